This design comes from an exercise in tuning for small area, a short achievable clock period and few clock cycles on the open sky130 flow, not from production work.
In this exercise RTL edits were held to simulation tests only and were not proved equivalent to the original.
Order is by start time. A run may have started before the one above it ended, and the first run may already hold edits.
The series may have gaps, and a smaller design here may also do less where the tests do not look.
Power is estimated from default activity; no workload was simulated.

===== run.sh =====
#!/bin/bash
# synth_recipe.tcl (not shown) runs the flow's synth.tcl, then flattens the netlist and writes it again
# the make line also repeats each setting of config.mk as NAME=value (left out here)
make -C /OpenROAD-flow-scripts/flow DESIGN_CONFIG=/design/flow/config.mk WORK_HOME=/design/flow/orfs CLKGATE_MAP_FILE= SYNTH_SCRIPT=/design/flow/synth_recipe.tcl finish

===== config.mk =====
export PLATFORM = sky130hd
export DESIGN_NAME = core
export DESIGN_NICKNAME = core
export VERILOG_FILES = /design/flow/design.v
export SDC_FILE = /design/flow/constraint.sdc
export NUM_CORES = 4
export LEC_CHECK = 0
export CAP_MARGIN = 20
export CORE_MARGIN = 2
export CORE_UTILIZATION = 40
export SLEW_MARGIN = 20

===== constraint.sdc =====
create_clock -name core_clock -period 12.0 [get_ports {clk}]
set_input_delay 2.4000 -clock core_clock [delete_from_list [all_inputs] [get_ports {clk}]]
set_output_delay 2.4000 -clock core_clock [all_outputs]
set_load 0.01 [all_outputs]

===== design.v =====
module alu(  
    input [31:0] srcA,  
    input [31:0] srcB,  
    output reg [31:0] result,  
    input [9:0] funct,  
    output reg zero  
);
always @(funct, srcA, srcB) begin
    case(funct)
        10'b0000000000:
            result = srcA + srcB;
        10'b1000000000:
            result = (srcA + srcB) & -32'd2;
        10'b0100000000:
            result = srcA - srcB;
        10'b0000000001:
            result = srcA << srcB[4:0];
        10'b0000000010:
            result = ((srcA[31] == 1 && srcB[31] == 0) || ((srcA[31] == srcB[31]) && (srcA[30:0] < srcB[30:0]))) ? 32'b1 : 32'b0;
        10'b0000000011:
            result = (srcA < srcB) ? 32'b1 : 32'b0;
        10'b0000000100:
            result = srcA ^ srcB;
        10'b0000000101:
            result = srcA >> srcB[4:0];
        10'b0100000101:
            result = ((srcA ^ {32{srcA[31]}}) >> srcB[4:0]) ^ {32{srcA[31]}};
        10'b0000000110:
            result = srcA | srcB;
        10'b0000000111:
            result = srcA & srcB;
        default: result = 32'b0;
    endcase
    zero = result == 32'b0;
end
endmodule
module load_extend(
  input [1:0] address,
  input [31:0] data_in,
  output reg [31:0] data_out,
  input [2:0] funct
);
reg [31:0] data_shift;
always @(address, data_in) begin
    case(address)
        2'b00:  
            data_shift = data_in;
        2'b01:  
            data_shift = data_in >> 8;
        2'b10:  
            data_shift = data_in >> 16;
        2'b11:  
            data_shift = data_in >> 24;
        default:
            data_shift = data_in;
    endcase
end
always @(funct, data_shift) begin
    case(funct)
        3'b000:  
            data_out = {{24{data_shift[7]}}, data_shift[7:0]};
        3'b001:  
            data_out = {{16{data_shift[15]}}, data_shift[15:0]};
        3'b010:  
            data_out = data_shift;
        3'b100:  
            data_out = {24'd0, data_shift[7:0]};
        3'b101:  
            data_out = {16'd0, data_shift[15:0]};
        default:
            data_out = data_shift;
    endcase
end
endmodule
module store_mask(
  input [1:0] address,
  input [31:0] data_in,
  input [31:0] data_current,
  output [31:0] data_out,
  input [1:0] funct
);
reg [31:0] data_masked;
reg [31:0] data_shifted;
reg [31:0] data_current_masked;
always @(funct, data_in) begin
    case(funct)
        2'b00:  
            data_masked = data_in & 32'hFF;
        2'b01:  
            data_masked = data_in & 32'hFFFF;
        2'b10:  
            data_masked = data_in;
        default:
            data_masked = data_in;
    endcase
end
always @(address, data_masked) begin
    case(address)
        2'b00:  
            data_shifted = data_masked;
        2'b01 :  
            data_shifted = data_masked << 8;
        2'b10:  
            data_shifted = data_masked << 16;
        2'b11:  
            data_shifted = data_masked << 24;
        default:
            data_shifted = data_masked;
    endcase
end
always @(funct, address, data_current) begin
    case(funct)
        2'b00:  
            case(address)
                2'b00:  
                    data_current_masked = data_current & 32'hFFFFFF00;
                2'b01:  
                    data_current_masked = data_current & 32'hFFFF00FF;
                2'b10:  
                    data_current_masked = data_current & 32'hFF00FFFF;
                2'b11:  
                    data_current_masked = data_current & 32'h00FFFFFF;
                default:
                    data_current_masked = 32'h0;
            endcase
        2'b01:  
            case(address)
                2'b00:  
                    data_current_masked = data_current & 32'hFFFF0000;
                2'b10:  
                    data_current_masked = data_current & 32'h0000FFFF;
                default:
                    data_current_masked = 32'h0;
            endcase
        2'b10:  
            data_current_masked = 32'h0;
        2'b11:
            data_current_masked = 32'h0;
        default:
            data_current_masked = 32'h0;
    endcase
end
assign data_out = data_current_masked | data_shifted;
endmodule
module regfile(  
    input clk,  
    input we,  
    input [4:0] rs1,  
    input [4:0] rs2,  
    input [4:0] rd,  
    input [31:0] wd,  
    output reg [31:0] rd1,  
    output reg [31:0] rd2  
);
reg [31:0] registers [31:1];  
always @(posedge clk) begin
    if(we == 1 && rd != 0) begin
        registers[rd] <= wd;
    end
    rd1 <= (rs1 == 0) ? 32'b0 : registers[rs1];
    rd2 <= (rs2 == 0) ? 32'b0 : registers[rs2];
end
endmodule
module control_unit(  
    input clk,  
    input resetn,  
    input zero,  
    input less,  
    input [6:0] opcode,  
    input [2:0] funct3,  
    input [6:0] funct7,  
    output reg [9:0] alu_control,  
    output reg pc_en,  
    output reg mem_en,
    output reg reg_en,
    output reg instr_en,
    output reg mask_en,
    output reg adr_sel,  
    output reg [2:0] imm_sel,
    output reg [1:0] srcA_sel,
    output reg [1:0] srcB_sel,
    output reg [1:0] result_sel,
    output reg mask_sel
);
reg [3:0] state, next_state;
parameter [3:0]
    FETCH = 4'd0,
    DECODE = 4'd1,
    R_EXECUTE = 4'd2,
    WRITE_BACK = 4'd3,
    I_EXECUTE = 4'd4,
    MEM_EXECUTE = 4'd5,
    MEM_READ = 4'd6,
    LOAD_WRITE_BACK = 4'd7,
    MEM_WRITE = 4'd8,
    COMPARE = 4'd9,
    DECIDE = 4'd10,
    LINK = 4'd11,
    JUMP = 4'd12,
    U_EXECUTE = 4'd13,
    MASK_EXECUTE = 4'd14,
    HALT = 4'd15;
parameter [6:0]
    rtype = 7'b0110011,
    itype = 7'b0010011,
    load = 7'b0000011,
    store = 7'b0100011,
    btype = 7'b1100011,
    jal = 7'b1101111,
    lui = 7'b0110111,
    auipc = 7'b0010111,
    jalr = 7'b1100111,
    ebreak = 7'b1110011;
always @(state, opcode, funct3, funct7, zero, less) begin
    pc_en = 1'b0;
    mem_en = 1'b0;
    reg_en = 1'b0;
    instr_en = 1'b0;
    mask_en = 1'b0;
    adr_sel = 1'b0;
    imm_sel = 3'b000;
    srcA_sel = 2'b01;
    srcB_sel = 2'b10;
    result_sel = 2'b10;
    mask_sel = 1'b0;
    alu_control = 10'b0000000000;
    next_state = FETCH;
    case(state)
        FETCH: begin
            instr_en = 1'b1;
            srcA_sel = 2'b00;
            srcB_sel = 2'b10;
            alu_control = 10'b0000000000;
            result_sel = 2'b00;
            pc_en = 1'b1;
            next_state = DECODE;
        end
        DECODE:
            case(opcode)
                rtype:
                    next_state = R_EXECUTE;
                itype:
                    next_state = I_EXECUTE;
                store, load:
                    next_state = MEM_EXECUTE;
                btype:
                    next_state = COMPARE;
                jal, jalr:
                    next_state = LINK;
                lui, auipc:
                    next_state = U_EXECUTE;
                ebreak:
                    next_state = HALT;
                default:
                    next_state = FETCH;
            endcase
        R_EXECUTE: begin
            srcA_sel = 2'b10;
            srcB_sel = 2'b00;
            alu_control = {funct7, funct3};
            next_state = WRITE_BACK;
        end
        WRITE_BACK: begin
            reg_en = 1'b1;
            result_sel = 2'b10;
            next_state = FETCH;
        end
        I_EXECUTE: begin
            srcA_sel = 2'b10;
            srcB_sel = 2'b01;
            alu_control = (funct3 == 3'b101) ? {funct7, funct3} : {7'd0, funct3};
            imm_sel = 3'b000;
            next_state = WRITE_BACK;
        end
        MEM_EXECUTE: begin
            srcA_sel = 2'b10;
            srcB_sel = 2'b01;
            alu_control = 10'b0000000000;
            if(opcode == load) begin
                imm_sel = 3'b000;
                next_state = MEM_READ;
            end else if(funct3 == 3'b010) begin
                imm_sel = 3'b001;
                next_state = MEM_WRITE;
            end else begin
                imm_sel = 3'b001;
                next_state = MASK_EXECUTE;
            end
        end
        MEM_READ: begin
            result_sel = 2'b10;
            adr_sel = 1'b1;
            next_state = LOAD_WRITE_BACK;
        end
        LOAD_WRITE_BACK: begin
            result_sel = 2'b01;
            reg_en = 1'b1;
            next_state = FETCH;
        end
        MEM_WRITE: begin
            result_sel = 2'b10;
            adr_sel = 1'b1;
            mem_en = 1'b1;
            if(funct3 != 3'b010)
                mask_sel = 1'b1;
            next_state = FETCH;
        end
        COMPARE: begin
            srcA_sel = 2'b10;
            srcB_sel = 2'b00;
                case(funct3)
                    3'b000, 3'b001:
                        alu_control = 10'b0100000000;
                    3'b100, 3'b101:
                        alu_control = 10'b0000000010;
                    3'b110, 3'b111:
                        alu_control = 10'b0000000011;
                    default:
                        alu_control = 10'b0000000000;
                endcase
            next_state = DECIDE;
        end
        DECIDE: begin
            srcA_sel = 2'b01;
            srcB_sel = 2'b01;
            imm_sel = 3'b010;
            alu_control = 10'b0000000000;
            result_sel = 2'b00;
            case(funct3)
                3'b000:
                    pc_en = zero;
                3'b001:
                    pc_en = ~zero;
                3'b100, 3'b110:
                    pc_en = less;
                3'b101, 3'b111:
                    pc_en = ~less;
                default:
                    pc_en = 1'b0;
            endcase
            next_state = FETCH;
        end
        LINK: begin
            srcA_sel = 2'b01;
            srcB_sel = 2'b10;
            alu_control = 10'b0000000000;
            result_sel = 2'b00;
            reg_en = 1'b1;
            next_state = JUMP;
        end
        JUMP: begin
            srcA_sel = (opcode == jal) ? 2'b01 : 2'b10;
            srcB_sel = 2'b01;
            imm_sel = (opcode == jal) ? 3'b011: 3'b000;
            alu_control = (opcode == jal) ? 10'b0000000000 : 10'b1000000000;
            result_sel = 2'b00;
            pc_en = 1'b1;
            next_state = FETCH;
        end
        U_EXECUTE: begin
            srcA_sel = (opcode == lui) ? 2'b11 : 2'b01;
            srcB_sel = 2'b01;
            imm_sel = 3'b101;
            alu_control = 10'b0000000000;
            next_state = WRITE_BACK;
        end
        MASK_EXECUTE: begin
            srcA_sel = 2'b10;
            srcB_sel = 2'b01;
            alu_control = 10'b0000000000;
            imm_sel = 3'b001;
            result_sel = 2'b10;
            adr_sel = 1'b1;
            mask_en = 1'b1;
            next_state = MEM_WRITE;
        end
        HALT:
            next_state = HALT;
        default:
            next_state = FETCH;
    endcase
end
always @(posedge clk) begin
    if (resetn == 1'b0) state <= FETCH;
    else state <= next_state;
end
endmodule
module core(  
  input clk,  
  input resetn,  
  output reg [31:0] address,  
  output [31:0] data_out,  
  input [31:0] data_in,  
  output we  
);
wire reg_en;
wire pc_en;
reg [31:0] instr;
wire [31:0] rd1;
wire [31:0] rd2;
reg [31:0] srcA;
reg [31:0] srcB;
wire [31:0] alu_result;
wire zero;
wire [9:0]  alu_control;
reg [31:0] alu_out;
reg zero_out;
reg [31:0] result;
reg [31:0] imm_ext;
wire instr_en;
wire adr_sel;
wire [1:0] srcA_sel;
wire [1:0] srcB_sel;
wire [2:0] imm_sel;
wire [1:0] result_sel;
wire mask_en;
wire mask_sel;
reg [31:0] pc_out;
reg [31:0] old_pc;
reg [31:0] data_in_stored;
wire [31:0] data_in_ext;
reg [31:0] data_current;
wire [31:0] data_masked;
store_mask smsk_inst(
  .data_in(rd2),
  .address(result[1:0]),
  .data_current(data_current),
  .data_out(data_masked),
  .funct(instr[13:12])
);
load_extend ext_inst(
  .data_in(data_in),
  .address(address[1:0]),
  .data_out(data_in_ext),
  .funct(instr[14:12])
);
alu alu_inst(
  .srcA(srcA),
  .srcB(srcB),
  .result(alu_result),
  .funct(alu_control),
  .zero(zero)
);
regfile reg_inst(
  .clk(clk),  
  .we(reg_en),  
  .rs1(instr[19:15]),  
  .rs2(instr[24:20]),  
  .rd(instr[11:7]),  
  .wd(result),  
  .rd1(rd1),  
  .rd2(rd2)  
);
control_unit ctrl_inst(
  .clk(clk),
  .resetn(resetn),
  .zero(zero_out),
  .less(alu_out[0]),
  .opcode(instr[6:0]),
  .funct3(instr[14:12]),
  .funct7(instr[31:25]),
  .alu_control(alu_control),
  .pc_en(pc_en),
  .mem_en(we),
  .reg_en(reg_en),
  .instr_en(instr_en),
  .mask_en(mask_en),
  .adr_sel(adr_sel),
  .imm_sel(imm_sel),
  .srcA_sel(srcA_sel),
  .srcB_sel(srcB_sel),
  .result_sel(result_sel),
  .mask_sel(mask_sel)
);
always @(adr_sel, pc_out, result) begin
  if(adr_sel == 1'b0) begin
    address = pc_out;
  end else begin
    address = result;
  end
end
always @(srcA_sel, pc_out, old_pc, rd1) begin
  case(srcA_sel)
    2'b00:
      srcA = pc_out;
    2'b01:
      srcA = old_pc;
    2'b10:
      srcA = rd1;
    2'b11:
      srcA = 32'd0;
    default:
      srcA = rd1;
  endcase
end
always @(srcB_sel, imm_ext, rd2) begin
  case(srcB_sel)
    2'b00:
      srcB = rd2;
    2'b01:
      srcB = imm_ext;
    2'b10:
      srcB = 32'd4;
    default:
      srcB = 32'd0;
  endcase
end
always @(result_sel, alu_result, alu_out, data_in_stored) begin
  case(result_sel)
    2'b00:
      result = alu_result;
    2'b01:
      result = data_in_stored;
    2'b10:
      result = alu_out;
    default:
      result = alu_out;
  endcase
end
always @(imm_sel, instr[31:7]) begin
  case(imm_sel)
    3'b000:
      imm_ext = {{21{instr[31]}}, instr[30:20]};
    3'b001:
      imm_ext = {{21{instr[31]}}, instr[30:25], instr[11:7]};
    3'b010:
      imm_ext = {{20{instr[31]}}, instr[7], instr[30:25], instr[11:8], 1'b0};
    3'b011:
      imm_ext = {{12{instr[31]}}, instr[19:12], instr[20], instr[30:21], 1'b0};
    3'b100:
      imm_ext = {{13{instr[31]}}, instr[30:12]};
    3'b101:
      imm_ext = {instr[31:12], 12'd0};
    default
      imm_ext = 32'd0;
  endcase
end
assign data_out = mask_sel ? data_masked : rd2;
always @(posedge clk) begin
  if(mask_en == 1'b1) begin
    data_current <= data_in;
  end
end
always @(posedge clk) begin
  data_in_stored <= data_in_ext;
end
always @(posedge clk) begin
  alu_out <= alu_result;
  zero_out <= zero;
end
always @(posedge clk) begin
  if(instr_en == 1'b1) begin
    old_pc <= pc_out;
    instr <= data_in;
  end
end
always @(posedge clk) begin
  if (resetn == 1'b0) begin
    pc_out <= 32'h00000000;
  end else if(pc_en == 1'b1) begin
    pc_out <= result;
  end
end
endmodule

==> impl_metrics.env, run 1 <==
export IMPL_status="complete, no violations"
export IMPL_required_ns=9.60
export IMPL_dieArea_mm2=0.170
export IMPL_wl_per_cell_um=36.4
export IMPL_place_area_mm2=0.0707
export IMPL_cts_clk_slew_worst_paths_ns=0.06
export IMPL_synth_mux_area_frac=0.237
export IMPL_grt_overflow_total=0
export IMPL_yosysWarnings=6
export IMPL_ir_drop_v=0.000159
export IMPL_drt_wl_total_um=257000
export IMPL_synth_top_family_by_area="multiplexers"
export IMPL_synth_fa_ha_area_frac=0.0193
export IMPL_path_class="register to primary output"
export IMPL_die_width_um=412
export IMPL_coreArea_mm2=0.165
export IMPL_netlist_top_cells_count="edfxtp_1, mux4_2, nor2_1"
export IMPL_critPathCaptureType="primary output"
export IMPL_combinationalPowerShare=0.229
export IMPL_portBuffers=98
export IMPL_drtIter0Drc=6957
export IMPL_dp_hpwl_um=171000
export IMPL_nNetsFinal=4889
export IMPL_synth_simple_gate_area_frac=0.0679
export IMPL_ys_types=108
export IMPL_cts_tree="yes"
export IMPL_n_fill_cell=14619
export IMPL_cts_buffers=134
export IMPL_finalClockSkew_ns=0.0476
export IMPL_dp_slack_ns=0.736
export IMPL_max_slew_margin=0.177
export IMPL_seqPwrFrac=0.436
export IMPL_tns_ns=0
export IMPL_avgSynthCellArea_um2=14.2
export IMPL_fin_ws_ns=0.399
export IMPL_ioPinCount=99
export IMPL_synth_seq_cells=1253
export IMPL_crit_path_start_kind="register"
export IMPL_grt_usage=0.299
export IMPL_power_internal_uw=8530
export IMPL_synth_xor_area_frac=0.00287
export IMPL_synth_most_common_cell="edfxtp_1"
export IMPL_viasPerCell=6.62
export IMPL_dr_pass1_iters=6
export IMPL_hold_viol=0
export IMPL_post_route_period_util=0.967
export IMPL_p_per_area_mw_per_mm2=164
export IMPL_leakagePower_uw=0.0258
export IMPL_stdcell_count=7047
export IMPL_cp_slowest_cell="clkdlybuf4s50_1"
export IMPL_critPathMaxStageDelay_ns=0.54
export IMPL_clockRootBuffer="clkbuf_16"
export IMPL_synth_edf_count=1088
export IMPL_mappedNetlistArea_mm2=0.0666
export IMPL_drv_cap=0
export IMPL_critPathArrivalTime_ns=9.20
export IMPL_grt_pass1_vias=45140
export IMPL_synthArstFlopShare=0
export IMPL_synthToLayoutAreaGrowth_pct=12.8
export IMPL_slew_viol_final=0
export IMPL_fmax_mhz=86.2
export IMPL_ant_nets=0
export IMPL_final_min_clock_period_ns=11.60
export IMPL_insertion_delay_ns=0.78
export IMPL_switching_share=0.309
export IMPL_grt_pass1_wl_um=357000
export IMPL_seq_area_frac_synth=0.540
export IMPL_drc=0
export IMPL_synth_compound_area_frac=0.102
export IMPL_setup_viol=0
export IMPL_gp_congestion=1.05
export IMPL_hp_class="register to register"
export IMPL_vias=46679
export IMPL_cts_buffer_depth=3
export IMPL_die_h_um=412
export IMPL_yosys_area_top_type="edfxtp_1"
export IMPL_path_common_cell="buf_4"
export IMPL_antenna_found_initial=18
export IMPL_grt_start_max_net_pins=124
export IMPL_stdcell_area_mm2=0.0752
export IMPL_synth_top_area_share=0.490
export IMPL_synth_top_flop_cell="edfxtp_1"
export IMPL_drive_gt1_frac=0.228
export IMPL_postSynthCellCount=4693
export IMPL_dp_cells=6798
export IMPL_cp_max_fo=23
export IMPL_rows=149
export IMPL_initial_utilization=0.403
export IMPL_ys_top_cells_by_area="edfxtp_1, mux4_2, dfxtp_1"
export IMPL_holdWs_ns=0.493
export IMPL_h_tree_depth=4
export IMPL_worst_pin_slew_ns=1.23
export IMPL_power_switching_uw=3810
export IMPL_clkSinkCount=1253
export IMPL_pwr_share_clk=0.336
-- path summary, 6_finish.rpt --
kind              start      endpoint  slack [ns]  cells past startpoint
max            instr[4]  data_out[14]        0.40                     34
min          pc_out[22]    old_pc[22]        0.49                      0
max reg2reg    instr[4]      zero_out        3.22                     33
min reg2reg  pc_out[22]    old_pc[22]        0.49                      0
-- power groups by stage --
stage | clock network, uW | logic (uW) | registers (uW)
after floorplan | 0 | 1660 | 5290
after global placement | 0 | 2730 | 5440
after detailed placement | 0 | 2740 | 5440
after CTS | 4190 | 2740 | 5350
after global routing | 4360 | 2960 | 5370
final | 4150 | 2820 | 5370
-- stage by stage --
| step | total power, uW | utilization |
|---|---|---|
| finish | 12300 | 0.455 |
| global route | 12700 | 0.455 |
| CTS | 12300 | 0.454 |
| detailed placement | 8180 | 0.428 |
| global placement | 8180 | 0.428 |
| floorplan | 6960 | - |
-- registers in the layout, indices dropped and copies added (netlist names) --
name,cells
ctrl_inst.state,4
old_pc,32
zero_out,1
alu_out,32
pc_out,32
reg_inst.registers,992
reg_inst.rd1,32
data_current,32
reg_inst.rd2,32
instr,32
data_in_stored,32
-- what timing repair did --
item,CTS,global route
endpoints found under the setup margin,15,32
buffers inserted,0,10
resized for setup,2,13
pin swaps,0,5
hold buffers,0,0
-- layout by cell type (no fill, tap or decap), types with 47 or more instances in the layout --
cell type        Yosys  routed
ha_1                97      96
clkbuf_16            0     136
nor3_1              57      56
inv_1              128     128
buf_4               11     180
o21ai_0            133     124
mux4_2             593     593
nand3_1             66      65
nand2_1            295     294
dfxtp_1            165     161
edfxtp_1          1088    1088
nor2_1             377     336
mux2i_1            221     221
a21oi_1            300     296
and2_1              48      47
clkdlybuf4s50_1      0      97
-- routing by layer --
layer	track usage	vias to the layer above	share of wire
met5	0	-	0.00043
met4	0.131	16	0.049
met3	0.0676	571	0.10
met2	0.458	2818	0.45
met1	0.410	24220	0.40
li1	-	19054	-
-- cell type report --
| class | count | area [um2] | share of cell area |
|---|---|---|---|
| clock inverters | 57 | 709 | 0.00944 |
| diodes | 1 | 2.50 | 0.0000333 |
| inverters | 144 | 547 | 0.00727 |
| repair buffers | 287 | 2490 | 0.0332 |
| flip-flops and latches | 1253 | 36000 | 0.479 |
| clock buffers | 181 | 3650 | 0.0486 |
| multi-input cells | 2935 | 29000 | 0.386 |
| well taps | 2189 | 2740 | 0.0364 |
-- kinds of logic (layout without fill, tap and decap cells) --
family	count (synthesis)	count (layout)
AOI/OAI and AO/OA	989	989
xor gates and xnor gates	21	21
adders and majority gates	101	101
buffers and inverters	505	669
DFF	1253	1253
muxes	829	829
other	0	1
and+or+nand+nor	995	995
-- critical path: cells and delay by family, from the launching register on --
family          cells  cell delay, ns
flops               1            0.44
simple gates        7            1.68
compound gates     17            3.82
buf+inv             8            1.75
fa+ha+maj           2            0.75
Testbench counts, summed over its fixed seeds: cycles 693,069.
==> run 2: changes to the inputs <==
==> design.v (replaced) <==
module core(
  input clk,
  input resetn,
  output [31:0] address,
  output [31:0] data_out,
  input [31:0] data_in,
  output we
);
reg [31:0] ir;         
reg        v;          
reg [31:1] pc;         
reg        m;          
reg        halted;
reg [31:0] maddr;      
reg [4:0]  mrd;        
reg [2:0]  mf3;        
reg        mst;        
reg [4:0]  r2;         
reg [31:0] rf [1:31];
wire [6:0] op = ir[6:0];
wire [2:0] f3 = ir[14:12];
wire [4:0] rd = ir[11:7];
wire [4:0] rs1 = ir[19:15];
wire is_lui   = op == 7'b0110111;
wire is_auipc = op == 7'b0010111;
wire is_jal   = op == 7'b1101111;
wire is_jalr  = op == 7'b1100111;
wire is_br    = op == 7'b1100011;
wire is_load  = op == 7'b0000011;
wire is_store = op == 7'b0100011;
wire is_opi   = op == 7'b0010011;
wire is_op    = op == 7'b0110011;
wire is_sys   = op == 7'b1110011;
wire ex = v & ~m & ~halted;    
wire [31:0] imm_i = {{21{ir[31]}}, ir[30:20]};
wire [31:0] imm_s = {{21{ir[31]}}, ir[30:25], ir[11:7]};
wire [31:0] imm_b = {{20{ir[31]}}, ir[7], ir[30:25], ir[11:8], 1'b0};
wire [31:0] imm_u = {ir[31:12], 12'd0};
wire [31:0] imm_j = {{12{ir[31]}}, ir[19:12], ir[20], ir[30:21], 1'b0};
wire [31:0] a  = (rs1 == 5'd0) ? 32'd0 : rf[rs1];
wire [31:0] b  = (r2 == 5'd0) ? 32'd0 : rf[r2];
wire [31:0] pcv = {pc, 1'b0};
wire [31:0] pc4 = pcv + 32'd4;
reg [31:0] add_a, add_b;
always @(*) begin
  if (is_auipc | is_jal | is_br) add_a = pcv;
  else if (is_lui) add_a = 32'd0;
  else add_a = a;
  if (is_op) add_b = b;
  else if (is_store) add_b = imm_s;
  else if (is_br) add_b = imm_b;
  else if (is_jal) add_b = imm_j;
  else if (is_lui | is_auipc) add_b = imm_u;
  else add_b = imm_i;
end
wire [31:0] sum = add_a + add_b;
wire [31:0] cb = is_opi ? imm_i : b;
wire [32:0] diff = {1'b0, a} - {1'b0, cb};
wire ltu = diff[32];
wire lt  = (a[31] ^ cb[31]) ? a[31] : diff[31];
wire eq  = (a == b);
wire [4:0] shamt = is_op ? b[4:0] : ir[24:20];
wire shl = ~f3[2];
reg [31:0] sh_in, sh_rev;
integer k;
always @(*) begin
  for (k = 0; k < 32; k = k + 1) sh_in[k] = shl ? a[31-k] : a[k];
end
wire sh_fill = ir[30] & a[31] & ~shl;
wire [63:0] sh_ext = {{32{sh_fill}}, sh_in} >> shamt;
wire [31:0] sh_out = sh_ext[31:0];
always @(*) begin
  for (k = 0; k < 32; k = k + 1) sh_rev[k] = shl ? sh_out[31-k] : sh_out[k];
end
wire alt = is_op & ir[30];    
reg [31:0] alu;
always @(*) begin
  case (f3)
    3'b000: alu = alt ? diff[31:0] : sum;
    3'b001: alu = sh_rev;
    3'b010: alu = {31'd0, lt};
    3'b011: alu = {31'd0, ltu};
    3'b100: alu = a ^ cb;
    3'b101: alu = sh_rev;
    3'b110: alu = a | cb;
    default: alu = a & cb;
  endcase
end
reg taken;
always @(*) begin
  case (f3)
    3'b000: taken = eq;
    3'b001: taken = ~eq;
    3'b100: taken = lt;
    3'b101: taken = ~lt;
    3'b110: taken = ltu;
    3'b111: taken = ~ltu;
    default: taken = 1'b0;
  endcase
end
reg [31:0] ldata;
reg [31:0] lsh;
always @(*) begin
  lsh = data_in >> {maddr[1:0], 3'b000};
  case (mf3)
    3'b000: ldata = {{24{lsh[7]}}, lsh[7:0]};
    3'b001: ldata = {{16{lsh[15]}}, lsh[15:0]};
    3'b100: ldata = {24'd0, lsh[7:0]};
    3'b101: ldata = {16'd0, lsh[15:0]};
    default: ldata = lsh;
  endcase
end
reg [31:0] sdata;
always @(*) begin
  sdata = b;
  if (mf3[1:0] == 2'b00) begin
    sdata = data_in;
    case (maddr[1:0])
      2'b00: sdata[7:0]   = b[7:0];
      2'b01: sdata[15:8]  = b[7:0];
      2'b10: sdata[23:16] = b[7:0];
      default: sdata[31:24] = b[7:0];
    endcase
  end else if (mf3[1:0] == 2'b01) begin
    sdata = data_in;
    if (maddr[1]) sdata[31:16] = b[15:0];
    else sdata[15:0] = b[15:0];
  end
end
assign address  = m ? maddr : (v ? pc4 : pcv);
assign data_out = sdata;
assign we       = m & mst;
reg [31:0] wdata;
always @(*) begin
  if (m) wdata = ldata;
  else if (is_jal | is_jalr) wdata = pc4;
  else if (is_op | is_opi) wdata = alu;
  else wdata = sum;
end
wire wen_ex = ex & (is_op | is_opi | is_lui | is_auipc | is_jal | is_jalr);
wire wen = m ? ~mst : wen_ex;
wire [4:0] wa = m ? mrd : rd;
always @(posedge clk) begin
  if (wen && wa != 5'd0) rf[wa] <= wdata;
end
wire redirect = ex & (is_jal | is_jalr | (is_br & taken));
wire mem_op = ex & (is_load | is_store);
wire fetch = ~m & ~halted;
always @(posedge clk) begin
  if (!resetn) begin
    pc <= 31'd0;
    v <= 1'b0;
    m <= 1'b0;
    halted <= 1'b0;
  end else begin
    if (ex & is_sys) begin
      halted <= 1'b1;
      v <= 1'b0;
    end else if (redirect) begin
      pc <= sum[31:1];
      v <= 1'b0;
    end else if (fetch) begin
      pc <= address[31:1];
      v <= 1'b1;
    end
    m <= mem_op;
  end
end
always @(posedge clk) begin
  if (fetch) ir <= data_in;
  if (mem_op) begin
    maddr <= sum;
    mrd <= rd;
    mf3 <= f3;
    mst <= is_store;
  end
  if (fetch & ~(ex & is_store)) r2 <= data_in[24:20];
  else if (m) r2 <= ir[24:20];
end
endmodule
==> run 2 against run 1 <==
Effect of this change: still clean; count of clock-buffer cells in the layout is 38 lower; core utilization is 0.28 points lower; hold slack better by 0.053 ns; critical path depth shrank 6; combinational power shrank 1%; clock skew is 0.0044 ns lower; synthesized cell count grew 10%; largest cell class unchanged; highest routed layer unchanged.
==> impl_metrics.env, run 2 <==
export IMPL_status="complete, no violations"
export IMPL_grt_usage=0.327
export IMPL_antenna_found_initial=7
export IMPL_ys_top_cells_by_area="edfxtp_1, mux4_2, mux2i_1"
export IMPL_drt_wl_total_um=274000
export IMPL_fmax_mhz=115
export IMPL_reg2reg_depth=28
export IMPL_stdcell_count=7510
export IMPL_drv_cap=0
export IMPL_grt_overflow_total=0
export IMPL_grt_pass1_wl_um=378000
export IMPL_combinationalPowerShare=0.248
export IMPL_critPathMaxStageDelay_ns=0.94
export IMPL_yosysWarnings=1
export IMPL_setup_viol=0
export IMPL_dieArea_mm2=0.166
export IMPL_leakagePower_uw=0.0255
export IMPL_wl_per_cell_um=36.5
export IMPL_largest_register_ffs=992
export IMPL_hp_class="register to register"
export IMPL_h_tree_depth=3
export IMPL_max_slew_margin=0.123
export IMPL_cts_buffers=119
export IMPL_cts_buffer_depth=3
export IMPL_ioPinCount=99
export IMPL_slew_viol_final=0
export IMPL_crit_path_start_kind="register"
export IMPL_post_route_period_util=0.722
export IMPL_vias=49698
export IMPL_mostFrequentLayoutCells="edfxtp_1, mux2i_1, nor2_1, nand2_1, a21oi_1"
export IMPL_path_common_cell="o21ai_0"
export IMPL_synth_seq_cells=1114
export IMPL_synth_most_common_cell="edfxtp_1"
export IMPL_synth_top_area_share=0.494
export IMPL_required_ns=12.60
export IMPL_cts_tree="yes"
export IMPL_timing_rr_end="pc[20]"
export IMPL_p_per_area_mw_per_mm2=154
export IMPL_ys_types=105
export IMPL_cp_slowest_cell="dfxtp_4"
export IMPL_die_h_um=407
export IMPL_hold_depth=0
export IMPL_grt_pass1_vias=47649
export IMPL_ant_nets=0
export IMPL_reg_largest_list="rf x992, ir x32, maddr x32"
export IMPL_cts_clk_slew_worst_paths_ns=0.06
export IMPL_finalClockSkew_ns=0.0433
export IMPL_seqPwrFrac=0.427
export IMPL_place_area_mm2=0.0689
export IMPL_hold_viol=0
export IMPL_initial_utilization=0.404
export IMPL_synthArstFlopShare=0
export IMPL_fin_ws_ns=3.34
export IMPL_regMostFlops="rf"
export IMPL_yosys_area_top_type="edfxtp_1"
export IMPL_pwr_share_clk=0.325
export IMPL_synth_top_flop_cell="edfxtp_1"
export IMPL_mostFrequentLayoutCell="edfxtp_1"
export IMPL_power_switching_uw=3650
export IMPL_gp_congestion=1.04
export IMPL_switching_share=0.325
export IMPL_drc=0
export IMPL_drive_gt1_frac=0.174
export IMPL_grt_start_max_net_pins=114
export IMPL_seq_area_frac_synth=0.508
export IMPL_path_class="register to register"
export IMPL_critPathCaptureType="register"
export IMPL_rows=147
export IMPL_ir_drop_v=0.000134
export IMPL_nNetsFinal=5409
export IMPL_min_from="ir[11]"
export IMPL_tns_ns=0
export IMPL_synth_edf_count=1070
export IMPL_netlist_top_cells_count="edfxtp_1, mux2i_1, nor2_1"
export IMPL_power_internal_uw=7570
export IMPL_clkSinkCount=1114
export IMPL_clockRootBuffer="clkbuf_16"
export IMPL_post_cts_buffers=0
export IMPL_final_min_clock_period_ns=8.66
export IMPL_synthToLayoutAreaGrowth_pct=12.0
export IMPL_insertion_delay_ns=0.78
export IMPL_critPathArrivalTime_ns=9.26
export IMPL_avgSynthCellArea_um2=12.6
export IMPL_min_to="mrd[4]"
export IMPL_coreArea_mm2=0.161
export IMPL_hold_buffers=0
export IMPL_dp_slack_ns=3.28
export IMPL_mappedNetlistArea_mm2=0.0650
export IMPL_portBuffers=98
export IMPL_worst_pin_slew_ns=1.31
export IMPL_dp_hpwl_um=184000
export IMPL_stdcell_area_mm2=0.0728
export IMPL_cts_resized=0
export IMPL_viasPerCell=6.62
export IMPL_die_width_um=407
export IMPL_cp_max_fo=44
export IMPL_dp_cells=7282
export IMPL_ff2ff_setup_slack_ns=3.34
export IMPL_drtIter0Drc=7209
export IMPL_rsz0062_at_grt="no"
export IMPL_dr_pass1_iters=6
export IMPL_postSynthCellCount=5160
-- run 2: cell families (layout without fill, tap and decap cells) --
logic type,count (synthesis),after routing,share of synthesized area
fa+ha+maj,131,131,0.0256
flops,1114,1114,0.508
buf+inv,495,681,0.0410
other cells,0,4,0
compound gates,1239,1239,0.125
mux,902,902,0.201
simple gates,1144,1144,0.0815
xor+xnor,135,135,0.0182
-- run 2: metal layers --
layer	global-route usage	vias to the layer above	routed length (um)
li1	-	20468	-
met1	0.444	25378	108000
met2	0.495	3193	120000
met3	0.0701	657	29700
met4	0.162	2	15800
met5	0	-	13
-- run 2: worst max-delay path by stage --
stage / from / end / cells past startpoint
after floorplan: register / rf[10][0] / 30
after global placement: register / rf[11][30] / 22
after detailed placement: register / rf[9][30] / 19
after CTS: register / rf[22][30] / 19
after global routing: register / rf[5][30] / 19
final: register / pc[20] / 28
-- run 2: area by class of cell --
cell class,instances,area [um2]
timing repair buffer,334,2860
tap,2160,2700
multi-input combinational,3551,29900
clock buffer,143,3070
clock inverter,80,737
antenna,4,10.0
sequential,1114,33000
inverter,124,465
fill,14491,88100
-- run 2: critical path, delay by kind of cell (launching register included) --
family / cells / cell delay [ns]
mux: 2 / 0.83
fa+ha+maj: 2 / 0.50
buf+inv: 2 / 1.11
compound gates: 15 / 3.55
flops: 1 / 0.94
xor+xnor: 1 / 0.08
simple gates: 6 / 1.37
-- run 2: power groups by stage --
stage                     logic (uW)  clock network, uW  registers, uW
final                           2780               3650           4800
after detailed placement        2680                  0           4880
after floorplan                 1510                  0           4860
after global placement          2650                  0           4880
after global routing            2890               3830           4800
after CTS                       2680               3680           4800
-- run 2: per-stage QoR --
stage	power (uW)	hold WS, ns	utilization
global placement	7530	0.493	0.428
detailed placement	7550	0.511	0.428
finish	11200	0.546	0.452
floorplan	6370	0.424	-
CTS	11200	0.542	0.452
global route	11500	0.558	0.452
Testbench counts for the RTL of run 2, summed over its fixed seeds: cycles 215,680.
==> run 3: changes to the inputs <==
==> design.v (replaced) <==
module core(
  input clk,
  input resetn,
  output [31:0] address,
  output [31:0] data_out,
  input [31:0] data_in,
  output we
);
reg [31:0] areg;       
reg [31:1] fpc;        
reg [31:0] sd;         
reg [31:0] ir;         
reg        v;          
reg [31:1] alt;        
reg [31:0] ra;         
reg [31:0] bx;         
reg        cin;        
reg        bpa, bpb, bps;   
reg is_lui, is_auipc, is_jal, is_jalr, is_br, is_load, is_store, is_opi, is_op, is_sys;
reg        m;          
reg        mw;         
reg        halted;
reg [4:0]  mrd;        
reg [2:0]  mf3;        
reg        mst;        
reg [31:0] wb;         
reg [4:0]  wbr;        
reg        wbv;        
reg [31:0] rf [1:31];
wire [2:0] f3 = ir[14:12];
wire [4:0] rd = ir[11:7];
wire ex = v & ~m & ~halted;
wire [31:0] xa = bpa ? wb : ra;
wire [31:0] xb = bpb ? (cin ? ~wb : wb) : bx;
wire [32:0] sum = {1'b0, xa} + {1'b0, xb} + {32'd0, cin};
wire ltu = ~sum[32];
wire lt  = (xa[31] == xb[31]) ? xa[31] : sum[31];
wire eq  = &(xa ^ xb);    
wire [4:0] shamt = xb[4:0];
wire shl = ~f3[2];
reg [31:0] sh_in, sh_rev;
integer k;
always @(*) begin
  for (k = 0; k < 32; k = k + 1) sh_in[k] = shl ? xa[31-k] : xa[k];
end
wire sh_fill = ir[30] & xa[31] & ~shl;
wire [63:0] sh_ext = {{32{sh_fill}}, sh_in} >> shamt;
wire [31:0] sh_out = sh_ext[31:0];
always @(*) begin
  for (k = 0; k < 32; k = k + 1) sh_rev[k] = shl ? sh_out[31-k] : sh_out[k];
end
reg [31:0] alu;
always @(*) begin
  case (f3)
    3'b000: alu = sum[31:0];
    3'b001: alu = sh_rev;
    3'b010: alu = {31'd0, lt};
    3'b011: alu = {31'd0, ltu};
    3'b100: alu = xa ^ xb;
    3'b101: alu = sh_rev;
    3'b110: alu = xa | xb;
    default: alu = xa & xb;
  endcase
end
reg taken;
always @(*) begin
  case (f3)
    3'b000: taken = eq;
    3'b001: taken = ~eq;
    3'b100: taken = lt;
    3'b101: taken = ~lt;
    3'b110: taken = ltu;
    3'b111: taken = ~ltu;
    default: taken = 1'b0;
  endcase
end
wire pred = is_br & ir[31];
wire redirect = ex & (is_jalr | is_jal | (is_br & (taken ^ pred)));
wire mem_op = ex & (is_load | is_store);
reg [31:0] result;
always @(*) begin
  if (is_op | is_opi) result = alu;
  else if (is_auipc) result = sum[31:0];
  else if (is_lui) result = bx;
  else result = {alt, 1'b0};
end
wire e_wr = ex & (is_op | is_opi | is_lui | is_auipc | is_jal | is_jalr);
reg [31:0] lsh, ldata;
always @(*) begin
  lsh = data_in >> {areg[1:0], 3'b000};
  case (mf3)
    3'b000: ldata = {{24{lsh[7]}}, lsh[7:0]};
    3'b001: ldata = {{16{lsh[15]}}, lsh[15:0]};
    3'b100: ldata = {24'd0, lsh[7:0]};
    3'b101: ldata = {16'd0, lsh[15:0]};
    default: ldata = lsh;
  endcase
end
reg [31:0] merged;
always @(*) begin
  merged = data_in;
  if (mf3[0]) begin
    if (areg[1]) merged[31:16] = sd[15:0];
    else merged[15:0] = sd[15:0];
  end else begin
    case (areg[1:0])
      2'b00: merged[7:0]   = sd[7:0];
      2'b01: merged[15:8]  = sd[7:0];
      2'b10: merged[23:16] = sd[7:0];
      default: merged[31:24] = sd[7:0];
    endcase
  end
end
wire sub_word = ~mf3[1];             
wire m_last = m & (mw | ~mst | ~sub_word);
wire [31:0] faddr = areg;
assign address  = areg;
assign data_out = sd;
assign we       = m & mst & (mw | ~sub_word);
always @(posedge clk) begin
  if (wbv && wbr != 5'd0) rf[wbr] <= wb;
end
wire fetch = ~m & ~halted;
wire [31:0] fi = data_in;
wire f_jal   = fi[6:0] == 7'b1101111;
wire f_jalr  = fi[6:0] == 7'b1100111;
wire f_br    = fi[6:0] == 7'b1100011;
wire f_auipc = fi[6:0] == 7'b0010111;
wire f_lui   = fi[6:0] == 7'b0110111;
wire f_store = fi[6:0] == 7'b0100011;
wire f_op    = fi[6:0] == 7'b0110011;
wire kill = ex & is_store & f_store;    
wire f_pred  = f_br & fi[31];
wire [12:0] f_imm = {fi[31], fi[7], fi[30:25], fi[11:8], 1'b0};
wire [13:0] f_lo;
wire [18:0] f_hi = faddr[31:13];
wire [18:0] f_hi_p, f_hi_m, f_up;
core_add13 u_flo (.a(faddr[12:0]), .b(f_imm), .s(f_lo));
core_incdec19 u_fhi (.h(f_hi), .hp(f_hi_p), .hm(f_hi_m));
core_csel19 u_fup (.h(f_hi), .hp(f_hi_p), .hm(f_hi_m), .neg(fi[31]), .c(f_lo[13]), .up(f_up));
wire [31:0] f_tgt = {f_up, f_lo[12:0]};
wire [31:0] f_seq = faddr + 32'd4;
wire [4:0] rs1 = fi[19:15];
wire [4:0] rs2 = fi[24:20];
reg [31:0] rd1, rd2;
integer i;
always @(*) begin
  rd1 = 32'd0;
  rd2 = 32'd0;
  for (i = 1; i < 32; i = i + 1) begin
    rd1 = rd1 | ({32{rs1 == i}} & rf[i]);
    rd2 = rd2 | ({32{rs2 == i}} & rf[i]);
  end
end
wire fw = wbv & (wbr != 5'd0);
wire [31:0] opa = (fw && wbr == rs1) ? wb : rd1;
wire [31:0] opb = (fw && wbr == rs2) ? wb : rd2;
wire e_dst = (e_wr | (ex & is_load)) & (rd != 5'd0);
wire f_use1 = ~(f_lui | f_auipc | f_jal);
wire hit1 = e_dst & (rd == rs1);
wire hit2 = e_dst & (rd == rs2);
wire [2:0] s_f3 = fi[14:12];
wire s_cmp = (s_f3 == 3'b010) | (s_f3 == 3'b011);
reg [31:0] s_b;
reg s_inv;
always @(*) begin
  s_inv = 1'b0;
  case (fi[6:0])
    7'b0110011: begin    
      s_b = opb;
      s_inv = s_cmp | (s_f3 == 3'b000 & fi[30]);
    end
    7'b1100011: begin    
      s_b = opb;
      s_inv = 1'b1;
    end
    7'b0100011: s_b = {{21{fi[31]}}, fi[30:25], fi[11:7]};    
    7'b0110111, 7'b0010111: s_b = {fi[31:12], 12'd0};          
    7'b1101111: s_b = {{12{fi[31]}}, fi[19:12], fi[20], fi[30:21], 1'b0};   
    default: begin        
      s_b = {{21{fi[31]}}, fi[30:20]};
      s_inv = (fi[6:0] == 7'b0010011) & s_cmp;
    end
  endcase
end
always @(posedge clk) begin
  if (!resetn) begin
    areg <= 32'd0;
    v <= 1'b0;
    m <= 1'b0;
    mw <= 1'b0;
    halted <= 1'b0;
    wbv <= 1'b0;
  end else begin
    if (ex & is_sys) begin
      halted <= 1'b1;
      v <= 1'b0;
    end else if (fetch) begin
      v <= ~redirect & ~kill;
    end
    if (mem_op) areg <= sum[31:0];
    else if (m_last) areg <= {fpc, 1'b0};
    else if (m | halted) areg <= areg;
    else if (redirect) areg <= is_br ? {alt, 1'b0} : {sum[31:1], 1'b0};
    else areg <= f_pred ? f_tgt : f_seq;
    if (mem_op) m <= 1'b1;
    else if (m_last) m <= 1'b0;
    mw <= m & ~mw & mst & sub_word;
    wbv <= (m & ~mst) | e_wr;
  end
end
always @(posedge clk) begin
  if (m) begin
    wb <= ldata;
    wbr <= mrd;
  end else begin
    wb <= result;
    wbr <= rd;
  end
  if (m) begin
    if (~m_last) sd <= merged;
  end else if (ex & is_store) begin
    if (bps) sd <= wb;
  end else if (fetch & f_store) sd <= opb;
  if (fetch) begin
    ir <= fi;
    fpc <= kill ? faddr[31:1] : f_pred ? f_tgt[31:1] : f_seq[31:1];
    alt <= (f_pred | f_jalr | f_jal) ? f_seq[31:1] : f_tgt[31:1];
    is_lui   <= f_lui;
    is_auipc <= f_auipc;
    is_jal   <= f_jal;
    is_jalr  <= f_jalr;
    is_br    <= f_br;
    is_load  <= fi[6:0] == 7'b0000011;
    is_store <= f_store;
    is_opi   <= fi[6:0] == 7'b0010011;
    is_op    <= f_op;
    is_sys   <= fi[6:0] == 7'b1110011;
    ra <= (f_auipc | f_jal) ? faddr : opa;
    bx <= s_inv ? ~s_b : s_b;
    cin <= s_inv;
    bpa <= hit1 & f_use1;
    bpb <= hit2 & (f_op | f_br);
    bps <= hit2 & f_store;
  end
  if (mem_op) begin
    mrd <= rd;
    mf3 <= f3;
    mst <= is_store;
  end
end
endmodule
module core_add13(input [12:0] a, input [12:0] b, output [13:0] s);
assign s = {1'b0, a} + {1'b0, b};
endmodule
module core_incdec19(input [18:0] h, output [18:0] hp, output [18:0] hm);
assign hp = h + 19'd1;
assign hm = h - 19'd1;
endmodule
module core_csel19(input [18:0] h, input [18:0] hp, input [18:0] hm, input neg, input c, output [18:0] up);
assign up = (neg == c) ? h : (c ? hp : hm);
endmodule
==> flow/run.sh (new file) <==
#!/bin/bash
# The standard layout (standard.sh) in two parts:
#  - synthesis to clock tree: adders are not mapped to the library's full/half-adder cells
#    (slow carry chains), ports are buffered with buf_4 (instead of a delay cell), and timing
#    repair aims at a 7.5 ns setup slack margin;
#  - global and detailed route: timing repair aims at a 7.0 ns margin, so it only fixes what
#    routing parasitics made worse.
# Registers are mapped as in the standard synthesis. Each part's make output goes to its own log.
set -euo pipefail
COMMON=(ADDER_MAP_FILE= "BUFFER_PORTS_ARGS=-buffer_cell sky130_fd_sc_hd__buf_4")
bash standard.sh "${COMMON[@]}" SETUP_SLACK_MARGIN=7.5 cts > make_to_cts.log 2>&1
bash standard.sh "${COMMON[@]}" SETUP_SLACK_MARGIN=7.0 finish > make_finish.log 2>&1
==> standard.sh (new file) <==
#!/bin/bash
# synth_recipe.tcl (not shown) runs the flow's synth.tcl, then flattens the netlist and writes it again
# the make line also repeats each setting of config.mk as NAME=value (left out here)
make -C /OpenROAD-flow-scripts/flow DESIGN_CONFIG=/design/flow/config.mk WORK_HOME=/design/flow/orfs CLKGATE_MAP_FILE= SYNTH_SCRIPT=/design/flow/synth_recipe.tcl "${@:-finish}"
--- a/config.mk
+++ b/config.mk
@@ -9,3 +9,4 @@
 export CORE_MARGIN = 2
-export CORE_UTILIZATION = 40
+export CORE_UTILIZATION = 45
 export SLEW_MARGIN = 20
+export SYNTH_HIERARCHICAL = 1
removed: run.sh
==> run 3 against run 2 <==
Effect of this change: routed wire length increased by 30%; largest cell class unchanged; still clean on timing, DRC and antenna; die area shrank 9.9%; cell count increased by 3.5%; register-to-register slack better by 3.9 ns; global-route usage rose by 14 points; setup slack gained 3.7 ns; combinational power increased to 2.8 times the previous value; fmax is 75% higher; highest routed layer unchanged; total power up 67%; via count rose by 23%.
==> impl_metrics.env, run 3 <==
export IMPL_status="complete, no violations"
export IMPL_grt_overflow_total=0
export IMPL_fin_ws_ns=7.06
export IMPL_post_route_period_util=0.412
export IMPL_h_tree_depth=4
export IMPL_worst_pin_slew_ns=1.25
export IMPL_insertion_delay_ns=0.83
export IMPL_path_common_cell="buf_4"
export IMPL_n_fill_cell=12386
export IMPL_die_h_um=386
export IMPL_cts_tree="yes"
export IMPL_topRoutingLayerUsed="met5"
export IMPL_clkSinkCount=1257
export IMPL_avgSynthCellArea_um2=11.8
export IMPL_route_met3_wl_um=53800
export IMPL_cts_buffer_depth=3
export IMPL_hold_depth=1
export IMPL_mostFrequentLayoutCell="edfxtp_1"
export IMPL_mostFrequentLayoutCells="edfxtp_1, a22oi_1, buf_4, nand2_1, a221oi_1"
export IMPL_drtIter0Drc=13123
export IMPL_critPathMaxStageDelay_ns=0.44
export IMPL_p_per_area_mw_per_mm2=241
export IMPL_leakagePower_uw=0.0255
export IMPL_ioPinCount=99
export IMPL_ir_drop_v=0.000131
export IMPL_yosysWarnings=7
export IMPL_grt_pass1_vias=56307
export IMPL_fmax_mhz=202
export IMPL_ff2ff_setup_slack_ns=7.25
export IMPL_grt_usage=0.467
export IMPL_wl_met2_um=147000
export IMPL_largest_register_ffs=992
export IMPL_crit_family="compound AO/OA/AOI/OAI gates"
export IMPL_critPathCaptureType="register"
export IMPL_die_width_um=386
export IMPL_path_class="input port to register"
export IMPL_fin_util=0.534
export IMPL_synthToLayoutAreaGrowth_pct=18.1
export IMPL_dp_slack_ns=5.35
export IMPL_setup_viol=0
export IMPL_synth_most_common_cell="edfxtp_1"
export IMPL_grt_start_max_net_pins=73
export IMPL_timing_rr_start="bpa"
export IMPL_synthArstFlopShare=0
export IMPL_cts_clk_slew_worst_paths_ns=0.06
export IMPL_cp_slowest_cell="nor3_1"
export IMPL_netlist_top_cells_count="edfxtp_1, a22oi_1, nor2_1"
export IMPL_drt_wl_total_um=357000
export IMPL_tns_ns=0
export IMPL_ys_top_cells_by_area="edfxtp_1, a22oi_1, a221oi_1"
export IMPL_grt_pass1_wl_um=475000
export IMPL_postSynthCellCount=5597
export IMPL_rsz0062_at_grt="no"
export IMPL_wl_per_cell_um=45.9
export IMPL_dp_hpwl_um=210000
export IMPL_dieArea_mm2=0.149
export IMPL_wl_met1_um=118000
export IMPL_initial_utilization=0.453
export IMPL_antenna_found_initial=25
export IMPL_slew_viol_final=0
export IMPL_coreArea_mm2=0.145
export IMPL_cts_buffers=138
export IMPL_drive_gt1_frac=0.198
export IMPL_mappedNetlistArea_mm2=0.0658
export IMPL_yosys_area_top_type="edfxtp_1"
export IMPL_path_depth=12
export IMPL_cp_buffers_inverters=3
export IMPL_portBuffers=98
export IMPL_ant_nets=0
export IMPL_vias=60947
export IMPL_reg2reg_depth=17
export IMPL_required_ns=12.52
export IMPL_seq_area_frac_synth=0.562
export IMPL_synth_top_flop_cell="edfxtp_1"
export IMPL_cp_max_fo=29
export IMPL_hold_viol=0
export IMPL_synth_edf_count=1183
export IMPL_max_slew_margin=0.160
export IMPL_final_min_clock_period_ns=4.94
export IMPL_hold_buffers=0
export IMPL_hp_class="register to register"
export IMPL_viasPerCell=7.84
export IMPL_clockRootBuffer="clkbuf_16"
export IMPL_crit_path_start_kind="input port"
export IMPL_drc=0
export IMPL_finalClockSkew_ns=0.0309
export IMPL_nNetsFinal=5767
export IMPL_min_from="mw"
export IMPL_rows=140
export IMPL_ys_types=104
export IMPL_timing_rr_end="areg[18]"
export IMPL_p_total_uw=18700
export IMPL_critPathArrivalTime_ns=5.46
export IMPL_worstPathCellList="buf_4 > nand3b_1 > buf_4 > nor2_4 > buf_4 > a22o_1 > a221oi_1 > nand4_1 > nor3_1 > nand2_1 > o21ai_0 > o21ai_0"
export IMPL_synth_top_area_share=0.540
export IMPL_drv_cap=0
export IMPL_critPathLaunch="data_in[15]"
export IMPL_min_to="mw"
export IMPL_regMostFlops="rf"
export IMPL_gp_congestion=1.04
export IMPL_dr_pass1_iters=14
export IMPL_synth_seq_cells=1257
run 3: worst max-delay path by stage:
stage               slack, ns  endpoint
global placement         5.36    bx[21]
detailed placement       5.35   areg[2]
CTS                      7.37    ra[26]
global route             7.14    ra[11]
finish                   7.06    ra[28]
floorplan                7.28  areg[15]
run 3: final cells by class:
type                            count  area [um2]  share of cell area
Timing Repair Buffer              479        4570              0.0588
Antenna cell                       12        30.0            0.000387
Tap cell                         1917        2400              0.0309
Inverter                           30         136             0.00176
Clock inverter                     83        1060              0.0136
Clock buffer                      166        3610              0.0465
Sequential cell                  1257       37000               0.476
Multi-Input combinational cell   3827       28900               0.372
run 3: kinds of logic after synthesis:
| family | synth area share |
|---|---|
| compound gates | 0.220 |
| xor+xnor | 0.0351 |
| fa+ha+maj | 0.00487 |
| buf+inv | 0.0331 |
| flops | 0.562 |
| mux | 0.0550 |
| other cells | 0.0000570 |
| simple gates | 0.0890 |
run 3: metrics by stage:
step                cell area (um2)  instances  hold WS (ns)
floorplan                     66000       5599         0.407
global placement              69300       7324         0.418
detailed placement            69300       7325         0.423
CTS                           77600       7759         0.432
global route                  77700       7761         0.456
finish                        77700       7771         0.436
run 3: power breakdown:
group	total, uW	leakage, uW	internal (uW)	switching, uW
Clock	4510	0.00225	2600	1910
Combinational	7910	0.0116	2650	5260
Sequential	6280	0.0116	5720	556
Total	18700	0.0255	11000	7720
run 3: per-layer routing:
metal	up-vias	global-route usage
met4	20	0.379
met5	-	0.00617
met1	29576	0.552
met3	2042	0.188
li1	22923	-
met2	6386	0.666
run 3: what timing repair did:
| item | 4_1_cts | 5_1_grt |
|---|---|---|
| gates resized for setup | 365 | 1 |
| hold endpoints to repair | 0 | 0 |
| cloned | 16 | 0 |
| setup endpoints to repair | 206 | 3 |
| setup buffers | 169 | 0 |
| pin swaps | 110 | 0 |
run 3: per-module statistics from Yosys, one instance, submodules excluded:
module         area (um2)  copies in the design  flip-flops and latches
core                64000                     1                    1257
core_incdec19         631                     1                       0
core_add13            536                     1                       0
core_csel19           642                     1                       0
Testbench counts for the RTL of run 3, summed over its fixed seeds: cycles 196,504.
==> run 4: changes to the inputs <==
==> flow/run.sh (replaced) <==
#!/bin/bash
# The standard layout (standard.sh) in two parts:
#  - synthesis to clock tree: adders are not mapped to the library's full/half-adder cells
#    (slow carry chains), ports are buffered with buf_4 (instead of a delay cell), the clock
#    tree uses clkbuf_4/clkbuf_8, and timing repair aims at a 7.5 ns setup slack margin;
#  - global and detailed route: timing repair aims at a 7.0 ns margin, so it only fixes what
#    routing parasitics made worse.
# Registers are mapped as in the standard synthesis. Each part's make output goes to its own log.
set -euo pipefail
COMMON=(ADDER_MAP_FILE= "BUFFER_PORTS_ARGS=-buffer_cell sky130_fd_sc_hd__buf_4"
        "CTS_BUF_LIST=sky130_fd_sc_hd__clkbuf_4 sky130_fd_sc_hd__clkbuf_8")
bash standard.sh "${COMMON[@]}" SETUP_SLACK_MARGIN=7.5 cts > make_to_cts.log 2>&1
bash standard.sh "${COMMON[@]}" SETUP_SLACK_MARGIN=7.0 finish > make_finish.log 2>&1
==> run 4 against run 3 <==
Effect of this change: still clean; fmax up 0.37%; clock skew is 0.035 ns higher; setup slack better by 0.018 ns; hold slack got worse by 0.0026 ns; synthesized cell count unchanged; count of clock-buffer cells in the layout up 110; core utilization shrank 0.65 points; critical path type unchanged; largest cell class unchanged; highest routed layer unchanged.
==> impl_metrics.env, run 4 <==
export IMPL_holdWs_ns=0.433
export IMPL_worst_pin_slew_ns=1.27
export IMPL_antenna_found_initial=19
export IMPL_yosys_area_top_type="edfxtp_1"
export IMPL_crit_path_start_kind="input port"
export IMPL_mappedNetlistArea_mm2=0.0658
export IMPL_dp_slack_ns=5.35
export IMPL_leakagePower_uw=0.0254
export IMPL_rows=140
export IMPL_cts_buffer_depth=3
export IMPL_coreArea_mm2=0.145
export IMPL_p_per_area_mw_per_mm2=237
export IMPL_post_route_period_util=0.410
export IMPL_worstPathCellList="buf_4 > nand3b_1 > buf_4 > nor2_4 > buf_4 > a22o_1 > a221oi_1 > nand4_1 > nor3_1 > nand2_1 > o21ai_0 > o21ai_0"
export IMPL_ys_top_cells_by_area="edfxtp_1, a22oi_1, a221oi_1"
export IMPL_grt_usage=0.466
export IMPL_netlist_top_cells_count="edfxtp_1, a22oi_1, nor2_1"
export IMPL_ant_nets=0
export IMPL_insertion_delay_ns=1.01
export IMPL_rsz0062_at_grt="no"
export IMPL_mostFrequentLayoutCell="edfxtp_1"
export IMPL_cts_buffers=205
export IMPL_h_tree_depth=4
export IMPL_clockRootBuffer="clkbuf_8"
export IMPL_required_ns=12.65
export IMPL_cp_buffers_inverters=3
export IMPL_fin_util=0.528
export IMPL_avgSynthCellArea_um2=11.8
export IMPL_drtIter0Drc=13564
export IMPL_mostFrequentLayoutCells="edfxtp_1, a22oi_1, buf_4, nand2_1, a221oi_1"
export IMPL_dp_hpwl_um=210000
export IMPL_drive_gt1_frac=0.213
export IMPL_die_h_um=386
export IMPL_clkSinkCount=1257
export IMPL_ioPinCount=99
export IMPL_n_fill_cell=12624
export IMPL_nNetsFinal=5825
export IMPL_ir_drop_v=0.000129
export IMPL_critPathArrivalTime_ns=5.58
export IMPL_gp_congestion=1.04
export IMPL_cp_slowest_cell="nor3_1"
export IMPL_fmax_mhz=203
export IMPL_regMostFlops="rf"
export IMPL_postSynthCellCount=5597
export IMPL_path_common_cell="buf_4"
export IMPL_portBuffers=98
export IMPL_synth_seq_cells=1257
export IMPL_grt_pass1_wl_um=475000
export IMPL_hold_buffers=0
export IMPL_grt_overflow_total=0
export IMPL_final_min_clock_period_ns=4.92
export IMPL_synth_top_flop_cell="edfxtp_1"
export IMPL_dr_pass1_iters=10
export IMPL_synth_edf_count=1183
export IMPL_synthArstFlopShare=0
export IMPL_drt_wl_total_um=356000
export IMPL_cts_tree="yes"
export IMPL_p_total_uw=18200
export IMPL_tns_ns=0
export IMPL_seq_area_frac_synth=0.562
export IMPL_hp_class="register to register"
export IMPL_hold_viol=0
export IMPL_fin_ws_ns=7.08
export IMPL_slew_viol_final=0
export IMPL_grt_start_max_net_pins=73
export IMPL_max_slew_margin=0.151
export IMPL_status="complete, no violations"
export IMPL_ys_types=104
export IMPL_critPathMaxStageDelay_ns=0.92
export IMPL_die_width_um=386
export IMPL_largest_register_ffs=992
export IMPL_cts_clk_slew_worst_paths_ns=0.06
export IMPL_viasPerCell=7.75
export IMPL_vias=61180
export IMPL_crit_family="simple AND/OR/NAND/NOR gates"
export IMPL_grt_pass1_vias=56814
export IMPL_dieArea_mm2=0.149
export IMPL_synth_top_area_share=0.540
export IMPL_path_class="input port to register"
export IMPL_setup_viol=0
export IMPL_synth_most_common_cell="edfxtp_1"
export IMPL_initial_utilization=0.453
export IMPL_yosysWarnings=7
export IMPL_wl_per_cell_um=45.1
export IMPL_drv_cap=0
export IMPL_drc=0
export IMPL_synthToLayoutAreaGrowth_pct=16.6
export IMPL_finalClockSkew_ns=0.0659
export IMPL_cp_max_fo=18
export IMPL_critPathCaptureType="register"
==> run 4: cell counts after synthesis <==
Identical to the previous run, type by type.
==> run 4: worst reg2reg max path, delay by kind of cell (launching register included) <==
| family | cells | cell delay (ns) |
|---|---|---|
| AO/OA/AOI/OAI | 5 | 1.84 |
| multiplexers | 5 | 1.84 |
| buffers and inverters | 2 | 0.45 |
| flip-flops | 1 | 0.40 |
| AND/OR/NAND/NOR | 1 | 0.07 |
==> run 4: what timing repair did <==
item,in CTS,in global routing
setup endpoints to repair,183,0
setup buffers,166,0
gates resized for setup,285,0
==> run 4: stage by stage <==
step / cell area (um2) / std cells
final: 76700 / 7893
after floorplan: 66000 / 5599
after detailed placement: 69300 / 7325
after CTS: 76700 / 7882
after global placement: 69300 / 7324
after global routing: 76700 / 7884
==> run 4: layer usage <==
metal,vias up,wire [um],global-route usage
li1,23037,-,-
met1,29604,117000,0.548
met2,6514,146000,0.661
met3,2005,54800,0.191
met4,20,38200,0.389
met5,-,338,0.00845
==> run 4: cell families after synthesis <==
group           after synthesis  share of synthesized area
xor+xnor                    264                     0.0351
flops                      1257                      0.562
mux                         309                     0.0550
compound gates             1978                      0.220
other cells                   1                  0.0000570
fa+ha+maj                    31                    0.00487
buf+inv                     517                     0.0331
simple gates               1240                     0.0890
==> run 4: worst paths after layout <==
check         startpoint    end  slack (ns)  cells past startpoint
min reg2reg           mw     mw        0.43                      1
max reg2reg          bpa  wb[3]        7.26                     13
min                   mw     mw        0.43                      1
max          data_in[17]  ra[0]        7.08                     12
==> run 4: power by group <==
group	internal [uW]	total (uW)	switching, uW
clock network	2160	4060	1900
logic	2640	7870	5230
registers	5720	6280	553
==> run 4: area by class of cell <==
cell class	instances	area, um2	share of cell area
sequential	1257	37000	0.482
multi-input combinational	3826	28600	0.373
timing repair buffer	471	4220	0.0550
clock buffer	276	3390	0.0442
tap	1917	2400	0.0313
clock inverter	105	942	0.0123
inverter	30	136	0.00178
antenna	11	27.5	0.000359
==> run 4: modules after synthesis (local to each module, per instance) <==
| module | copies in the design | flip-flops and latches | cells |
|---|---|---|---|
| core | 1 | 1257 | 5363 |
| core_csel19 | 1 | 0 | 63 |
| core_incdec19 | 1 | 0 | 94 |
| core_add13 | 1 | 0 | 77 |
==> run 5: changes to the inputs <==
--- a/flow/run.sh
+++ b/flow/run.sh
@@ -5,4 +5,4 @@
 #    tree uses clkbuf_4/clkbuf_8, and timing repair aims at a 7.5 ns setup slack margin;
-#  - global and detailed route: timing repair aims at a 7.0 ns margin, so it only fixes what
-#    routing parasitics made worse.
+#  - global and detailed route: timing repair aims at the same 7.5 ns margin, and fixes what
+#    global-routing parasitics made worse.
 # Registers are mapped as in the standard synthesis. Each part's make output goes to its own log.
@@ -12,2 +12,2 @@
 bash standard.sh "${COMMON[@]}" SETUP_SLACK_MARGIN=7.5 cts > make_to_cts.log 2>&1
-bash standard.sh "${COMMON[@]}" SETUP_SLACK_MARGIN=7.0 finish > make_finish.log 2>&1
+bash standard.sh "${COMMON[@]}" SETUP_SLACK_MARGIN=7.5 finish > make_finish.log 2>&1
==> run 5 against run 4 <==
Effect of this change: register-to-register slack improved by 0.08 ns; largest cell class unchanged; setup slack better by 0.25 ns; core utilization grew 0.79 points; combinational power rose by 3.4%; cell count is 0.49% higher; synthesized area did not move; clock skew up 0.0073 ns.
==> impl_metrics.env, run 5 <==
export IMPL_h_tree_depth=4
export IMPL_cts_buffer_depth=3
export IMPL_reg2reg_depth=16
export IMPL_synth_seq_cells=1257
export IMPL_cp_buffers_inverters=2
export IMPL_initial_utilization=0.453
export IMPL_stdcell_count=7932
export IMPL_rows=140
export IMPL_grt_usage=0.466
export IMPL_synthArstFlopShare=0
export IMPL_dp_hpwl_um=210000
export IMPL_path_common_cell="a21oi_1"
export IMPL_drc=0
export IMPL_nNetsFinal=5866
export IMPL_fin_util=0.536
export IMPL_p_per_area_mw_per_mm2=237
export IMPL_mappedNetlistArea_mm2=0.0658
export IMPL_grt_overflow_total=0
export IMPL_drv_cap=0
export IMPL_power_switching_uw=7830
export IMPL_stdcell_area_mm2=0.0779
export IMPL_grt_pass1_vias=56814
export IMPL_largest_register_ffs=992
export IMPL_avgSynthCellArea_um2=11.8
export IMPL_ant_nets=0
export IMPL_synth_most_common_cell="edfxtp_1"
export IMPL_synth_top_area_share=0.540
export IMPL_die_h_um=386
export IMPL_ir_drop_v=0.000132
export IMPL_leakagePower_uw=0.0258
export IMPL_fmax_mhz=214
export IMPL_multi_input_area_mm2=0.0292
export IMPL_grt_start_max_net_pins=73
export IMPL_yosys_area_top_type="edfxtp_1"
export IMPL_coreArea_mm2=0.145
export IMPL_synth_top_flop_cell="edfxtp_1"
export IMPL_power_internal_uw=10700
export IMPL_path_depth=11
export IMPL_status="complete, no violations"
export IMPL_portBuffers=98
export IMPL_dp_slack_ns=5.35
export IMPL_antenna_found_initial=18
export IMPL_grt_pass1_wl_um=475000
export IMPL_wl_per_cell_um=45.1
export IMPL_required_ns=12.73
export IMPL_postSynthCellCount=5597
export IMPL_insertion_delay_ns=1.04
export IMPL_setup_viol=0
export IMPL_synthToLayoutAreaGrowth_pct=18.4
export IMPL_combinationalPowerShare=0.440
export IMPL_dieArea_mm2=0.149
export IMPL_cts_buffers=205
export IMPL_gp_congestion=1.04
export IMPL_vias=61422
export IMPL_dp_cells=7325
export IMPL_final_min_clock_period_ns=4.67
export IMPL_n_fill_cell=12504
export IMPL_worst_pin_slew_ns=1.24
export IMPL_clkSinkCount=1257
export IMPL_seqPwrFrac=0.340
export IMPL_cts_tree="yes"
export IMPL_crit_path_start_kind="input port"
export IMPL_crit_family="compound AO/OA/AOI/OAI gates"
export IMPL_clockRootBuffer="clkbuf_8"
export IMPL_die_width_um=386
export IMPL_cp_max_fo=27
export IMPL_slew_viol_final=0
export IMPL_synth_edf_count=1183
export IMPL_drtIter0Drc=13067
export IMPL_dr_pass1_iters=16
export IMPL_ys_types=104
export IMPL_hp_class="register to register"
export IMPL_ys_top_cells_by_area="edfxtp_1, a22oi_1, a221oi_1"
export IMPL_cp_slowest_cell="buf_6"
export IMPL_critPathArrivalTime_ns=5.41
export IMPL_drive_gt1_frac=0.229
export IMPL_pwr_share_clk=0.220
export IMPL_critPathMaxStageDelay_ns=0.59
export IMPL_hold_viol=0
export IMPL_place_area_mm2=0.0693
export IMPL_finalClockSkew_ns=0.0733
export IMPL_critPathCaptureType="register"
export IMPL_worstPathCellList="buf_8 > nand3_2 > nor2_4 > buf_6 > a22o_1 > a221oi_1 > nand4_1 > nor3_2 > a21oi_1 > mux2i_1 > a21oi_1"
export IMPL_hold_depth=1
export IMPL_yosysWarnings=7
export IMPL_cts_clk_slew_worst_paths_ns=0.07
export IMPL_fin_ws_ns=7.33
export IMPL_regMostFlops="rf"
export IMPL_post_route_period_util=0.390
export IMPL_drt_wl_total_um=358000
export IMPL_switching_share=0.423
export IMPL_tns_ns=0
export IMPL_path_class="input port to register"
export IMPL_mostFrequentLayoutCells="edfxtp_1, a22oi_1, buf_4, nand2_1, a221oi_1"
export IMPL_viasPerCell=7.74
export IMPL_netlist_top_cells_count="edfxtp_1, a22oi_1, nor2_1"
export IMPL_seq_area_mm2=0.0370
export IMPL_max_slew_margin=0.169
export IMPL_mostFrequentLayoutCell="edfxtp_1"
export IMPL_rsz0062_at_grt="yes"
export IMPL_seq_area_frac_synth=0.562
export IMPL_ioPinCount=99
-- run 5: changes by cell type in the layout (fill, tap and decap cells not counted), moves of 5 or more --
cell / change
nor3_1: -9
nor3_4: +17
buf_12: +9
a221oi_1: -6
a211oi_1: -6
o21ai_1: +5
a221oi_2: +6
a21oi_2: +11
nor3_2: -8
buf_6: +7
a21oi_1: -12
o21ai_0: -8
buf_8: +10
buf_4: +12
-- run 5: metrics by stage --
step | power, uW | hold slack (ns)
floorplan | 10200 | 0.407
global placement | 12900 | 0.418
detailed placement | 13000 | 0.423
CTS | 17800 | 0.431
global route | 18900 | 0.477
finish | 18500 | 0.454
-- run 5: per-layer routing --
layer / vias to the layer above / share of wire / global-route usage / routed length, um
met4: 22 / 0.11 / 0.389 / 40200
met3: 2129 / 0.15 / 0.191 / 55200
li1: 23125 / - / - / -
met5: - / 0.0010 / 0.00845 / 357
met1: 29626 / 0.33 / 0.548 / 117000
met2: 6520 / 0.41 / 0.661 / 145000
-- run 5: path summary, 6_finish.rpt --
path	startpoint	end	slack [ns]
worst max-delay path	data_in[22]	sd[27]	7.33
worst min-delay path	mw	mw	0.45
worst max register to register	cin	areg[17]	7.34
worst min register to register	mw	mw	0.45
-- run 5: per-module statistics from Yosys, one instance, submodules excluded --
module / copies in the design / flops+latches / cell area [um2]
core_add13: 1 / 0 / 536
core: 1 / 1257 / 64000
core_incdec19: 1 / 0 / 631
core_csel19: 1 / 0 / 642
-- run 5: power groups by stage --
stage	clock (uW)	sequential [uW]	combinational, uW
floorplan	0	6270	3960
global placement	0	6300	6640
detailed placement	0	6310	6680
CTS	4050	6240	7510
global route	4240	6280	8360
finish	4060	6280	8140
-- run 5: worst register-to-register path, cell delays in order (launching register included) --
cell and delay, ns:
edfxtp_1 0.43, buf_12 0.20, buf_16 0.23, xnor2_1 0.32
a211oi_2 0.15, maj3_1 0.42, clkinv_1 0.10, o21bai_1 0.10
a211o_1 0.34, or2_1 0.25, a211o_1 0.29, or4_4 0.58
a311o_2 0.45, buf_6 0.14, a21oi_2 0.15, a21oi_2 0.05
o41ai_2 0.33
-- run 5: final cells by class --
class | instances | area share
Clock inverter | 105 | 0.0121
Sequential cell | 1257 | 0.475
Timing Repair Buffer | 511 | 0.0611
Clock buffer | 276 | 0.0436
Multi-Input combinational cell | 3827 | 0.375
Antenna cell | 9 | 0.000289
Inverter | 30 | 0.00180
Tap cell | 1917 | 0.0308
-- run 5: kinds of logic after synthesis --
logic type	Yosys count	share of synthesized area
buffers and inverters	517	0.0331
xor gates and xnor gates	264	0.0351
muxes	309	0.0550
AOI/OAI and AO/OA	1978	0.220
DFF	1257	0.562
adders and majority gates	31	0.00487
other	1	0.0000570
and+or+nand+nor	1240	0.0890
-- run 5: timing repair --
| action | in CTS | in global routing |
|---|---|---|
| pin swaps | 88 | 79 |
| gates resized for setup | 285 | 169 |
| setup endpoints to repair | 183 | 133 |
| hold buffers | 0 | 0 |
| buffers inserted | 166 | 38 |
| gates cloned | 10 | 3 |
==> run 6: changes to the inputs <==
--- a/design.v
+++ b/design.v
@@ -10,2 +10,3 @@
 reg [31:1] fpc;        
+reg [31:2] xaddr;      
 reg [31:0] sd;         
@@ -132,2 +133,3 @@
 wire kill = ex & is_store & f_store;    
+wire smc = mst & v & (areg[31:16] == 16'd0) & (areg[15:2] == xaddr[15:2]);
 wire f_pred  = f_br & fi[31];
@@ -199,5 +201,7 @@
       v <= ~redirect & ~kill;
+    end else if (m_last & smc) begin
+      v <= 1'b0;
     end
     if (mem_op) areg <= sum[31:0];
-    else if (m_last) areg <= {fpc, 1'b0};
+    else if (m_last) areg <= smc ? {xaddr, 2'b00} : {fpc, 1'b0};
     else if (m | halted) areg <= areg;
@@ -245,2 +249,3 @@
   end
+  if (ex & is_store) xaddr <= faddr[31:2];
   if (mem_op) begin
==> run 6 against run 5 <==
Effect of this change: total power decreased by 1.5%; non-clock buffer count increased by 21; cell count increased by 1.3%; final area increased by 1.3%; combinational power decreased by 3.3%; global-route usage decreased by 2.9 points; core utilization decreased by 0.14 points; via count increased by 1.0%; hold slack got worse by 0.024 ns; routed wire length decreased by 3.3%; sequential power increased by 1%.
==> impl_metrics.env, run 6 <==
export IMPL_status="complete, no violations"
export IMPL_grt_pass1_vias=56700
export IMPL_max_slew_margin=0.183
export IMPL_power_internal_uw=10500
export IMPL_crit_path_start_kind="register"
export IMPL_critPathArrivalTime_ns=5.63
export IMPL_h_tree_depth=4
export IMPL_ys_top_cells_by_area="edfxtp_1, a22oi_1, a221oi_1"
export IMPL_ioPinCount=99
export IMPL_die_width_um=390
export IMPL_hold_viol=0
export IMPL_synthToLayoutAreaGrowth_pct=17.9
export IMPL_drv_cap=0
export IMPL_cp_slowest_cell="maj3_1"
export IMPL_rows=141
export IMPL_cp_buffers_inverters=3
export IMPL_ff2ff_setup_slack_ns=7.26
export IMPL_fmax_mhz=211
export IMPL_avgSynthCellArea_um2=11.8
export IMPL_p_per_area_mw_per_mm2=231
export IMPL_mostFrequentLayoutCells="edfxtp_1, buf_4, a22oi_1, nand2_1, a21oi_1"
export IMPL_insertion_delay_ns=1.02
export IMPL_min_to="mw"
export IMPL_coreArea_mm2=0.148
export IMPL_cts_buffers=210
export IMPL_dp_hpwl_um=204000
export IMPL_pwr_share_clk=0.218
export IMPL_ir_drop_v=0.000142
export IMPL_regMostFlops="rf"
export IMPL_synth_edf_count=1213
export IMPL_dieArea_mm2=0.152
export IMPL_grt_start_max_net_pins=71
export IMPL_slew_viol_final=0
export IMPL_clockRootBuffer="clkbuf_8"
export IMPL_crit_family="compound AO/OA/AOI/OAI gates"
export IMPL_post_route_period_util=0.395
export IMPL_ant_nets=0
export IMPL_cts_clk_slew_worst_paths_ns=0.06
export IMPL_leakagePower_uw=0.0265
export IMPL_finalClockSkew_ns=0.133
export IMPL_grt_overflow_total=0
export IMPL_synthArstFlopShare=0
export IMPL_gp_congestion=1.06
export IMPL_hold_buffers=0
export IMPL_drc=0
export IMPL_nNetsFinal=5966
export IMPL_path_depth=17
export IMPL_rsz0062_at_grt="yes"
export IMPL_drtIter0Drc=14831
export IMPL_stdcell_count=8039
export IMPL_hp_class="register to register"
export IMPL_final_min_clock_period_ns=4.74
export IMPL_postSynthCellCount=5672
export IMPL_synth_top_flop_cell="edfxtp_1"
export IMPL_antenna_found_initial=14
export IMPL_critPathCaptureType="register"
export IMPL_combinationalPowerShare=0.432
export IMPL_dp_cells=7434
export IMPL_synth_seq_cells=1287
export IMPL_worst_pin_slew_ns=1.22
export IMPL_timing_rr_start="bpa"
export IMPL_switching_share=0.421
export IMPL_seqPwrFrac=0.350
export IMPL_critPathMaxStageDelay_ns=0.46
export IMPL_vias=62039
export IMPL_clkSinkCount=1287
export IMPL_netlist_top_cells_count="edfxtp_1, a22oi_1, nor2_1"
export IMPL_tns_ns=0
export IMPL_largest_register_ffs=992
export IMPL_synth_top_area_share=0.544
export IMPL_worstPathCellList="buf_12 > bufbuf_16 > mux2i_2 > a211oi_2 > maj3_1 > a311oi_2 > nor3_2 > o21ai_1 > o311a_4 > o32ai_4 > mux2i_2 > mux2_4 > or2_4 > buf_8 > mux2_4 > a221o_1 > a221oi_2"
export IMPL_grt_usage=0.437
export IMPL_required_ns=12.89
export IMPL_dr_pass1_iters=17
export IMPL_seq_area_frac_synth=0.566
export IMPL_n_fill_cell=12616
export IMPL_die_h_um=390
export IMPL_cts_buffer_depth=3
export IMPL_mostFrequentLayoutCell="edfxtp_1"
export IMPL_power_switching_uw=7670
export IMPL_wl_per_cell_um=43.0
export IMPL_portBuffers=98
export IMPL_viasPerCell=7.72
export IMPL_drt_wl_total_um=346000
export IMPL_setup_viol=0
export IMPL_path_class="register to register"
export IMPL_drive_gt1_frac=0.228
export IMPL_cts_tree="yes"
export IMPL_initial_utilization=0.453
export IMPL_timing_rr_end="areg[4]"
export IMPL_yosys_area_top_type="edfxtp_1"
export IMPL_yosysWarnings=7
export IMPL_min_from="mw"
export IMPL_hold_depth=1
export IMPL_grt_pass1_wl_um=461000
export IMPL_reg2reg_depth=17
export IMPL_mappedNetlistArea_mm2=0.0669
export IMPL_synth_most_common_cell="edfxtp_1"
export IMPL_cp_max_fo=15
export IMPL_ys_types=98
==> run 6: cell types whose count changed after synthesis, sizes merged, moves of 9 or more <==
cell | before | now
a211oi | 82 | 73
a21oi | 285 | 329
a22oi | 434 | 416
edfxtp | 1183 | 1213
mux2 | 60 | 77
nor2 | 370 | 380
==> run 6: power by group through the flow <==
stage	logic [uW]	clock network (uW)	registers, uW
6_report	7870	3970	6370
3_3_place_gp	6380	0	6400
2_1_floorplan	3800	0	6350
4_1_cts	7060	3960	6320
5_1_grt	8060	4150	6360
3_5_place_dp	6420	0	6400
==> run 6: kinds of logic (layout without fill, tap and decap cells) <==
| family | after synthesis | count (layout) | share of synthesized area |
|---|---|---|---|
| buf+inv | 515 | 943 | 0.0321 |
| simple gates | 1239 | 1239 | 0.0867 |
| fa+ha+maj | 29 | 29 | 0.00447 |
| flops | 1287 | 1287 | 0.566 |
| mux | 331 | 331 | 0.0574 |
| compound gates | 1994 | 1996 | 0.217 |
| other cells | 1 | 8 | 0.0000560 |
| xor+xnor | 276 | 276 | 0.0361 |
==> run 6: area by class of cell <==
class	count	area, um2	share of cell area
sequential	1287	37900	0.481
multi-input combinational	3874	29400	0.372
timing repair buffer	532	4840	0.0613
clock buffer	276	3410	0.0432
tap	1930	2410	0.0306
clock inverter	108	827	0.0105
inverter	27	109	0.00138
antenna	5	12.5	0.000159
==> run 6: repair_timing <==
item                       in CTS  in global routing
resized for setup             231                199
pin swaps                      71                 84
gates cloned                    8                  6
setup endpoints to repair     184                169
setup buffers                 103                 99
==> run 6: per-stage QoR <==
stage                     instance area (um2)  power [uW]  setup WS, ns  hold WS [ns]   util
after global placement                  70600       12800          5.39         0.420  0.478
after CTS                               77100       17300          7.27         0.433  0.522
after detailed placement                70600       12800          5.47         0.426  0.478
after global routing                    78900       18600          7.25         0.466  0.534
after floorplan                         67200       10100          7.13         0.411      -
final                                   78900       18200          7.26         0.429  0.534
==> run 6: Yosys stat by module, one instance, submodules excluded <==
| module | cell area (um2) | copies in the design | cells inside | flops+latches |
|---|---|---|---|---|
| core_add13 | 536 | 1 | 77 | 0 |
| core | 65100 | 1 | 5438 | 1287 |
| core_csel19 | 642 | 1 | 63 | 0 |
| core_incdec19 | 631 | 1 | 94 | 0 |
==> run 6: worst max path at each step <==
| stage | slack (ns) | endpoint | start |
|---|---|---|---|
| 5_1_grt | 7.25 | areg[4] | bpa |
| 2_1_floorplan | 7.13 | areg[29] | data_in[26] |
| 3_3_place_gp | 5.39 | bx[22] | data_in[20] |
| 6_report | 7.26 | areg[4] | bpa |
| 4_1_cts | 7.27 | areg[4] | bpa |
| 3_5_place_dp | 5.47 | bx[22] | data_in[20] |
==> run 6: per-layer routing <==
metal	track usage	vias to the layer above	wire, um
li1	-	23477	-
met1	0.530	29504	113000
met2	0.617	6888	138000
met3	0.180	2150	57400
met4	0.333	20	37100
met5	0.00861	-	299
Testbench counts for the RTL of run 6, summed over its fixed seeds: cycles 196,504.
==> run 7: changes to the inputs <==
--- a/design.v
+++ b/design.v
@@ -146,12 +146,22 @@
 wire [4:0] rs2 = fi[24:20];
-reg [31:0] rd1, rd2;
+reg [31:1] sel1, sel2;
 integer i;
 always @(*) begin
-  rd1 = 32'd0;
-  rd2 = 32'd0;
   for (i = 1; i < 32; i = i + 1) begin
-    rd1 = rd1 | ({32{rs1 == i}} & rf[i]);
-    rd2 = rd2 | ({32{rs2 == i}} & rf[i]);
-  end
-end
+    sel1[i] = rs1 == i;
+    sel2[i] = rs2 == i;
+  end
+end
+wire [31:0] rd1, rd2;
+genvar gb, gr;
+generate
+  for (gb = 0; gb < 32; gb = gb + 1) begin : g_rd
+    wire [31:1] col;
+    for (gr = 1; gr < 32; gr = gr + 1) begin : g_col
+      assign col[gr] = rf[gr][gb];
+    end
+    core_rdbit u_rd1 (.d(col), .s(sel1), .y(rd1[gb]));
+    core_rdbit u_rd2 (.d(col), .s(sel2), .y(rd2[gb]));
+  end
+endgenerate
 wire fw = wbv & (wbr != 5'd0);
@@ -267 +277,16 @@
 endmodule
+module core_rdbit(input [31:1] d, input [31:1] s, output y);
+wire [10:0] n;
+genvar g;
+generate
+  for (g = 0; g < 10; g = g + 1) begin : g_aoi
+    core_aoi222 u (.a0(d[3*g+1]), .b0(s[3*g+1]), .a1(d[3*g+2]), .b1(s[3*g+2]),
+                   .a2(d[3*g+3]), .b2(s[3*g+3]), .y(n[g]));
+  end
+endgenerate
+assign n[10] = ~(d[31] & s[31]);
+assign y = ~(&n);
+endmodule
+module core_aoi222(input a0, input b0, input a1, input b1, input a2, input b2, output y);
+assign y = ~((a0 & b0) | (a1 & b1) | (a2 & b2));
+endmodule
==> run 7 against run 6 <==
Effect of this change: still clean; sequential cell count unchanged; combinational power increased by 22%; total power increased by 11%; clock power increased by 4%; highest routed layer unchanged.
==> impl_metrics.env, run 7 <==
export IMPL_dieArea_mm2=0.150
export IMPL_nNetsFinal=5630
export IMPL_cts_tree="yes"
export IMPL_rows=140
export IMPL_grtUsageMet3=0.170
export IMPL_fmax_mhz=213
export IMPL_regMostFlops="rf"
export IMPL_crit_path_start_kind="input port"
export IMPL_grt_pass1_vias=52813
export IMPL_grt_usage=0.398
export IMPL_slew_viol_final=0
export IMPL_cp_buffers_inverters=3
export IMPL_timing_rr_start="bpa"
export IMPL_dp_hpwl_um=198000
export IMPL_gp_congestion=1.04
export IMPL_grt_overflow_total=0
export IMPL_mappedNetlistArea_mm2=0.0662
export IMPL_cts_clk_slew_worst_paths_ns=0.06
export IMPL_hold_viol=0
export IMPL_netlist_top_cells_count="edfxtp_1, a222oi_1, nand2_1"
export IMPL_clkSinkCount=1287
export IMPL_drtIter0Drc=13476
export IMPL_antenna_found_initial=32
export IMPL_ir_drop_v=0.000205
export IMPL_coreArea_mm2=0.146
export IMPL_ff2ff_setup_slack_ns=7.53
export IMPL_drt_wl_total_um=318000
export IMPL_worstSetupEndpoint="ra[25]"
export IMPL_status="complete, no violations"
export IMPL_rsz0062_at_grt="yes"
export IMPL_busiest_layer="met2"
export IMPL_ys_top_cells_by_area="edfxtp_1, a222oi_1, mux2i_1"
export IMPL_die_h_um=388
export IMPL_hp_class="register to register"
export IMPL_ant_nets=0
export IMPL_crit_family="compound AO/OA/AOI/OAI gates"
export IMPL_stdcell_area_mm2=0.0785
export IMPL_n_fill_cell=12297
export IMPL_largest_register_ffs=992
export IMPL_post_route_period_util=0.391
export IMPL_seq_area_mm2=0.0379
export IMPL_portBuffers=98
export IMPL_vias=58201
export IMPL_insertion_delay_ns=0.98
export IMPL_synthToLayoutAreaGrowth_pct=18.5
export IMPL_die_width_um=388
export IMPL_critPathCaptureType="register"
export IMPL_multi_input_area_mm2=0.0284
export IMPL_initial_utilization=0.454
export IMPL_leakagePower_uw=0.0268
export IMPL_seq_area_frac_synth=0.572
export IMPL_ioPinCount=99
export IMPL_viasPerCell=7.56
export IMPL_yosysWarnings=7
export IMPL_drive_gt1_frac=0.222
export IMPL_tns_ns=0
export IMPL_mostFrequentLayoutCells="edfxtp_1, a222oi_1, buf_4, nand2_1, mux2i_1"
export IMPL_wl_per_cell_um=41.3
export IMPL_ys_types=110
export IMPL_mostFrequentLayoutCell="edfxtp_1"
export IMPL_path_depth=10
export IMPL_required_ns=12.66
export IMPL_cts_buffer_depth=3
export IMPL_timing_rr_end="wb[12]"
export IMPL_place_area_mm2=0.0705
export IMPL_reg2reg_depth=15
export IMPL_cp_slowest_cell="nand4_1"
export IMPL_synth_top_area_share=0.550
export IMPL_clockRootBuffer="clkbuf_8"
export IMPL_drc=0
export IMPL_yosys_area_top_type="edfxtp_1"
export IMPL_grt_start_max_net_pins=154
export IMPL_critPathArrivalTime_ns=5.35
export IMPL_path_class="input port to register"
export IMPL_h_tree_depth=4
export IMPL_grt_pass1_wl_um=422000
export IMPL_setup_viol=0
export IMPL_finalClockSkew_ns=0.0796
export IMPL_max_slew_margin=0.198
export IMPL_cts_buffers=209
export IMPL_dr_pass1_iters=19
export IMPL_postSynthCellCount=5197
export IMPL_p_per_area_mw_per_mm2=256
export IMPL_drv_cap=0
export IMPL_avgSynthCellArea_um2=12.7
export IMPL_synth_top_flop_cell="edfxtp_1"
export IMPL_synth_edf_count=1213
export IMPL_min_from="mw"
export IMPL_final_min_clock_period_ns=4.69
export IMPL_cp_max_fo=32
export IMPL_critPathLaunch="data_in[15]"
export IMPL_grt_util_met1=0.529
export IMPL_critPathMaxStageDelay_ns=0.60
export IMPL_worst_pin_slew_ns=1.20
export IMPL_synthArstFlopShare=0
export IMPL_synth_seq_cells=1287
export IMPL_met2_usage=0.549
export IMPL_synth_most_common_cell="edfxtp_1"
export IMPL_worstPathCellList="buf_12 > nand2b_4 > buf_4 > nor3_4 > buf_8 > a222oi_1 > nand4_1 > a2111o_1 > mux2i_1 > o21ai_0"
==> run 7: per-module statistics from Yosys, one instance, submodules excluded <==
module         flops+latches  cells inside  cell area [um2]
core_rdbit                 0             4             27.5
core_aoi222                0             1             10.0
core                    1287          4048            56100
core_csel19                0            63              642
core_incdec19              0            91              619
core_add13                 0            99              651
==> run 7: logic make-up after synthesis <==
group	share of synthesized area
adders and majority gates	0.00421
and+or+nand+nor	0.0789
buffers and inverters	0.0252
DFF	0.572
other	0.0000566
muxes	0.0772
AOI/OAI and AO/OA	0.206
xor gates and xnor gates	0.0365
==> run 7: power breakdown <==
group | switching [uW] | leakage (uW) | internal [uW] | total (uW)
Sequential | 510 | 0.0119 | 5910 | 6420
Clock | 1900 | 0.00231 | 2210 | 4110
Combinational | 6490 | 0.0126 | 3110 | 9600
Total | 8900 | 0.0268 | 11200 | 20100
==> run 7: repair_timing <==
action | in CTS | in global routing
endpoints found under the setup margin | 179 | 92
setup buffers | 78 | 78
gates cloned | 12 | 22
gates resized for setup | 176 | 150
pin swaps | 46 | 86
hold buffers | 0 | 0
==> run 7: area by class of cell <==
cell class / instances / share of cell area
clock inverters: 104 / 0.0123
diodes: 12 / 0.000383
multi-input cells: 3569 / 0.362
well taps: 1917 / 0.0306
flip-flops and latches: 1287 / 0.483
repair inverters: 1 / 0.0000638
repair buffers: 492 / 0.0653
inverters: 36 / 0.00209
clock buffers: 279 / 0.0441
==> run 7: metrics by stage <==
stage / utilization / std cells / hold WS (ns) / power, uW / worst slack [ns]
2_1_floorplan: - / 5200 / 0.406 / 11400 / 6.41
3_3_place_gp: 0.483 / 7111 / 0.419 / 14700 / 5.71
3_5_place_dp: 0.483 / 7111 / 0.428 / 14700 / 5.73
4_1_cts: 0.525 / 7584 / 0.457 / 19300 / 7.44
5_1_grt: 0.538 / 7689 / 0.484 / 20600 / 7.39
6_report: 0.538 / 7697 / 0.458 / 20100 / 7.31
==> run 7: worst min path at each step <==
stage	slack (ns)	endpoint	depth (start not counted)
after floorplan	0.41	mw	1
after global placement	0.42	mw	1
after global routing	0.48	mw	1
final	0.46	mw	1
after CTS	0.46	mw	1
after detailed placement	0.43	mw	1
==> run 7: layer usage <==
layer / routed length, um / vias up
met5: 361 / -
met3: 54400 / 1133
li1: - / 22950
met4: 23300 / 38
met1: 113000 / 28654
met2: 126000 / 5426
==> run 7: worst reg2reg max path, delay by kind of cell, from the launching register on <==
| kind | cells | cell delay [ns] |
|---|---|---|
| AO/OA/AOI/OAI | 7 | 1.75 |
| XOR/XNOR | 2 | 0.86 |
| buffers and inverters | 3 | 0.69 |
| flip-flops | 1 | 0.43 |
| multiplexers | 1 | 0.37 |
| AND/OR/NAND/NOR | 2 | 0.26 |
Testbench counts for the RTL of run 7, summed over its fixed seeds: cycles 196,504.
==> run 8: changes to the inputs <==
==> flow/run.sh (replaced) <==
#!/bin/bash
# The standard layout (standard.sh) in two parts:
#  - synthesis to clock tree: adders are not mapped to the library's full/half-adder cells
#    (slow carry chains), ports are buffered with buf_4 (instead of a delay cell), the clock
#    tree uses clkbuf_4/clkbuf_8, and timing repair aims at a 7.75 ns setup slack margin;
#  - global and detailed route: timing repair aims at the same 7.75 ns margin, and fixes what
#    global-routing parasitics made worse.
# Registers are mapped as in the standard synthesis. Each part's make output goes to its own log.
set -euo pipefail
COMMON=(ADDER_MAP_FILE= "BUFFER_PORTS_ARGS=-buffer_cell sky130_fd_sc_hd__buf_4"
        "CTS_BUF_LIST=sky130_fd_sc_hd__clkbuf_4 sky130_fd_sc_hd__clkbuf_8")
bash standard.sh "${COMMON[@]}" SETUP_SLACK_MARGIN=7.75 cts > make_to_cts.log 2>&1
bash standard.sh "${COMMON[@]}" SETUP_SLACK_MARGIN=7.75 finish > make_finish.log 2>&1
==> run 8 against run 7 <==
Effect of this change: critical endpoint is now areg[1]; largest cell class unchanged; hold slack gained 0.026 ns; cell count up 2.2%; count of clock-buffer cells in the layout grew 9; register-to-register slack worse by 0.096 ns; clock power is 3% higher; synthesized cell count stayed put; clock skew grew 0.0020 ns; first-iteration DRC count is 3.3% lower; total power is 7.6% higher; sequential cell count is the same; largest power group unchanged.
==> impl_metrics.env, run 8 <==
export IMPL_min_from="mrd[1]"
export IMPL_rsz0062_at_grt="yes"
export IMPL_fmax_mhz=219
export IMPL_ioPinCount=99
export IMPL_cp_max_fo=63
export IMPL_viasPerCell=7.54
export IMPL_portBuffers=98
export IMPL_hold_depth=1
export IMPL_cts_clk_slew_worst_paths_ns=0.06
export IMPL_largest_register_ffs=992
export IMPL_drtIter0Drc=13037
export IMPL_grt_pass1_wl_um=451000
export IMPL_tns_ns=0
export IMPL_synthToLayoutAreaGrowth_pct=23.6
export IMPL_crit_path_start_kind="register"
export IMPL_required_ns=12.80
export IMPL_critPathMaxStageDelay_ns=0.49
export IMPL_seq_area_mm2=0.0380
export IMPL_ys_top_cells_by_area="edfxtp_1, a222oi_1, mux2i_1"
export IMPL_nNetsFinal=5800
export IMPL_path_class="register to register"
export IMPL_regMostFlops="rf"
export IMPL_hp_class="register to register"
export IMPL_post_route_period_util=0.381
export IMPL_slew_viol_final=0
export IMPL_coreArea_mm2=0.146
export IMPL_postSynthCellCount=5197
export IMPL_cts_buffers=213
export IMPL_die_h_um=388
export IMPL_dp_cells=7109
export IMPL_seq_area_frac_synth=0.572
export IMPL_insertion_delay_ns=1.00
export IMPL_vias=59300
export IMPL_die_width_um=388
export IMPL_synth_most_common_cell="edfxtp_1"
export IMPL_gp_congestion=1.07
export IMPL_grt_overflow_total=0
export IMPL_mostFrequentLayoutCells="edfxtp_1, a222oi_1, buf_4, nand2_1, mux2i_1"
export IMPL_critPathArrivalTime_ns=5.37
export IMPL_leakagePower_uw=0.0283
export IMPL_setup_viol=0
export IMPL_finalClockSkew_ns=0.0816
export IMPL_yosys_area_top_type="edfxtp_1"
export IMPL_wl_per_cell_um=43.1
export IMPL_cts_buffer_depth=3
export IMPL_yosysWarnings=7
export IMPL_antenna_found_initial=32
export IMPL_ff2ff_setup_slack_ns=7.43
export IMPL_grt_start_max_net_pins=154
export IMPL_worstPathCellList="buf_12 > buf_16 > inv_8 > o21ai_1 > o22ai_4 > nand4_1 > nor4_4 > a31o_1 > o2111ai_1 > a211o_1 > a311o_2 > buf_6 > and3_4 > a311oi_2 > a221oi_1"
export IMPL_hold_viol=0
export IMPL_multi_input_area_mm2=0.0294
export IMPL_ir_drop_v=0.000193
export IMPL_drv_cap=0
export IMPL_h_tree_depth=4
export IMPL_synth_top_flop_cell="edfxtp_1"
export IMPL_grt_pass1_vias=54591
export IMPL_synth_edf_count=1213
export IMPL_dp_hpwl_um=209000
export IMPL_grt_usage=0.428
export IMPL_hold_buffers=0
export IMPL_final_min_clock_period_ns=4.57
export IMPL_mostFrequentLayoutCell="edfxtp_1"
export IMPL_max_slew_margin=0.176
export IMPL_timing_rr_end="areg[1]"
export IMPL_clkSinkCount=1287
export IMPL_worst_pin_slew_ns=1.23
export IMPL_dieArea_mm2=0.150
export IMPL_netlist_top_cells_count="edfxtp_1, a222oi_1, nand2_1"
export IMPL_stdcell_count=7866
export IMPL_synthArstFlopShare=0
export IMPL_synth_top_area_share=0.550
export IMPL_holdWs_ns=0.484
export IMPL_synth_seq_cells=1287
export IMPL_drc=0
export IMPL_cp_slowest_cell="o22ai_4"
export IMPL_initial_utilization=0.454
export IMPL_ant_nets=0
export IMPL_mappedNetlistArea_mm2=0.0662
export IMPL_reg2reg_depth=15
export IMPL_n_fill_cell=12029
export IMPL_critPathCaptureType="register"
export IMPL_ys_types=110
export IMPL_min_to="wbr[1]"
export IMPL_drive_gt1_frac=0.269
export IMPL_crit_family="compound AO/OA/AOI/OAI gates"
export IMPL_dr_pass1_iters=15
export IMPL_p_per_area_mw_per_mm2=265
export IMPL_timing_rr_start="bpa"
export IMPL_drt_wl_total_um=339000
export IMPL_cp_buffers_inverters=4
export IMPL_avgSynthCellArea_um2=12.7
export IMPL_status="complete, no violations"
export IMPL_cts_tree="yes"
export IMPL_clockRootBuffer="clkbuf_8"
export IMPL_rows=140
## run 8: cell types whose count changed in the layout (fill, tap and decap cells not counted), moves of 21 or more
cell / before / now
a21oi_2: 6 / 27
buf_6: 24 / 48
buf_4: 378 / 453
a21oi_1: 293 / 268
buf_12: 43 / 76
o21ai_1: 60 / 111
mux2i_1: 306 / 280
o21ai_0: 202 / 141
## run 8: Yosys stat by module, one instance, submodules excluded
| module | cell area, um2 | cells | flip-flops and latches |
|---|---|---|---|
| core | 56100 | 4048 | 1287 |
| core_add13 | 651 | 99 | 0 |
| core_csel19 | 642 | 63 | 0 |
| core_incdec19 | 619 | 91 | 0 |
| core_rdbit | 27.5 | 4 | 0 |
| core_aoi222 | 10.0 | 1 | 0 |
## run 8: how the worst max path moves through the flow
stage               from       end  slack (ns)  cells past startpoint
finish               bpa   areg[1]        7.43                     15
detailed placement   cin  areg[31]        5.86                     15
CTS                  cin  areg[21]        7.46                     15
global placement     cin  areg[31]        5.87                     15
floorplan              m     sd[0]        6.41                     13
global route         bpa  areg[29]        7.44                     17
## run 8: through the flow
step	total power [uW]	setup WS, ns	instance area (um2)	util
detailed placement	15200	5.86	70600	0.484
global route	22000	7.44	81800	0.561
floorplan	11500	6.41	67300	-
global placement	15200	5.87	70500	0.483
CTS	20500	7.46	79200	0.542
finish	21700	7.43	81800	0.561
## run 8: cells by family after synthesis
| group | count (synthesis) | share of synthesized area |
|---|---|---|
| flops | 1287 | 0.572 |
| other cells | 1 | 0.0000566 |
| compound gates | 1703 | 0.206 |
| fa+ha+maj | 27 | 0.00421 |
| simple gates | 1108 | 0.0789 |
| xor+xnor | 275 | 0.0365 |
| mux | 449 | 0.0772 |
| buf+inv | 347 | 0.0252 |
## run 8: worst reg2reg max path, stage by stage (launching register included)
cell and delay [ns]:
edfxtp_1 0.43, buf_12 0.18, buf_16 0.17, inv_8 0.32
o21ai_1 0.20, o22ai_4 0.49, nand4_1 0.35, nor4_4 0.41
a31o_1 0.20, o2111ai_1 0.10, a211o_1 0.36, a311o_2 0.39
buf_6 0.15, and3_4 0.23, a311oi_2 0.28, a221oi_1 0.11
## run 8: power breakdown
group          leakage, uW  switching (uW)  total, uW  internal (uW)
registers           0.0119             558       6470           5910
clock network      0.00237            1930       4230           2300
logic               0.0140            7280      11000           3680
## run 8: per-layer routing
metal,global-route usage,share of wire
met3,0.146,0.15
met5,0,0.0014
met1,0.534,0.34
met4,0.294,0.098
met2,0.627,0.41
## run 8: final cells by class
cell class / instances / share of cell area
Timing Repair inverter: 1 / 0.0000917
Multi-Input combinational cell: 3578 / 0.360
Timing Repair Buffer: 649 / 0.0892
Sequential cell: 1287 / 0.464
Clock buffer: 288 / 0.0433
Clock inverter: 94 / 0.0120
Antenna cell: 16 / 0.000489
Inverter: 36 / 0.00194
Tap cell: 1917 / 0.0293
## run 8: what timing repair did
action / CTS / global route
gates resized for setup: 367 / 240
endpoints found under the setup margin: 216 / 152
pin swaps: 99 / 198
gates cloned: 36 / 22
endpoints found under the hold margin: 0 / 0
buffers inserted: 174 / 127
==> run 9: changes to the inputs <==
==> flow/run.sh (replaced) <==
#!/bin/bash
# The standard layout (standard.sh) in two parts:
#  - synthesis to clock tree: adders are not mapped to the library's full/half-adder cells
#    (slow carry chains), ports are buffered with buf_4 (instead of a delay cell), the clock
#    tree uses clkbuf_4/clkbuf_8, and timing repair aims at a 7.5 ns setup slack margin;
#  - global and detailed route: timing repair aims at the same 7.5 ns margin, and fixes what
#    global-routing parasitics made worse.
# Registers are mapped as in the standard synthesis. Each part's make output goes to its own log.
set -euo pipefail
COMMON=(ADDER_MAP_FILE= "BUFFER_PORTS_ARGS=-buffer_cell sky130_fd_sc_hd__buf_4"
        "CTS_BUF_LIST=sky130_fd_sc_hd__clkbuf_4 sky130_fd_sc_hd__clkbuf_8")
bash standard.sh "${COMMON[@]}" SETUP_SLACK_MARGIN=7.5 cts > make_to_cts.log 2>&1
bash standard.sh "${COMMON[@]}" SETUP_SLACK_MARGIN=7.5 finish > make_finish.log 2>&1
--- a/config.mk
+++ b/config.mk
@@ -9,3 +9,3 @@
 export CORE_MARGIN = 2
-export CORE_UTILIZATION = 45
+export CORE_UTILIZATION = 50
 export SLEW_MARGIN = 20
==> run 9 against run 8 <==
Effect of this change: still clean; setup slack got worse by 0.30 ns; hold slack got worse by 0.013 ns; synthesized area did not move; sequential power is 3% higher; largest cell class unchanged; highest routed layer unchanged.
==> impl_metrics.env, run 9 <==
export IMPL_timing_rr_start="bpa"
export IMPL_synth_fa_ha_area_frac=0.00421
export IMPL_coreArea_mm2=0.131
export IMPL_drt_wl_total_um=325000
export IMPL_cp_slowest_cell="nand4_1"
export IMPL_critPathCaptureType="register"
export IMPL_synthArstFlopShare=0
export IMPL_reg2reg_depth=16
export IMPL_cts_clk_slew_worst_paths_ns=0.07
export IMPL_grt_start_max_net_pins=71
export IMPL_netlist_top_cells_count="edfxtp_1, a222oi_1, nand2_1"
export IMPL_dp_hpwl_um=198000
export IMPL_pwr_share_clk=0.195
export IMPL_portBuffers=98
export IMPL_critPathLaunch="data_in[18]"
export IMPL_rsz0062_at_grt="yes"
export IMPL_max_slew_margin=0.0959
export IMPL_crit_path_start_kind="input port"
export IMPL_yosysWarnings=7
export IMPL_path_depth=9
export IMPL_stdcell_count=7613
export IMPL_dp_cells=6951
export IMPL_power_switching_uw=9420
export IMPL_ant_nets=0
export IMPL_crit_family="compound AO/OA/AOI/OAI gates"
export IMPL_worstPathCellList="buf_8 > nand2_8 > nor2_4 > buf_6 > a222oi_1 > nand4_1 > a2111o_1 > mux2i_1 > o21ai_1"
export IMPL_ff2ff_setup_slack_ns=7.34
export IMPL_status="complete, no violations"
export IMPL_drtIter0Drc=14557
export IMPL_mostFrequentLayoutCells="edfxtp_1, a222oi_1, buf_4, nand2_1, mux2i_1"
export IMPL_grt_pass1_wl_um=428000
export IMPL_synth_top_flop_cell="edfxtp_1"
export IMPL_timing_rr_end="areg[31]"
export IMPL_dieArea_mm2=0.135
export IMPL_p_per_area_mw_per_mm2=263
export IMPL_synth_xor_area_frac=0.0365
export IMPL_synth_seq_cells=1287
export IMPL_antenna_found_initial=16
export IMPL_grt_pass1_vias=53033
export IMPL_synth_most_common_cell="edfxtp_1"
export IMPL_seq_area_frac_synth=0.572
export IMPL_seqPwrFrac=0.321
export IMPL_setup_viol=0
export IMPL_min_from="mrd[3]"
export IMPL_synth_top_area_share=0.550
export IMPL_synth_simple_gate_area_frac=0.0789
export IMPL_hold_viol=0
export IMPL_worstSetupEndpoint="ra[4]"
export IMPL_largest_register_ffs=992
export IMPL_post_route_period_util=0.405
export IMPL_power_internal_uw=11400
export IMPL_ys_types=110
export IMPL_tns_ns=0
export IMPL_leakagePower_uw=0.0272
export IMPL_cts_tree="yes"
export IMPL_hold_buffers=0
export IMPL_synthToLayoutAreaGrowth_pct=19.5
export IMPL_final_min_clock_period_ns=4.86
export IMPL_combinationalPowerShare=0.484
export IMPL_initial_utilization=0.504
export IMPL_clkSinkCount=1287
export IMPL_cp_buffers_inverters=2
export IMPL_postSynthCellCount=5197
export IMPL_path_class="input port to register"
export IMPL_ir_drop_v=0.000228
export IMPL_synth_compound_area_frac=0.206
export IMPL_fmax_mhz=206
export IMPL_worst_pin_slew_ns=1.35
export IMPL_switching_share=0.453
export IMPL_grt_overflow_total=0
export IMPL_slew_viol_final=0
export IMPL_drc=0
export IMPL_required_ns=12.67
export IMPL_viasPerCell=7.81
export IMPL_cts_buffer_depth=3
export IMPL_finalClockSkew_ns=0.0636
export IMPL_vias=59450
export IMPL_insertion_delay_ns=1.01
export IMPL_cts_buffers=208
export IMPL_drv_cap=0
export IMPL_synth_top_family_by_area="compound AO/OA/AOI/OAI gates"
export IMPL_synth_mux_area_frac=0.0772
export IMPL_clockRootBuffer="clkbuf_8"
export IMPL_mostFrequentLayoutCell="edfxtp_1"
export IMPL_critPathMaxStageDelay_ns=0.83
export IMPL_rows=133
export IMPL_die_h_um=368
export IMPL_regMostFlops="rf"
export IMPL_cp_max_fo=32
export IMPL_h_tree_depth=4
export IMPL_die_width_um=368
export IMPL_critPathArrivalTime_ns=5.53
export IMPL_nNetsFinal=5702
export IMPL_wl_per_cell_um=42.7
export IMPL_ioPinCount=99
export IMPL_yosys_area_top_type="edfxtp_1"
export IMPL_grt_usage=0.452
export IMPL_avgSynthCellArea_um2=12.7
export IMPL_ys_top_cells_by_area="edfxtp_1, a222oi_1, mux2i_1"
export IMPL_gp_congestion=1.06
export IMPL_drive_gt1_frac=0.237
export IMPL_dr_pass1_iters=15
export IMPL_hp_class="register to register"
export IMPL_synth_edf_count=1213
export IMPL_mappedNetlistArea_mm2=0.0662
## run 9: Yosys stat by module, one instance, submodules excluded
| module | cells inside | times used |
|---|---|---|
| core_rdbit | 4 | 64 |
| core_csel19 | 63 | 1 |
| core | 4048 | 1 |
| core_add13 | 99 | 1 |
| core_incdec19 | 91 | 1 |
| core_aoi222 | 1 | 640 |
## run 9: kinds of logic after synthesis
family,Yosys count
AOI/OAI and AO/OA,1703
DFF,1287
and+or+nand+nor,1108
muxes,449
buffers and inverters,347
xor gates and xnor gates,275
adders and majority gates,27
other,1
## run 9: worst register-to-register path: stages (launching register included)
cell,delay (ns)
edfxtp_1,0.46
buf_6,0.16
clkbuf_16,0.17
buf_4,0.15
mux2i_4,0.35
a211oi_1,0.17
maj3_1,0.46
a31oi_2,0.39
o211ai_1,0.19
nand3_1,0.12
o2111ai_1,0.11
a211o_1,0.41
a311o_2,0.43
buf_6,0.15
and3_4,0.23
or4_1,0.42
a31oi_1,0.19
## run 9: power groups by stage
| stage | clock, uW | sequential [uW] | combinational (uW) |
|---|---|---|---|
| 6_report | 4040 | 6670 | 10100 |
| 5_1_grt | 4220 | 6630 | 10200 |
| 4_1_cts | 4030 | 6570 | 8870 |
| 2_1_floorplan | 0 | 6430 | 5010 |
| 3_3_place_gp | 0 | 6660 | 8320 |
| 3_5_place_dp | 0 | 6650 | 8370 |
## run 9: what timing repair did
item,in CTS,in global routing
pin swaps,50,148
gates resized for setup,160,228
endpoints found under the setup margin,196,114
cloned,16,18
setup buffers,64,163
## run 9: worst min-delay path by stage
stage	to	depth (start not counted)
3_5_place_dp	mw	1
3_3_place_gp	mw	1
4_1_cts	wbr[2]	1
6_report	wbr[3]	1
5_1_grt	wbr[3]	1
2_1_floorplan	mw	1
## run 9: cell type report
type	instances	area, um2
Clock inverter	116	950
Timing Repair Buffer	563	5700
Multi-Input combinational cell	3571	28800
Antenna cell	12	30.0
Inverter	36	155
Sequential cell	1287	37900
Clock buffer	272	3380
Tap cell	1755	2200
Fill cell	10482	52400
Timing Repair inverter	1	5.00
## run 9: per-layer routing
metal  wire length (um)  track usage  vias to the layer above
li1                   -            -                    23092
met1             107000        0.566                    28899
met2             135000        0.651                     5925
met3              48800        0.138                     1520
met4              34500        0.356                       14
met5                 78      0.00178                        -
## run 9: per-stage QoR
stage                     setup slack (ns)  hold WS [ns]  total power [uW]  cell area [um2]  utilization
after floorplan                       6.41         0.406             11400            67100            -
final                                 7.14         0.471             20800            79100        0.602
after global placement                5.66         0.416             15000            70300        0.534
after CTS                             7.40         0.480             19500            76300        0.580
after global routing                  7.28         0.494             21000            79100        0.602
after detailed placement              5.79         0.432             15000            70300        0.535
==> run 10: changes to the inputs <==
--- a/config.mk
+++ b/config.mk
@@ -7,6 +7,6 @@
 export LEC_CHECK = 0
-export CAP_MARGIN = 20
+export CAP_MARGIN = 10
 export CORE_MARGIN = 2
-export CORE_UTILIZATION = 50
-export SLEW_MARGIN = 20
+export CORE_UTILIZATION = 45
+export SLEW_MARGIN = 10
 export SYNTH_HIERARCHICAL = 1
==> run 10 against run 9 <==
Effect of this change: still clean on timing, DRC and antenna; routed wire length shrank 2.0%; hold slack lost 0.013 ns; synthesized cell count is the same; synthesized area is the same; cell count grew 1.1%; largest power group unchanged; highest routed layer unchanged.
==> impl_metrics.env, run 10 <==
export IMPL_dr_pass1_iters=33
export IMPL_viasPerCell=7.57
export IMPL_timing_rr_start="bpa"
export IMPL_seq_area_frac_synth=0.572
export IMPL_hold_viol=0
export IMPL_synth_top_flop_cell="edfxtp_1"
export IMPL_grt_pass1_wl_um=422000
export IMPL_cts_buffer_depth=3
export IMPL_vias=58218
export IMPL_timing_rr_end="wb[12]"
export IMPL_worst_pin_slew_ns=1.20
export IMPL_die_h_um=388
export IMPL_mappedNetlistArea_mm2=0.0662
export IMPL_netlist_top_cells_count="edfxtp_1, a222oi_1, nand2_1"
export IMPL_reg2reg_depth=15
export IMPL_cts_tree="yes"
export IMPL_grt_usage=0.398
export IMPL_seqPwrFrac=0.319
export IMPL_leakagePower_uw=0.0268
export IMPL_combinationalPowerShare=0.477
export IMPL_path_class="input port to register"
export IMPL_drc=0
export IMPL_fmax_mhz=216
export IMPL_pwr_share_clk=0.205
export IMPL_initial_utilization=0.454
export IMPL_required_ns=12.66
export IMPL_cts_buffers=209
export IMPL_cp_max_fo=32
export IMPL_antenna_found_initial=31
export IMPL_slew_viol_final=0
export IMPL_dieArea_mm2=0.150
export IMPL_critPathArrivalTime_ns=5.29
export IMPL_gp_congestion=1.04
export IMPL_power_internal_uw=11200
export IMPL_post_route_period_util=0.386
export IMPL_ys_types=110
export IMPL_dp_hpwl_um=198000
export IMPL_yosysWarnings=7
export IMPL_nNetsFinal=5629
export IMPL_h_tree_depth=4
export IMPL_n_fill_cell=12299
export IMPL_crit_path_start_kind="input port"
export IMPL_grt_start_max_net_pins=154
export IMPL_drv_cap=0
export IMPL_ys_top_cells_by_area="edfxtp_1, a222oi_1, mux2i_1"
export IMPL_ant_nets=0
export IMPL_grt_pass1_vias=52813
export IMPL_coreArea_mm2=0.146
export IMPL_avgSynthCellArea_um2=12.7
export IMPL_ff2ff_setup_slack_ns=7.54
export IMPL_status="complete, no violations"
export IMPL_drtIter0Drc=13544
export IMPL_synthToLayoutAreaGrowth_pct=18.5
export IMPL_regMostFlops="rf"
export IMPL_seq_area_mm2=0.0379
export IMPL_drt_wl_total_um=318000
export IMPL_tns_ns=0
export IMPL_place_area_mm2=0.0705
export IMPL_power_switching_uw=8920
export IMPL_holdWs_ns=0.458
export IMPL_setup_viol=0
export IMPL_max_slew_margin=0.198
export IMPL_synthArstFlopShare=0
export IMPL_ir_drop_v=0.000205
export IMPL_critPathCaptureType="register"
export IMPL_stdcell_area_mm2=0.0785
export IMPL_p_per_area_mw_per_mm2=257
export IMPL_cts_clk_slew_worst_paths_ns=0.06
export IMPL_synth_edf_count=1213
export IMPL_finalClockSkew_ns=0.0757
export IMPL_synth_top_area_share=0.550
export IMPL_drive_gt1_frac=0.221
export IMPL_hp_class="register to register"
export IMPL_mostFrequentLayoutCells="edfxtp_1, a222oi_1, buf_4, nand2_1, mux2i_1"
export IMPL_yosys_area_top_type="edfxtp_1"
export IMPL_clockRootBuffer="clkbuf_8"
export IMPL_die_width_um=388
export IMPL_hold_buffers=0
export IMPL_critPathLaunch="data_in[15]"
export IMPL_synth_seq_cells=1287
export IMPL_portBuffers=98
export IMPL_multi_input_area_mm2=0.0284
export IMPL_synth_most_common_cell="edfxtp_1"
export IMPL_wl_per_cell_um=41.4
export IMPL_switching_share=0.443
export IMPL_mostFrequentLayoutCell="edfxtp_1"
export IMPL_insertion_delay_ns=0.97
export IMPL_p_total_uw=20100
export IMPL_rsz0062_at_grt="yes"
export IMPL_postSynthCellCount=5197
export IMPL_ioPinCount=99
export IMPL_clkSinkCount=1287
export IMPL_rows=140
export IMPL_grt_overflow_total=0
export IMPL_largest_register_ffs=992
export IMPL_worstSetupEndpoint="ra[25]"
export IMPL_final_min_clock_period_ns=4.63
## run 10: cell count changes in the layout (fill, tap and decap cells not counted), moves of 8 or more
| cell | change |
|---|---|
| a21oi_2 | -8 |
| buf_12 | +8 |
| clkinv_1 | -11 |
| buf_6 | -25 |
| mux2i_1 | +10 |
| o21ai_1 | -8 |
| a21oi_1 | +8 |
| buf_4 | -52 |
## run 10: timing repair
| item | CTS | global route |
|---|---|---|
| pin swaps | 46 | 86 |
| buffers inserted | 78 | 78 |
| gates resized for setup | 176 | 150 |
| endpoints found under the setup margin | 179 | 92 |
| cloned | 12 | 22 |
## run 10: worst min-delay path by stage
stage                     depth (start not counted)  to  start  slack [ns]
after floorplan                                   1  mw     mw        0.41
after global placement                            1  mw     mw        0.42
after detailed placement                          1  mw     mw        0.43
after CTS                                         1  mw     mw        0.46
after global routing                              1  mw     mw        0.48
final                                             1  mw     mw        0.46
## run 10: cell type report
| cell class | instances | share of cell area |
|---|---|---|
| sequential | 1287 | 0.483 |
| clock inverter | 104 | 0.0123 |
| tap | 1917 | 0.0306 |
| timing repair buffer | 491 | 0.0651 |
| multi-input combinational | 3569 | 0.362 |
| inverter | 36 | 0.00209 |
| antenna | 9 | 0.000287 |
| clock buffer | 279 | 0.0441 |
| timing repair inverter | 1 | 0.0000638 |
## run 10: modules after synthesis (local to each module, per instance)
module	cells	cell area [um2]	copies in the design	flip-flops and latches
core_add13	99	651	1	0
core_incdec19	91	619	1	0
core	4048	56100	1	1287
core_csel19	63	642	1	0
core_aoi222	1	10.0	640	0
core_rdbit	4	27.5	64	0
## run 10: cells by family (layout without fill, tap and decap cells)
logic type	Yosys count	after routing	synth area share
AOI/OAI and AO/OA	1703	1703	0.206
xor gates and xnor gates	275	275	0.0365
adders and majority gates	27	27	0.00421
buffers and inverters	347	911	0.0252
DFF	1287	1287	0.572
muxes	449	449	0.0772
other	1	13	0.0000566
and+or+nand+nor	1108	1111	0.0789
## run 10: per-layer routing
| layer | vias to the layer above | wire (um) | global-route usage | share of wire |
|---|---|---|---|---|
| li1 | 22968 | - | - | - |
| met1 | 28708 | 113000 | 0.529 | 0.36 |
| met2 | 5389 | 127000 | 0.549 | 0.40 |
| met3 | 1119 | 54800 | 0.170 | 0.17 |
| met4 | 34 | 22900 | 0.205 | 0.072 |
| met5 | - | 295 | 0.00287 | 0.00093 |
## run 10: worst max-delay path: stages
cell      delay (ns)
buf_12          0.17
nand2b_4        0.25
buf_4           0.15
nor3_4          0.04
buf_8           0.22
a222oi_1        0.36
nand4_1         0.57
a2111o_1        0.53
mux2i_1         0.42
o21ai_0         0.14
## run 10: power groups by stage
stage	combinational [uW]	clock (uW)	sequential (uW)
global route	9850	4300	6420
global placement	8280	0	6450
CTS	8840	4110	6370
floorplan	5010	0	6430
finish	9600	4120	6420
detailed placement	8290	0	6450
## run 10: stage by stage
stage	util	setup WS (ns)	cells
2_1_floorplan	-	6.41	5200
3_3_place_gp	0.483	5.71	7111
3_5_place_dp	0.483	5.73	7111
4_1_cts	0.525	7.44	7584
5_1_grt	0.538	7.39	7688
6_report	0.538	7.37	7693

==> separate check: timing with driven ports <==
Ports are ideal in the flow. The routed layouts listed here were re-timed in OpenROAD.
Step 1 sets driving cells, clkbuf_16 on the clock port and buf_2 on the other inputs (assumed; they add their load-dependent delay and slew).
Step 2 also shifts input and output timing later by t, the mid clock arrival at the registers, as if the neighbouring blocks saw the same clock.
Slacks: ideal ports / drivers / drivers and shift; pairs: ideal ports / drivers.
run	t, ns	setup WS [ns]	hold WS [ns]
run 1	0.839	0.399 / 0.314 / 1.153	0.493 / 0.493 / 0.493
run 2	0.843	3.341 / 3.341 / 3.341	0.546 / 0.546 / 0.546
run 3	0.896	7.060 / 7.113 / 6.217	0.436 / 0.436 / 0.436
run 4	1.062	7.078 / 7.137 / 6.075	0.433 / 0.433 / 0.433
run 5	1.091	7.326 / 7.299 / 6.208	0.454 / 0.454 / 0.454
run 6	1.035	7.264 / 7.238 / 6.203	0.429 / 0.429 / 0.429
run 7	1.016	7.309 / 7.213 / 6.197	0.458 / 0.458 / 0.458
run 8	1.036	7.434 / 7.298 / 6.263	0.484 / 0.484 / 0.484
run 9	1.053	7.135 / 6.948 / 5.895	0.471 / 0.471 / 0.471
run 10	1.018	7.368 / 7.205 / 6.188	0.458 / 0.458 / 0.458
After both steps every run listed still meets setup and hold. For run 9, which loses most, drivers alone change the setup slack by -0.187 ns; drivers and shift together by -1.240 ns.
